From an optimization exercise on the open Yosys and OpenROAD flow, aimed at small area; shortcuts taken in it are not production practice.
Only simulation tests tie the RTL to the original design; equivalence was not proved.
Runs are listed by start time; runs that overlapped did not see each other's results, and the first one shown may already differ from the original design.
The series may have gaps, and a smaller design here may also do less where the tests do not look.
The clock cells of run 8 come from the design's own scripts or RTL, not from TritonCTS.
No driver is modelled on the clock port, so clock power and skew are understated where the tree is cut down; a real chip needs a root buffer or a tree.
No activity file was given, so power comes from the tool's default toggle rates.

[flow/config.mk]
export PLATFORM = sky130hd
export DESIGN_NAME = stopwatch
export DESIGN_NICKNAME = stopwatch
export VERILOG_FILES = /design/flow/design.v
export SDC_FILE = /design/flow/constraint.sdc
export NUM_CORES = 4
export LEC_CHECK = 0
export CAP_MARGIN = 20
export CORE_MARGIN = 2
export CORE_UTILIZATION = 40
export SLEW_MARGIN = 20
[flow/constraint.sdc]
create_clock -name core_clock -period 10.0 [get_ports {clk}]
set_input_delay 2.0000 -clock core_clock [delete_from_list [all_inputs] [get_ports {clk}]]
set_output_delay 2.0000 -clock core_clock [all_outputs]
set_load 0.01 [all_outputs]
[flow/design.v]
`timescale 1ns / 1ps
module Debouncer(
    input button,
	 input src_clk,
	 input src_rst,
	 input src_en,
    output reg deb_sig
    );
always @ (posedge src_clk)
begin
	if (src_rst)
		deb_sig <= 1'b0;
	else if (src_en)
		deb_sig <= button;
end
endmodule
`timescale 1ns / 1ps
module initFourHz #(
    parameter HALF = 62
    )(
    input src_rst,
    input src_clk,
    output reg clk_out,
    output tick
    );
reg [$clog2(HALF+1)-1:0] fourhz;
assign tick = (fourhz == HALF) && !clk_out;
always @ (posedge src_clk)
begin
	if(src_rst)
	begin
		fourhz <= 0;
		clk_out <= 0;
	end
	else if (fourhz == HALF)
	begin
		fourhz <= 0;
		clk_out <= ~clk_out;
	end
	else
		fourhz <= fourhz + 1'b1;
end
endmodule
`timescale 1ns / 1ps
module clock_divider #(
    parameter HALF_1HZ  = 500,
    parameter HALF_2HZ  = 250,
    parameter HALF_4HZ  = 125,
    parameter HALF_50HZ = 4
    )(
    input reset,
    input src_clk,
    output reg clk_1hz,   
    output reg clk_2hz,   
    output reg clk_4hz,   
    output reg clk_50hz,  
    output tick_1hz,
    output tick_2hz,
    output tick_4hz,
    output tick_50hz
    );
reg [$clog2(HALF_1HZ+1)-1:0]  onehz;
reg [$clog2(HALF_2HZ+1)-1:0]  twohz;
reg [$clog2(HALF_4HZ+1)-1:0]  fourhz;
reg [$clog2(HALF_50HZ+1)-1:0] fiftyhz;
assign tick_1hz  = (onehz   == HALF_1HZ)  && !clk_1hz;
assign tick_2hz  = (twohz   == HALF_2HZ)  && !clk_2hz;
assign tick_4hz  = (fourhz  == HALF_4HZ)  && !clk_4hz;
assign tick_50hz = (fiftyhz == HALF_50HZ) && !clk_50hz;
always @ (posedge src_clk)
begin
	if(reset)
	begin
		onehz <= 0;
		clk_1hz <= 0;
	end
	else if (onehz == HALF_1HZ)
	begin
		onehz <= 0;
		clk_1hz <= ~clk_1hz;
	end
	else
	begin
		onehz <= onehz + 1'b1;
	end
end
always @ (posedge src_clk)
begin
	if(reset)
	begin
		twohz <= 0;
		clk_2hz <= 0;
	end
	else if (twohz == HALF_2HZ)
	begin
		twohz <= 0;
		clk_2hz <= ~clk_2hz;
	end
	else
		twohz <= twohz + 1'b1;
end
always @ (posedge src_clk)
begin
	if(reset)
	begin
		fourhz <= 0;
		clk_4hz <= 0;
	end
	else if (fourhz == HALF_4HZ)
	begin
		fourhz <= 0;
		clk_4hz <= ~clk_4hz;
	end
	else
		fourhz <= fourhz + 1'b1;
end
always @ (posedge src_clk)
begin
	if(reset)
	begin
		fiftyhz <= 0;
		clk_50hz <= 0;
	end
	else if (fiftyhz == HALF_50HZ)
	begin
		fiftyhz <= 0;
		clk_50hz <= ~clk_50hz;
	end
	else
		fiftyhz <= fiftyhz + 1'b1;
end
endmodule
`timescale 1ns / 1ps
module digitDivider(
    input src_clk,
    input src_rst,
    input [11:0] seconds,
    output reg [3:0] sec_u,
    output reg [3:0] sec_t,
    output reg [3:0] min_u,
    output reg [3:0] min_t
    );
reg [5:0] min;
reg [5:0] sec;
always @ (posedge src_clk)
begin
	if ( src_rst )
	begin
		min <= 0;
		sec <= 0;
		sec_u <= 0;
		sec_t <= 0;
		min_u <= 0;
		min_t <= 0;
	end
	else
	begin
		min <= seconds / 60;
		sec <= seconds - ((seconds / 60) * 60);
		min_u <= min % 10;
		min_t <= min / 10;
		sec_u <= sec % 10;
		sec_t <= sec / 10;
	end
end
endmodule
`timescale 1ns / 1ps
module display_digit(input [1:0] select,
    input [3:0] digit_val,
    input dp,
	 input src_clk,
	 input src_rst,
	 input src_en,
	 output reg [3:0]anode,
	 output reg [7:0]segment
    );
	always @ (posedge src_clk)
	begin
		if (src_rst)
		begin
			anode <= 4'b1111;
			segment <= 8'b11111111;
		end
		else if (src_en)
		begin
			case(select)
				0:	anode <= 4'b1110;
				1: anode <= 4'b1101;
				2: anode <= 4'b1011;
				default: anode <= 4'b0111;
			endcase
			case(digit_val)
				0:	segment <= 8'b11000000;  
				1:	segment <= 8'b11111001;
				2:	segment <= 8'b10100100;
				3:	segment <= 8'b10110000;
				4:	segment <= 8'b10011001;
				5:	segment <= 8'b10010010;
				6:	segment <= 8'b10000010;
				7:	segment <= 8'b11111000;
				8:	segment <= 8'b10000000;
				default: segment <= 8'b10011000;
			endcase
			segment[7] <= ~dp;
		end
	end
endmodule
`timescale 1ns / 1ps
module stopwatch(
	 reset,
	 btnS,
	 btnR,
	 sw,
    clk,
	 an,
	 seg,
	 Led,
	 LedA,
	 LedB
    );
input reset;
input btnS;
input btnR;
output reg [2:0] Led;
output [1:0] LedA;
output reg LedB;
input [2:0] sw;
input clk;
output reg [3:0] an;
output reg [7:0] seg;
wire init_eightHz;
wire tick_eightHz;
initFourHz #(.HALF(62)) initEightHz(.src_rst(reset), .src_clk(clk), .clk_out(init_eightHz), .tick(tick_eightHz));
wire rst_db;
Debouncer d1(.button(btnS), .src_clk(clk), .src_rst(reset), .src_en(tick_eightHz), .deb_sig(rst_db));
wire btnR_db;
Debouncer d2(.button(btnR), .src_clk(clk), .src_rst(reset), .src_en(tick_eightHz), .deb_sig(btnR_db));
wire rst;
assign rst = rst_db;
reg pauseLed;
assign LedA[1] = rst;
assign LedA[0] = pauseLed;
wire oneHz, twoHz, fourHz, fiftyHz;
wire tick_oneHz, tick_twoHz, tick_fourHz, tick_fiftyHz;
clock_divider #(.HALF_1HZ(500), .HALF_2HZ(250), .HALF_4HZ(125), .HALF_50HZ(4)) ckdv(
	.reset(reset), .src_clk(clk),
	.clk_1hz(oneHz), .clk_2hz(twoHz), .clk_4hz(fourHz), .clk_50hz(fiftyHz),
	.tick_1hz(tick_oneHz), .tick_2hz(tick_twoHz), .tick_4hz(tick_fourHz), .tick_50hz(tick_fiftyHz));
reg pause;
always @ (posedge clk)
begin
	if (reset)
	begin
		pause <= 1'b0;
		pauseLed <= 1'b0;
	end
	else if (tick_eightHz && btnR && !btnR_db)
	begin
		pause <= ~pause;
		pauseLed <= pause;
	end
end
always @ (posedge clk)
begin
	if (reset)
		Led <= 3'b000;
	else
		Led <= sw;
end
wire [3:0] s_units;
wire [3:0] s_tens;
wire [3:0] m_units;
wire [3:0] m_tens;
reg [11:0] secs;
wire clk_speed;
assign clk_speed = ((sw[0] == 1 && sw[1] == 0) ? tick_twoHz : tick_oneHz);
wire [1:0] mode;
assign mode[0] = sw[0];
assign mode[1] = sw[1];
always @ (posedge clk)
begin
	if (reset || rst)
	begin
		secs <= 0;
		LedB <= 0;
	end
	else if (clk_speed)
	begin
		if (pause == 1)
		begin
			LedB <= 1;
		end
		else if (mode == 0)
		begin
			LedB <= 0;
			if (secs == 3599)
				secs <= 0;
			else
				secs <= secs + 12'd1;
		end
		else if (mode == 1)
		begin
			LedB <= 0;
			if (sw[2] == 1)
			begin
				if (secs >= 3540)
					secs <= secs - 12'd3540;
				else
					secs <= secs + 12'd60;
			end
			else
			begin
				if (secs >= 3599)
					secs <= 0;
				else
					secs <= secs + 12'd1;
			end
		end
		else if (mode == 2)
		begin
			LedB <= 0;
			if (secs == 0)
				secs <= 3599;
			else
				secs <= secs - 12'd1;
		end
	end
end
digitDivider digDiv(.src_clk(clk), .src_rst(reset), .seconds(secs), .sec_u(s_units), .sec_t(s_tens), .min_u(m_units), .min_t(m_tens));
reg [3:0] digit_value [0:3];
always @ (posedge clk)
begin
	if(reset || rst)
	begin
		digit_value[0] <= 4'd0;
		digit_value[1] <= 4'd0;
		digit_value[2] <= 4'd0;
		digit_value[3] <= 4'd0;
	end
	else
	begin
		digit_value[0] <= s_units;
		digit_value[1] <= s_tens;
		digit_value[2] <= m_units;
		digit_value[3] <= m_tens;
	end
end
reg [1:0] digPos;
reg decp;
always @ (posedge clk)
begin
	if (reset)
	begin
		digPos <= 0;
		decp <= 0;
	end
	else if (tick_fiftyHz)
	begin
		if (digPos == 1)
		begin
			decp <= 1;
			digPos <= digPos + 2'b01;
		end
		else
		begin
			decp <= 0;
			digPos <= digPos + 2'b01;
		end
	end
end
wire [3:0]an_val;
wire [7:0]seg_val;
display_digit dispDig(.select(digPos), .digit_val(digit_value[digPos]), .dp(decp), .src_clk(clk), .src_rst(reset), .src_en(tick_fiftyHz), .anode(an_val), .segment(seg_val));
reg count_four;
always @ (posedge clk)
begin
	if (reset)
		count_four <= 0;
	else if (tick_fourHz)
		count_four <= ~count_four;
end
always @ (posedge clk)
begin
	if (reset)
	begin
		an <= 4'b1111;
		seg <= 8'b11111111;
	end
	else if (tick_fiftyHz)
	begin
		if (mode == 1)
		begin
			if (count_four == 1)
			begin
				if (sw[2] == 1)
				begin
					an[0] <= an_val[0];
					an[1] <= an_val[1];
					an[2] <= 1'b1;
					an[3] <= 1'b1;
					seg <= seg_val;
				end
				else
				begin
					an[0] <= 1'b1;
					an[1] <= 1'b1;
					an[2] <= an_val[2];
					an[3] <= an_val[3];
					seg <= seg_val;
				end
			end
			else
			begin
				an <= an_val;
				seg <= seg_val;
			end
		end
		else
		begin
			an <= an_val;
			seg <= seg_val;
		end
	end
end
endmodule
[flow/run.sh]
#!/bin/bash
# synth_recipe.tcl (not shown) runs the flow's synth.tcl, then flattens the netlist and writes it again
# the make line also repeats each setting of config.mk as NAME=value (left out here)
make -C /OpenROAD-flow-scripts/flow DESIGN_CONFIG=/design/flow/config.mk WORK_HOME=/design/flow/orfs CLKGATE_MAP_FILE= SYNTH_SCRIPT=/design/flow/synth_recipe.tcl finish
==> metrics.yaml, run 1 <==
placement:
  hpwlAfterDp_um: 10800
  gp_congestion: 0.910
  port_buffers: 24
  placed_area_mm2: 0.00755
min_path:
  min_path_type: "reg -> reg"
timing:
  tightestPinTransition_ps: 891
  hold_viol: 0
  period_share: 0.599
  rsz0062_at_grt: "false"
  tns_ps: 0
  finalMaxSlewViolations: 0
  finalSetupViolCount: 0
  slew_headroom: 0.406
  clock_skew_ps: 4.24
  max_freq_ghz: 0.167
  finalCriticalPeriod_ps: 5990
critical_path:
  critPathKind: "reg -> reg"
  r2r_setup_slack_ps: 4010
  cp-end-kind: "flop"
  path_cells: "nand3_1 -> inv_1 -> ha_1 -> nand4b_1 -> a221oi_1 -> o21ai_1 -> a211oi_2 -> xor2_1 -> a21oi_1 -> a21oi_1 -> nor4b_1 -> nand3_1 -> o32ai_2 -> nand2_1 -> ha_1 -> ha_1 -> ha_1 -> inv_1 -> ha_1 -> a21oi_1 -> xnor2_1 -> xnor2_1 -> nor2_1"
  cp_slowest_stage_delay_ps: 800
  cp-start-kind: "flop"
  cp.required_ps: 10280
  critical_path_arrival_ps: 6260
  path_max_fanout: 22
  path_common_cell: "ha_1"
  critPathSlowestCell: "dfxtp_1"
clocking:
  clkSinkCount: 126
  htreeDepth: 4
  post-cts-setup-buffers: 0
  cts_inserted_buffers: 17
  insertion_delay_ps: 410
  cts_root_buf: "clkbuf_16"
  clk_pin_slew_ps: 60
  hold_buffers: 0
  cts.path.max_buffers: 2
  cts_tree: "done"
  ctsResizeCount: 0
synth:
  syn_avg_cell_area_um2: 8.15
  synth_fa_ha_area_frac: 0.0830
  synth_cells: 884
  yosys_warnings: 8
  postSynth.asyncResetShare: 0
  synthMuxAreaShare: 0.0125
  synth_area_leaders: "dfxtp_1 35%, ha_1 7.5%, nor2_1 5.6%"
  syn_nets: 935
  synth_xor_area_frac: 0.0729
  ys_ff_latch: 126
  synthDistinctLibCells: 80
  synth_edf_count: 0
  synth-simple-area-share: 0.231
  synth_compound_area_frac: 0.198
  synth_top_family_by_area: "simple AND/OR/NAND/NOR gates"
  post-synth-top-area-fraction: 0.350
  synth-main-ff-cell: "dfxtp_1"
  yosys.area.top_type: "dfxtp_1"
  syn_area_mm2: 0.00721
  seq_area_frac_synth: 0.350
global_route:
  grt_pass1_vias: 5612
  grt_max_degree: 76
  grt_pass1_wl_um: 26800
  antenna_found_initial: 0
  track_usage: 0.167
  overflow: 0
pwr:
  ir_worst_vdd_uv: 121
  power_density_mw_per_mm2: 147
  leakage_nw: 3.20
route:
  wl_um: 15700
  wl_per_cell_um: 14.0
  drt-initial-drc-count: 451
  first_pass_iters: 5
  postRouteAntennaNets: 0
  drc: 0
  routed_via_density: 5.30
  vias: 5957
floorplan:
  num_rows: 49
  die_w_um: 138
  ios: 25
  core_mm2: 0.0178
  die_h_um: 138
  start_util: 0.404
  die-area_mm2: 0.0191
finish:
  area_growth_pct: 13.2
  final_core_util: 0.457
  drive_gt1_frac: 0.0715
  antenna_cells: 0
  fillers: 1752
  fin_nets: 934
  layout_common_cells: "126 x dfxtp_1, 108 x nor2_1, 74 x nand2_1"
  final_area_mm2: 0.00816
  final_common_cell: "dfxtp_1"
run_status:
  outcome: "no timing/DRC/antenna violations"
flow_run:
  drv_cap: 0
[cells in the mapped netlist, types with 9 or more instances]
cell type,number
a21oi_1,53
nand3_1,38
nor3_1,20
xor2_1,20
or2_2,10
o22ai_1,9
clkbuf_1,34
o21ai_0,43
ha_1,43
xnor2_1,40
and2_1,17
nand2b_1,10
a31oi_1,9
and3_1,12
inv_1,41
nor2b_1,9
dfxtp_1,126
nand2_1,74
nor2_1,108
a211oi_1,12
mux2i_1,9
nand3b_1,10
[worst max-delay path, delay by kind of cell (launching register included)]
kind	cells	cell delay [ps]
compound gates	7	1910
xor+xnor	3	450
fa+ha+maj	5	1390
buf+inv	2	160
flops	1	800
simple gates	6	1130
[worst paths after layout]
kind         cells after the start                 to       startpoint
max                             23      digDiv.sec[5]          secs[9]
min                              1  digit_value[0][2]  digDiv.sec_u[2]
max reg2reg                     23      digDiv.sec[5]          secs[9]
min reg2reg                      1  digit_value[0][2]  digDiv.sec_u[2]
[routing by layer]
layer / GRT usage / vias to the layer above / share of wire
met2: 0.267 / 112 / 0.46
met3: 0.0436 / 16 / 0.035
met4: 0.0628 / 0 / 0.016
met1: 0.218 / 2743 / 0.49
met5: 0 / - / 0
li1: - / 3086 / -
[where the power goes]
| group | total [mW] | switching, mW | internal, mW | leakage (nW) |
|---|---|---|---|---|
| clock network | 0.633 | 0.233 | 0.400 | 0.298 |
| logic | 0.0512 | 0.0308 | 0.0204 | 1.88 |
| registers | 0.518 | 0.00681 | 0.511 | 1.02 |
[through the flow]
step	cells	hold slack, ps	worst slack, ps	total power [mW]
floorplan	884	406	4430	0.564
global placement	1093	410	4070	0.580
detailed placement	1093	412	4070	0.580
CTS	1124	421	4050	1.22
global route	1124	432	3570	1.25
finish	1124	421	4010	1.20
[cell families (layout without fill, tap and decap cells)]
group,count (synthesis),in the layout
multiplexers,9,9
adder cells (fa/ha/maj),48,48
buffers and inverters,92,103
flip-flops,126,126
XOR/XNOR,60,60
AO/OA/AOI/OAI,211,211
AND/OR/NAND/NOR,338,338
[state kept, by name, indices dropped and copies added, names as in the netlist, 2 cells and up]
name,flops
digit_value,14
secs,12
ckdv.onehz,9
ckdv.twohz,8
dispDig.segment,8
seg,8
ckdv.fourhz,7
digDiv.min,6
digDiv.sec,6
initEightHz.fourhz,6
an,4
digDiv.min_u,4
digDiv.sec_u,4
dispDig.anode,4
Led,3
ckdv.fiftyhz,3
digDiv.min_t,3
digDiv.sec_t,3
digPos,2
[layout make-up]
type                       count  area (µm²)  area share
clock buffer                  19         443      0.0543
tap                          229         287      0.0351
clock inverter                12         161      0.0198
timing repair buffer          30         280      0.0344
inverter                      42         158      0.0193
sequential                   126        2520       0.309
multi-input combinational    666        4310       0.528
==> inputs of run 2 (changes only) <==
==> flow/design.v (replaced) <==
`timescale 1ns / 1ps
`timescale 1ns / 1ps
`timescale 1ns / 1ps
`timescale 1ns / 1ps
`timescale 1ns / 1ps
`timescale 1ns / 1ps
module stopwatch(
    reset,
    btnS,
    btnR,
    sw,
    clk,
    an,
    seg,
    Led,
    LedA,
    LedB
    );
input reset;
input btnS;
input btnR;
output reg [2:0] Led;
output [1:0] LedA;
output reg LedB;
input [2:0] sw;
input clk;
output [3:0] an;
output [7:0] seg;
reg [9:0] c1;    
reg [8:0] c2;    
reg [6:0] c8;    
reg       p8;    
reg [3:0] c10;   
wire tick1  = &c1;
wire tick2  = &c2;
wire tick8  = &c8;
wire tick4  = (c8 == 7'd64) & p8;   
wire tick50 = &c10;
wire ph2    = (c10 == 4'd13);       
wire ph5    = (c10 == 4'd6);        
always @(posedge clk) begin
    if (reset) begin
        c1  <= 10'd523;
        c2  <= 9'd261;
        c8  <= 7'd65;
        p8  <= 1'b0;
        c10 <= 4'd11;
    end else begin
        c1  <= tick1  ? 10'd22 : c1 + 10'd1;
        c2  <= tick2  ? 9'd10  : c2 + 9'd1;
        c8  <= tick8  ? 7'd2   : c8 + 7'd1;
        p8  <= p8 ^ tick8;
        c10 <= tick50 ? 4'd6   : c10 + 4'd1;
    end
end
reg rst_db, btnR_db, pause, pauseLed;
assign LedA = {rst_db, pauseLed};
always @(posedge clk) begin
    if (reset) begin
        rst_db   <= 1'b0;
        btnR_db  <= 1'b0;
        pause    <= 1'b0;
        pauseLed <= 1'b0;
    end else if (tick8) begin
        rst_db  <= btnS;
        btnR_db <= btnR;
        if (btnR & ~btnR_db) begin
            pause    <= ~pause;
            pauseLed <= pause;
        end
    end
end
always @(posedge clk)
    Led <= reset ? 3'b000 : sw;
reg [3:0] su, mu;
reg [2:0] st, mt;
reg [1:0] pend;    
wire mode01 = ~sw[1] & sw[0];
wire cs     = mode01 ? tick2 : tick1;
wire go     = cs & ~pause & ~(sw[1] & sw[0]);
wire [1:0] op_now = sw[1] ? 2'd3 : (mode01 & sw[2]) ? 2'd2 : 2'd1;
wire hold   = go & ph2;
wire [1:0] op = (go & ~ph2) ? op_now : ph5 ? pend : 2'd0;
wire up   = (op == 2'd1);
wire upm  = (op == 2'd2);
wire dn   = (op == 2'd3);
wire su9 = (su == 4'd9), su0 = (su == 4'd0);
wire st5 = (st == 3'd5), st0 = (st == 3'd0);
wire mu9 = (mu == 4'd9), mu0 = (mu == 4'd0);
wire mt5 = (mt == 3'd5), mt0 = (mt == 3'd0);
wire e_st = (up & su9) | (dn & su0);
wire e_mu = (up & su9 & st5) | upm | (dn & su0 & st0);
wire e_mt = e_mu & (dn ? mu0 : mu9);
always @(posedge clk) begin
    if (reset | rst_db) begin
        su <= 4'd0; st <= 3'd0; mu <= 4'd0; mt <= 3'd0;
        pend <= 2'd0;
        LedB <= 1'b0;
    end else begin
        if (up | dn) su <= dn ? (su0 ? 4'd9 : su - 4'd1) : (su9 ? 4'd0 : su + 4'd1);
        if (e_st)    st <= dn ? (st0 ? 3'd5 : st - 3'd1) : (st5 ? 3'd0 : st + 3'd1);
        if (e_mu)    mu <= dn ? (mu0 ? 4'd9 : mu - 4'd1) : (mu9 ? 4'd0 : mu + 4'd1);
        if (e_mt)    mt <= dn ? (mt0 ? 3'd5 : mt - 3'd1) : (mt5 ? 3'd0 : mt + 3'd1);
        if (hold)      pend <= op_now;
        else if (ph5)  pend <= 2'd0;
        if (cs) begin
            if (pause) LedB <= 1'b1;
            else if (~(sw[1] & sw[0])) LedB <= 1'b0;
        end
    end
end
reg [1:0] digPos;
reg       valid;
reg       count_four;
reg [3:0] stage, segd;
reg       mHi, mLo;
always @(posedge clk) begin
    if (reset) begin
        digPos     <= 2'd0;
        valid      <= 1'b0;
        count_four <= 1'b0;
    end else begin
        if (tick4) count_four <= ~count_four;
        if (tick50) begin
            digPos <= digPos + 2'd1;
            if (digPos == 2'd1) valid <= 1'b1;
        end
    end
end
reg [3:0] cur;
always @(*) begin
    case (digPos)
        2'd0: cur = su;
        2'd1: cur = {1'b0, st};
        2'd2: cur = mu;
        default: cur = {1'b0, mt};
    endcase
end
always @(posedge clk) begin
    if (tick50) begin
        stage <= rst_db ? 4'd0 : cur;
        segd  <= stage;
        mHi   <= mode01 & count_four & sw[2];
        mLo   <= mode01 & count_four & ~sw[2];
    end
end
wire [1:0] shown = digPos - 2'd2;
assign an[0] = ~valid | mLo | (shown != 2'd0);
assign an[1] = ~valid | mLo | (shown != 2'd1);
assign an[2] = ~valid | mHi | (shown != 2'd2);
assign an[3] = ~valid | mHi | (shown != 2'd3);
wire [3:0] d = segd;
wire [6:0] pat;
assign pat[0] = (~d[3] & ~d[2] & ~d[1] & d[0]) | (d[2] & ~d[1] & ~d[0]);
assign pat[1] = d[2] & (d[1] ^ d[0]);
assign pat[2] = ~d[2] & d[1] & ~d[0];
assign pat[3] = (~d[2] & ~d[1] & d[0]) | (d[2] & ~d[1] & ~d[0]) | (d[2] & d[1] & d[0]);
assign pat[4] = d[0] | (d[2] & ~d[1]);
assign pat[5] = (~d[3] & ~d[2] & d[0]) | (~d[2] & d[1]) | (d[1] & d[0]);
assign pat[6] = (~d[3] & ~d[2] & ~d[1]) | (d[2] & d[1] & d[0]);
assign seg = valid ? {digPos != 2'd0, pat} : 8'hFF;
endmodule
--- a/flow/config.mk
+++ b/flow/config.mk
@@ -5,6 +5,7 @@
 export SDC_FILE = /design/flow/constraint.sdc
 export NUM_CORES = 4
 export LEC_CHECK = 0
+export ABC_AREA = 1
 export CAP_MARGIN = 20
 export CORE_MARGIN = 2
 export CORE_UTILIZATION = 40
==> metrics.yaml, run 2 <==
critical_path:
  cp_num_buf_inv: 2
  cp-end-kind: "primary output"
  cp_slowest_stage_delay_ps: 530
  path_cells: "inv_1 -> ha_1 -> nand3_1 -> clkdlybuf4s50_1"
  critPathKind: "reg -> out"
  critical_path_arrival_ps: 1750
  cp.required_ps: 8000
  crit_family: "buffers and inverters"
  critPathSlowestCell: "clkdlybuf4s50_1"
  cp-start-kind: "flop"
  path_max_fanout: 6
timing:
  finalCriticalPeriod_ps: 3750
  slew_headroom: 0.568
  max_freq_ghz: 0.267
  worst_slack_ps: 6250
  rsz0062_at_grt: "false"
  clock_skew_ps: 14.4
  period_share: 0.375
  finalSetupViolCount: 0
  tightestPinTransition_ps: 646
  tns_ps: 0
  finalMaxSlewViolations: 0
  hold_viol: 0
global_route:
  overflow: 0
  grt_max_degree: 22
  grt_pass1_wl_um: 12400
  track_usage: 0.158
  grt_pass1_vias: 2852
  antenna_found_initial: 0
synth:
  ys_ff_latch: 69
  synth-main-ff-cell: "dfxtp_1"
  yosys_warnings: 1
  synthDistinctLibCells: 39
  ys_top_cells_by_count: "84 x nand2_1, 64 x inv_1, 59 x dfxtp_1"
  synth_area_leaders: "dfxtp_1 33%, nand2_1 8.9%, edfxtp_1 8.5%"
  postSynth.asyncResetShare: 0
  yosys.area.top_type: "dfxtp_1"
  synth_most_common_cell: "nand2_1"
  synth_cells: 472
  syn_area_mm2: 0.00355
  post-synth-top-area-fraction: 0.333
  seq_area_frac_synth: 0.418
  syn_avg_cell_area_um2: 7.51
  synth_edf_count: 10
  syn_nets: 495
min_path:
  min_path_type: "reg -> reg"
clocking:
  ctsResizeCount: 0
  cts_tree: "done"
  post-cts-setup-buffers: 0
  hold_buffers: 0
  clkSinkCount: 69
  cts_root_buf: "clkbuf_8"
  insertion_delay_ps: 340
  htreeDepth: 3
  cts.path.max_buffers: 2
  cts_inserted_buffers: 9
  clk_pin_slew_ps: 60
finish:
  final_common_cell: "nand2_1"
  largest_register: "c1"
  antenna_cells: 0
  final_area_mm2: 0.00409
  layout_common_cells: "84 x nand2_1, 64 x inv_1, 59 x dfxtp_1"
  largest_reg_flops: 10
  top_regs: "c1 x10, c2 x9, c8 x7"
  fin_nets: 522
  drive_gt1_frac: 0.0794
  area_growth_pct: 15.2
route:
  vias: 3008
  drc: 0
  wl_um: 7150
  routed_via_density: 4.92
  first_pass_iters: 4
  postRouteAntennaNets: 0
  drt-initial-drc-count: 86
  wl_per_cell_um: 11.7
flow_run:
  drv_cap: 0
floorplan:
  die-area_mm2: 0.00963
  core_mm2: 0.00868
  start_util: 0.409
  die_h_um: 98.2
  ios: 25
  num_rows: 34
  die_w_um: 98.2
placement:
  placed_area_mm2: 0.00388
  gp_congestion: 0.847
  port_buffers: 24
  hpwlAfterDp_um: 5390
  pre_cts_ws_ps: 5940
pwr:
  leakage_nw: 1.66
  ir_worst_vdd_uv: 77.8
  power_density_mw_per_mm2: 147
  power.total_mw: 0.599
run_status:
  outcome: "no timing/DRC/antenna violations"
==> run 2: changes by cell type in the layout (fill, tap and decap cells not counted), sizes merged, moves of 21 or more <==
cell | before | now
inv | 45 | 66
nand2 | 74 | 96
xnor2 | 40 | 5
ha | 43 | 16
dfxtp | 126 | 59
nor2 | 109 | 57
==> run 2: worst reg2reg max path: cells and delay by family (launching register included) <==
kind	cells	cell delay [ps]
fa+ha+maj	2	480
simple gates	15	1510
flops	1	350
buf+inv	2	210
==> run 2: final timing paths <==
check	end	slack, ps	start	cells past startpoint
worst max register to register	st[0]	7350	c2[0]	19
worst min register to register	segd[0]	430	stage[0]	0
worst min-delay path	segd[0]	430	stage[0]	0
worst max-delay path	an[2]	6250	digPos[0]	4
==> run 2: power by group <==
part | switching [mW] | internal, mW | total, mW
Combinational | 0.0340 | 0.0221 | 0.0561
Sequential | 0.0115 | 0.297 | 0.308
Clock | 0.104 | 0.130 | 0.234
==> run 2: kinds of logic after synthesis <==
| logic type | share of synthesized area |
|---|---|
| compound gates | 0.141 |
| xor+xnor | 0.0272 |
| buf+inv | 0.0843 |
| fa+ha+maj | 0.0565 |
| simple gates | 0.273 |
| flops | 0.418 |
==> run 2: layer usage <==
metal / share of wire / wire [µm] / up-vias / track usage
li1: - / - / 1604 / -
met3: 0.045 / 319 / 8 / 0.0279
met1: 0.50 / 3590 / 1331 / 0.204
met2: 0.44 / 3140 / 65 / 0.253
met5: 0 / 0 / - / 0
met4: 0.014 / 99 / 0 / 0.0801
==> run 2: stage by stage <==
| stage | util | hold WS, ps | instances |
|---|---|---|---|
| floorplan | - | 400 | 472 |
| global placement | 0.447 | 402 | 596 |
| detailed placement | 0.447 | 412 | 596 |
| CTS | 0.471 | 428 | 612 |
| global route | 0.471 | 431 | 612 |
| finish | 0.471 | 426 | 612 |
==> run 2: layout make-up <==
type                       count  area (µm²)
fill                         875        4590
multi-input combinational    328        1770
sequential                    69        1480
inverter                      67         254
timing repair buffer          24         240
clock buffer                  11         153
tap                          108         135
clock inverter                 5        57.6
==> inputs of run 3 (changes only) <==
--- a/flow/design.v
+++ b/flow/design.v
@@ -31,26 +31,26 @@
 reg [6:0] c8;    
 reg       p8;    
 reg [3:0] c10;   
-wire tick1  = &c1;
-wire tick2  = &c2;
-wire tick8  = &c8;
-wire tick4  = (c8 == 7'd64) & p8;   
-wire tick50 = &c10;
-wire ph2    = (c10 == 4'd13);       
-wire ph5    = (c10 == 4'd6);        
+wire tick1  = (c1 == 10'd989);
+wire tick2  = (c2 == 9'd264);
+wire tick8  = (c8 == 7'd63);
+wire tick4  = (c8 == 7'd7) & p8;    
+wire tick50 = (c10 == 4'd14);
+wire ph2    = (c10 == 4'd7);        
+wire ph5    = (c10 == 4'd12);       
 always @(posedge clk) begin
     if (reset) begin
-        c1  <= 10'd523;
-        c2  <= 9'd261;
-        c8  <= 7'd65;
+        c1  <= 10'd709;
+        c2  <= 9'd21;
+        c8  <= 7'd14;
         p8  <= 1'b0;
-        c10 <= 4'd11;
+        c10 <= 4'd1;
     end else begin
-        c1  <= tick1  ? 10'd22 : c1 + 10'd1;
-        c2  <= tick2  ? 9'd10  : c2 + 9'd1;
-        c8  <= tick8  ? 7'd2   : c8 + 7'd1;
+        c1  <= {c1[8:0],  c1[9] ^ c1[2] ^ tick1};
+        c2  <= {c2[7:0],  c2[8] ^ c2[3] ^ tick2};
+        c8  <= {c8[5:0],  c8[6] ^ c8[5] ^ tick8};
         p8  <= p8 ^ tick8;
-        c10 <= tick50 ? 4'd6   : c10 + 4'd1;
+        c10 <= {c10[2:0], c10[3] ^ c10[0] ^ tick50};
     end
 end
 reg rst_db, btnR_db, pause, pauseLed;
--- a/flow/config.mk
+++ b/flow/config.mk
@@ -9,4 +9,7 @@
 export CAP_MARGIN = 20
 export CORE_MARGIN = 2
 export CORE_UTILIZATION = 40
+export CTS_BUF_LIST = sky130_fd_sc_hd__clkbuf_4
+export CTS_CLUSTER_DIAMETER = 100
+export CTS_CLUSTER_SIZE = 30
 export SLEW_MARGIN = 20
==> metrics.yaml, run 3 <==
clocking:
  cts_inserted_buffers: 9
  cts.path.max_buffers: 2
  insertion_delay_ps: 420
  ctsResizeCount: 0
  cts_root_buf: "clkbuf_4"
  cts_tree: "done"
  clk_pin_slew_ps: 110
  hold_buffers: 0
  htreeDepth: 3
  post-cts-setup-buffers: 0
  clkSinkCount: 69
route:
  vias: 2980
  routed_via_density: 4.80
  wl_per_cell_um: 11.7
  drt-initial-drc-count: 136
  first_pass_iters: 4
  drc: 0
  wl_um: 7270
  postRouteAntennaNets: 0
timing:
  finalSetupViolCount: 0
  rsz0062_at_grt: "false"
  clock_skew_ps: 12.6
  slew_headroom: 0.386
  holdWs_ps: 434
  finalMaxSlewViolations: 0
  max_freq_ghz: 0.258
  tns_ps: 0
  period_share: 0.387
  hold_viol: 0
  finalCriticalPeriod_ps: 3870
  tightestPinTransition_ps: 918
critical_path:
  r2r_setup_slack_ps: 7790
  critPathKind: "reg -> out"
  critical_path_arrival_ps: 1870
  cp-end-kind: "primary output"
  cp.required_ps: 8000
  r2r_end: "mt[2]"
  rr_startpoint: "c10[3]"
  r2r_cells: 13
  path_max_fanout: 6
  cp-start-kind: "flop"
placement:
  hpwlAfterDp_um: 5430
  placed_area_mm2: 0.00374
  port_buffers: 24
  gp_congestion: 0.825
finish:
  drive_gt1_frac: 0.0872
  layout_common_cells: "113 x nand2_1, 78 x inv_1, 69 x nor2_1"
  fin_nets: 526
  area_growth_pct: 12.2
  top_regs: "c1 x10, c2 x9, c8 x7"
  fillers: 860
  largest_register: "c1"
  final_common_cell: "nand2_1"
  final_area_mm2: 0.00386
  final_core_util: 0.467
  largest_reg_flops: 10
  antenna_cells: 0
global_route:
  grt_pass1_wl_um: 12700
  overflow: 0
  grt_max_degree: 31
  antenna_found_initial: 0
  track_usage: 0.165
  grt_pass1_vias: 2798
pwr:
  power_density_mw_per_mm2: 126
  p_int_mw: 0.358
  p_sw_frac: 0.261
  leakage_nw: 1.71
  combPwrFrac: 0.060
  ir_worst_vdd_uv: 45.0
  seq_power_share: 0.607
  clkPwrFrac: 0.333
  p_sw_mw: 0.126
floorplan:
  num_rows: 33
  die-area_mm2: 0.00935
  ios: 25
  start_util: 0.416
  core_mm2: 0.00826
  die_w_um: 96.7
  die_h_um: 96.7
synth:
  ys_top_cells_by_count: "113 x nand2_1, 78 x inv_1, 69 x nor2_1"
  syn_avg_cell_area_um2: 7.07
  synth_cells: 486
  synth_most_common_cell: "nand2_1"
  postSynth.asyncResetShare: 0
  yosys_warnings: 1
  syn_area_mm2: 0.00344
  ys_ff_latch: 69
  synth_area_leaders: "dfxtp_1 34%, nand2_1 12%, edfxtp_1 8.7%"
  synth-main-ff-cell: "dfxtp_1"
  syn_nets: 501
  yosys.area.top_type: "dfxtp_1"
  seq_area_frac_synth: 0.431
  post-synth-top-area-fraction: 0.344
  synth_edf_count: 10
  synthDistinctLibCells: 33
run_status:
  outcome: "no timing/DRC/antenna violations"
min_path:
  whs_path_depth: 2
  hold-path-endpoint: "c2[7]"
  hold_path_startpoint: "c2[6]"
  min_path_type: "reg -> reg"
flow_run:
  drv_cap: 0
-- run 3: changes by cell type after synthesis, moves of 4 or more --
cell	before	now
ha_1	16	8
o21ai_0	33	18
nor2_1	54	69
or2_2	3	7
inv_1	64	78
nand2_1	84	113
a21oi_1	38	24
xor2_1	6	1
-- run 3: cell families after synthesis --
group	count (synthesis)	share of synthesized area
AOI/OAI and AO/OA	57	0.0903
and+or+nand+nor	256	0.329
adders and majority gates	8	0.0291
buffers and inverters	93	0.113
xor gates and xnor gates	3	0.00765
DFF	69	0.431
-- run 3: cell type report --
type                    count  area [µm²]  share of cell area
well taps                 105         131              0.0341
clock buffers              11        82.6              0.0214
inverters                  82         310              0.0805
multi-input cells         324        1570               0.406
flip-flops and latches     69        1480               0.384
repair buffers             25         248              0.0642
clock inverters             5        36.3             0.00941
-- run 3: per-layer routing --
layer,GRT usage,vias up,wire length [µm]
li1,-,1578,-
met1,0.230,1346,3730
met2,0.248,50,3130
met3,0.0311,6,320
met4,0.0758,0,80
met5,0,-,0
-- run 3: worst max-delay path, stage by stage (launching register included) --
cell and delay [ps]:
dfxtp_1 410, inv_1 110, ha_1 290, nand3_1 120
clkdlybuf4s50_1 530
-- run 3: metrics by stage --
| stage | total power, mW | setup slack [ps] | cells |
|---|---|---|---|
| after floorplan | 0.320 | 6650 | 486 |
| after global placement | 0.329 | 5850 | 605 |
| after detailed placement | 0.329 | 5720 | 605 |
| after CTS | 0.489 | 6120 | 621 |
| after global routing | 0.507 | 5880 | 621 |
| final | 0.484 | 6130 | 621 |
-- run 3: power groups by stage --
stage               registers [mW]  logic (mW)  clock network [mW]
floorplan                    0.299      0.0203                   0
global placement             0.300      0.0288                   0
detailed placement           0.300      0.0291                   0
CTS                          0.294      0.0292               0.166
global route                 0.295      0.0337               0.178
finish                       0.294      0.0291               0.161
-- run 3: how the worst max path moves through the flow --
stage               slack, ps      to      start
global route             5880   mt[0]      sw[1]
floorplan                6650   mt[2]      sw[1]
CTS                      6120  seg[3]    segd[1]
finish                   6130   an[2]  digPos[0]
detailed placement       5720   mt[2]      sw[1]
global placement         5850   mt[0]      sw[1]
==> inputs of run 4 (changes only) <==
==> flow/flow/run.sh (new file) <==
#!/bin/bash
# Own layout flow: the standard layout, with three changes.
#  1. Synthesis is the standard synthesis script with only the ABC
#     mapping script replaced by an area-oriented one (flow/area.abc).
#     Everything before ABC (and so every register) is unchanged.
#  2. Ports are buffered with sky130_fd_sc_hd__buf_1.
#  3. CTS uses clkbuf_4 and no dummy loads.
set -euo pipefail
HERE=$(pwd)
FL=$HERE/flow
# Same make command as standard.sh, with our synthesis script.
sed -e "s#SYNTH_SCRIPT=[^ ]*#SYNTH_SCRIPT=$FL/my_synth.tcl#" standard.sh > own_synth.sh
export MY_ABC_SCRIPT=$FL/area.abc
export MY_ABC_NOD=1
bash own_synth.sh synth > synth_own.log 2>&1
export BUFFER_PORTS_ARGS="-buffer_cell sky130_fd_sc_hd__buf_1"
export CTS_ARGS="-sink_clustering_enable -repair_clock_nets -sink_clustering_size 30 -sink_clustering_max_diameter 100 -buf_list sky130_fd_sc_hd__clkbuf_4 -dont_use_dummy_load"
bash standard.sh finish > layout.log 2>&1
==> flow/flow/area.abc (new file) <==
strash
&get -n
&deepsyn -T 20 -S 1
&put
dch
map -a
topo
==> flow/flow/my_synth.tcl (new file) <==
proc synth {args} { yosys synth -nofsm -noshare {*}$args }
proc abc {args} {
  set i [lsearch -exact $args -script]
  if {$i >= 0 && [info exists ::env(MY_ABC_SCRIPT)]} { lset args [expr {$i + 1}] $::env(MY_ABC_SCRIPT) }
  set j [lsearch -exact $args -D]
  if {$j >= 0 && [info exists ::env(MY_ABC_NOD)]} { set args [lreplace $args $j [expr {$j + 1}]] }
  yosys abc {*}$args
}
source $::env(SCRIPTS_DIR)/synth.tcl
# left out here: clear keep_hierarchy, flatten, clean up, hide names made inside functions, write 1_2_yosys.v
==> flow/standard.sh (new file) <==
#!/bin/bash
# synth_recipe.tcl (not shown) runs the flow's synth.tcl, then flattens the netlist and writes it again
# the make line also repeats each setting of config.mk as NAME=value (left out here)
make -C /OpenROAD-flow-scripts/flow DESIGN_CONFIG=/design/flow/config.mk WORK_HOME=/design/flow/orfs CLKGATE_MAP_FILE= SYNTH_SCRIPT=/design/flow/synth_recipe.tcl "${@:-finish}"
removed: flow/run.sh
==> metrics.yaml, run 4 <==
floorplan:
  die_w_um: 89.2
  core_mm2: 0.00714
  ios: 25
  num_rows: 31
  die-area_mm2: 0.00795
  die_h_um: 89.2
  start_util: 0.407
critical_path:
  r2r_end: "mu[2]"
  critPathKind: "in -> reg"
  r2r_setup_slack_ps: 6440
  cp-start-kind: "primary input"
  cp-end-kind: "flop"
  path_common_cell: "nor2_1"
  cp.required_ps: 10350
  critPathSlowestCell: "nor2_1"
  cp_num_buf_inv: 3
  r2r_cells: 19
  critical_path_arrival_ps: 5130
  path_cells: "buf_1 -> clkinv_1 -> nor2_1 -> nand2_1 -> o22ai_1 -> nand2_1 -> nor2_1 -> nor3_1 -> a22o_2 -> nor2_1 -> nand3_1 -> nor2_1 -> a31oi_1 -> nor2_1 -> clkinv_1 -> a211oi_1 -> a31oi_1 -> nor2_1 -> o21ai_0 -> a21oi_1 -> o21a_1"
  cp_slowest_stage_delay_ps: 240
  path_depth: 21
  crit_family: "simple AND/OR/NAND/NOR gates"
  path_max_fanout: 4
  rr_startpoint: "c2[5]"
synth:
  synth-main-ff-cell: "dfxtp_1"
  synth_area_leaders: "dfxtp_1 41%, edfxtp_1 10%, clkinv_1 8.2%"
  ys_top_cells_by_count: "63 x clkinv_1, 59 x dfxtp_1, 58 x nor2_1"
  syn_nets: 378
  synth_edf_count: 10
  syn_area_mm2: 0.00290
  syn_avg_cell_area_um2: 7.99
  synth_most_common_cell: "clkinv_1"
  yosys.area.top_type: "dfxtp_1"
  seq_area_frac_synth: 0.511
  yosys_warnings: 1
  post-synth-top-area-fraction: 0.407
  ys_ff_latch: 69
  synthDistinctLibCells: 28
  synth_cells: 363
  postSynth.asyncResetShare: 0
clocking:
  post-cts-setup-buffers: 0
  cts_inserted_buffers: 9
  cts_tree: "done"
  ctsResizeCount: 0
  htreeDepth: 3
  clk_pin_slew_ps: 120
  cts.path.max_buffers: 2
  clkSinkCount: 69
  cts_root_buf: "clkbuf_4"
  hold_buffers: 0
  insertion_delay_ps: 420
pwr:
  power.total_mw: 0.436
  power_density_mw_per_mm2: 137
  leakage_nw: 1.16
  ir_worst_vdd_uv: 71.4
timing:
  finalCriticalPeriod_ps: 4780
  max_freq_ghz: 0.209
  slew_headroom: 0.586
  hold_viol: 0
  rsz0062_at_grt: "false"
  clock_skew_ps: 34.7
  finalSetupViolCount: 0
  period_share: 0.478
  finalMaxSlewViolations: 0
  tightestPinTransition_ps: 618
  tns_ps: 0
  holdWs_ps: 394
global_route:
  track_usage: 0.160
  grt_pass1_vias: 2166
  antenna_found_initial: 0
  overflow: 0
  grt_pass1_wl_um: 9600
  grt_max_degree: 29
finish:
  multiInputGateArea_mm2: 0.00117
  fillers: 752
  largest_register: "c1"
  fin_nets: 413
  register_area_mm2: 0.00148
  drive_gt1_frac: 0.0480
  layout_common_cells: "63 x clkinv_1, 59 x dfxtp_1, 58 x nor2_1"
  largest_reg_flops: 10
  top_regs: "c1 x10, c2 x9, c8 x7"
  final_common_cell: "clkinv_1"
  area_growth_pct: 9.70
  antenna_cells: 0
flow_run:
  drv_cap: 0
placement:
  hpwlAfterDp_um: 4190
  gp_congestion: 0.843
  port_buffers: 24
run_status:
  outcome: "no timing/DRC/antenna violations"
min_path:
  hold_path_startpoint: "c2[0]"
  min_path_type: "reg -> reg"
  whs_path_depth: 2
  hold-path-endpoint: "c2[1]"
route:
  wl_per_cell_um: 11.4
  wl_um: 5630
  drt-initial-drc-count: 151
  routed_via_density: 4.86
  first_pass_iters: 4
  postRouteAntennaNets: 0
  vias: 2407
  drc: 0
run 4: cell types whose count changed in the layout (fill, tap and decap cells not counted), sizes merged, moves of 8 or more:
cell,before,now
nor2,74,58
buf,1,26
nand2,120,54
nor4,0,8
clkdlybuf4s50,24,0
nand3,36,11
clkinv,2,63
inv,84,0
run 4: worst max path at each step:
| stage | slack [ps] | from | to |
|---|---|---|---|
| after floorplan | 5470 | sw[0] | mu[2] |
| after global placement | 5060 | sw[0] | mu[2] |
| after detailed placement | 4810 | sw[0] | mu[2] |
| after CTS | 5240 | sw[0] | mu[2] |
| after global routing | 4630 | sw[0] | mu[2] |
| final | 5220 | sw[0] | mu[2] |
run 4: layer usage:
layer  wire length, µm  GRT usage
met1              2760      0.202
met2              2510      0.252
met3               237     0.0517
met4               114     0.0692
met5                 0          0
run 4: cell type report:
class | count | area share
clock buffers | 9 | 0.0212
inverters | 63 | 0.0743
multi-input cells | 229 | 0.367
flip-flops and latches | 69 | 0.465
well taps | 99 | 0.0389
repair buffers | 26 | 0.0330
run 4: where the power goes:
part	internal, mW	leakage (nW)	total [mW]	switching [mW]
Sequential	0.288	0.577	0.293	0.00417
Clock	0.0418	0.0414	0.124	0.0822
Combinational	0.00608	0.544	0.0194	0.0133
Total	0.336	1.16	0.436	0.0997
run 4: worst reg2reg max path: cells and delay by family (launching register included):
kind | cells | cell delay, ps
and+or+nand+nor | 10 | 1810
buffers and inverters | 1 | 140
DFF | 1 | 320
AOI/OAI and AO/OA | 8 | 1250
run 4: stage by stage:
stage,std cells,area [µm²],utilization,setup WS [ps]
finish,495,3180,0.446,5220
global route,495,3180,0.446,4630
CTS,495,3180,0.446,5240
detailed placement,486,3120,0.437,4810
global placement,486,3120,0.437,5060
floorplan,363,2900,-,5470
run 4: logic make-up after synthesis:
logic type	after synthesis	share of synthesized area
fa+ha+maj	8	0.0345
xor+xnor	1	0.00302
compound gates	72	0.149
simple gates	148	0.216
buf+inv	65	0.0867
flops	69	0.511
==> inputs of run 5 (changes only) <==
--- a/flow/design.v
+++ b/flow/design.v
@@ -26,31 +26,35 @@
 input clk;
 output [3:0] an;
 output [7:0] seg;
-reg [9:0] c1;    
-reg [8:0] c2;    
-reg [6:0] c8;    
-reg       p8;    
-reg [3:0] c10;   
-wire tick1  = (c1 == 10'd989);
+reg [1:0] m4;
+reg [5:0] m63;
+reg [8:0] m501;
+reg [8:0] c2;
+reg [2:0] m5;
+wire even   = ~m4[0];
+wire s62    = (m63 == 6'd32);
+wire j501   = (m501 == 9'd289);
 wire tick2  = (c2 == 9'd264);
-wire tick8  = (c8 == 7'd63);
-wire tick4  = (c8 == 7'd7) & p8;    
-wire tick50 = (c10 == 4'd14);
-wire ph2    = (c10 == 4'd7);        
-wire ph5    = (c10 == 4'd12);       
+wire j5     = (m5 == 3'd6);
+wire tick1  = even & j501;
+wire tick8  = even & s62;
+wire tick4  = (m4 == 2'd1) & s62;
+wire tick50 = even & j5;
+wire ph2    = even & (m5 == 3'd3);      
+wire ph5    = m4[0] & (m5 == 3'd4);     
 always @(posedge clk) begin
     if (reset) begin
-        c1  <= 10'd709;
-        c2  <= 9'd21;
-        c8  <= 7'd14;
-        p8  <= 1'b0;
-        c10 <= 4'd1;
+        m4   <= 2'd0;
+        m63  <= 6'd1;
+        m501 <= 9'd66;
+        c2   <= 9'd21;
+        m5   <= 3'd4;
     end else begin
-        c1  <= {c1[8:0],  c1[9] ^ c1[2] ^ tick1};
-        c2  <= {c2[7:0],  c2[8] ^ c2[3] ^ tick2};
-        c8  <= {c8[5:0],  c8[6] ^ c8[5] ^ tick8};
-        p8  <= p8 ^ tick8;
-        c10 <= {c10[2:0], c10[3] ^ c10[0] ^ tick50};
+        m4   <= m4 + 2'd1;
+        m63  <= {m63[4:0],  m63[5] ^ m63[4]};
+        m501 <= {m501[7:0], m501[8] ^ m501[3] ^ j501};
+        c2   <= {c2[7:0],   c2[8] ^ c2[3] ^ tick2};
+        m5   <= {m5[1:0],   m5[2] ^ m5[0] ^ j5};
     end
 end
 reg rst_db, btnR_db, pause, pauseLed;
--- a/flow/flow/run.sh
+++ b/flow/flow/run.sh
@@ -14,5 +14,5 @@
 export MY_ABC_NOD=1
 bash own_synth.sh synth > synth_own.log 2>&1
 export BUFFER_PORTS_ARGS="-buffer_cell sky130_fd_sc_hd__buf_1"
-export CTS_ARGS="-sink_clustering_enable -repair_clock_nets -sink_clustering_size 30 -sink_clustering_max_diameter 100 -buf_list sky130_fd_sc_hd__clkbuf_4 -dont_use_dummy_load"
+export CTS_ARGS="-sink_clustering_enable -sink_clustering_size 24 -sink_clustering_max_diameter 300 -buf_list sky130_fd_sc_hd__clkbuf_4 -dont_use_dummy_load"
 bash standard.sh finish > layout.log 2>&1
==> flow/flow/area.abc (replaced) <==
strash
&get -n
&deepsyn -T 20 -S 1
&put
dch -f
amap
topo
==> metrics.yaml, run 5 <==
run_status:
  outcome: "no timing/DRC/antenna violations"
clocking:
  cts_root_buf: "clkbuf_4"
  clkSinkCount: 67
  clk_pin_slew_ps: 80
  cts.path.max_buffers: 2
  cts_inserted_buffers: 9
  ctsResizeCount: 0
  insertion_delay_ps: 400
  htreeDepth: 3
  hold_buffers: 0
  cts_tree: "done"
  post-cts-setup-buffers: 0
synth:
  yosys.area.top_type: "dfxtp_1"
  seq_area_frac_synth: 0.519
  yosys_warnings: 1
  ys_top_cells_by_count: "60 x nor2_1, 57 x dfxtp_1, 50 x clkinv_1"
  synth-main-ff-cell: "dfxtp_1"
  postSynth.asyncResetShare: 0
  synth_edf_count: 10
  syn_avg_cell_area_um2: 8.68
  synthDistinctLibCells: 35
  synth_area_leaders: "dfxtp_1 41%, edfxtp_1 11%, nor2_1 8.1%"
  synth_most_common_cell: "nor2_1"
  ys_ff_latch: 67
  post-synth-top-area-fraction: 0.411
  syn_nets: 337
  syn_area_mm2: 0.00278
  synth_cells: 320
finish:
  fillers: 695
  layout_common_cells: "60 x nor2_1, 57 x dfxtp_1, 50 x clkinv_1"
  top_regs: "c2 x9, m501 x9, m63 x6"
  fin_cells: 432
  antenna_cells: 0
  final_core_util: 0.448
  area_growth_pct: 9.01
  final_common_cell: "nor2_1"
  drive_gt1_frac: 0.0284
  fin_nets: 371
timing:
  tns_ps: 0
  finalCriticalPeriod_ps: 6180
  period_share: 0.618
  rsz0062_at_grt: "false"
  max_freq_ghz: 0.162
  finalSetupViolCount: 0
  finalMaxSlewViolations: 0
  tightestPinTransition_ps: 1040
  slew_headroom: 0.301
  hold_viol: 0
  clock_skew_ps: 48.7
placement:
  gp_congestion: 0.848
  dp.cells: 423
  port_buffers: 24
  hpwlAfterDp_um: 3830
route:
  drc: 0
  drt-initial-drc-count: 139
  wl_per_cell_um: 11.9
  vias: 2217
  wl_um: 5140
  first_pass_iters: 4
  routed_via_density: 5.13
  postRouteAntennaNets: 0
flow_run:
  drv_cap: 0
pwr:
  leakage_nw: 1.05
  ir_worst_vdd_uv: 95.3
  power_density_mw_per_mm2: 147
global_route:
  grt_max_degree: 41
  grt_pass1_vias: 2046
  grt_pass1_wl_um: 9060
  overflow: 0
  track_usage: 0.155
  antenna_found_initial: 0
critical_path:
  cp-end-kind: "flop"
  cp.required_ps: 10240
  r2r_setup_slack_ps: 4880
  critical_path_arrival_ps: 6410
  path_max_fanout: 5
  critPathKind: "in -> reg"
  cp-start-kind: "primary input"
floorplan:
  die_w_um: 87.3
  die-area_mm2: 0.00762
  ios: 25
  die_h_um: 87.3
  num_rows: 30
  core_mm2: 0.00676
  start_util: 0.411
min_path:
  min_path_type: "reg -> reg"
[run 5: final cells by class]
class | count | area (µm²) | area share
Multi-Input combinational cell | 201 | 1130 | 0.374
Inverter | 50 | 188 | 0.0620
Timing Repair Buffer | 25 | 97.6 | 0.0322
Tap cell | 80 | 100 | 0.0331
Clock buffer | 9 | 67.6 | 0.0223
Sequential cell | 67 | 1440 | 0.476
[run 5: final timing paths]
path                              start       to  cells after the start
worst max register to register    c2[3]    mt[1]                     27
worst min register to register  m501[7]  m501[8]                      2
worst min-delay path            m501[7]  m501[8]                      2
worst max-delay path              sw[1]    mt[1]                     26
[run 5: stage by stage]
step	total power [mW]	setup slack, ps	area (µm²)	hold WS (ps)
global route	0.474	3180	3030	418
floorplan	0.318	4360	2780	400
global placement	0.330	3720	2960	402
finish	0.446	3820	3030	407
CTS	0.454	3930	3030	413
detailed placement	0.331	3550	2960	409
[run 5: power by group]
part           total [mW]  internal [mW]  switching [mW]  leakage, nW
logic              0.0348         0.0119          0.0229        0.446
clock network       0.122         0.0418          0.0805       0.0414
registers           0.289          0.283         0.00611        0.559
total               0.446          0.337           0.110         1.05
[run 5: worst max-delay path, stage by stage]
cell and delay [ps]:
buf_1 130, clkinv_1 100, and3_1 160, o21ai_0 200, or2_0 210, nand2_1 90
o22ai_1 240, nor2b_1 360, clkinv_1 170, nor2_1 180, o21ai_0 130, nor2_1 150
o221ai_1 190, clkinv_1 130, o21ai_0 180, nor2_1 130, a21oi_1 90, nor3_1 400
clkinv_1 200, o22ai_1 180, nand3_1 140, clkinv_1 90, o21ai_0 150, a21oi_1 210
o21a_1 140, nor3_1 40
[run 5: kinds of logic after synthesis]
group                    Yosys count  synth area share
flip-flops                        67             0.519
buffers and inverters             52            0.0730
adder cells (fa/ha/maj)           10            0.0451
AND/OR/NAND/NOR                  130             0.210
AO/OA/AOI/OAI                     61             0.153
[run 5: per-layer routing]
metal | global-route usage | part of all wire | up-vias
li1 | - | - | 1167
met1 | 0.196 | 0.48 | 997
met2 | 0.240 | 0.44 | 42
met3 | 0.0351 | 0.045 | 11
met4 | 0.0937 | 0.026 | 0
met5 | 0 | 0 | -
==> inputs of run 6 (changes only) <==
--- a/flow/flow/run.sh
+++ b/flow/flow/run.sh
@@ -14,5 +14,5 @@
 export MY_ABC_NOD=1
 bash own_synth.sh synth > synth_own.log 2>&1
 export BUFFER_PORTS_ARGS="-buffer_cell sky130_fd_sc_hd__buf_1"
-export CTS_ARGS="-sink_clustering_enable -sink_clustering_size 24 -sink_clustering_max_diameter 300 -buf_list sky130_fd_sc_hd__clkbuf_4 -dont_use_dummy_load"
+export CTS_ARGS="-sink_clustering_enable -sink_clustering_size 35 -sink_clustering_max_diameter 300 -buf_list sky130_fd_sc_hd__clkbuf_8 -dont_use_dummy_load"
 bash standard.sh finish > layout.log 2>&1
==> metrics.yaml, run 6 <==
route:
  drc: 0
  wl_per_cell_um: 11.9
  postRouteAntennaNets: 0
  drt-initial-drc-count: 146
  routed_via_density: 5.13
  first_pass_iters: 4
  vias: 2215
  wl_um: 5140
critical_path:
  path_max_fanout: 5
  crit_family: "simple AND/OR/NAND/NOR gates"
  cp-end-kind: "flop"
  r2r_cells: 27
  r2r_setup_slack_ps: 4880
  cp_slowest_stage_delay_ps: 400
  cp-start-kind: "primary input"
  r2r_end: "mt[1]"
  critPathKind: "in -> reg"
  rr_startpoint: "c2[3]"
  cp_num_buf_inv: 6
  critical_path_arrival_ps: 6430
  path_common_cell: "clkinv_1"
  critPathSlowestCell: "nor3_1"
  cp.required_ps: 10180
pwr:
  power_density_mw_per_mm2: 158
  p_int_mw: 0.375
  combPwrFrac: 0.072
  p_sw_frac: 0.232
  ir_worst_vdd_uv: 103
  clkPwrFrac: 0.336
  p_sw_mw: 0.113
  leakage_nw: 1.07
  seq_power_share: 0.593
global_route:
  antenna_found_initial: 0
  grtUsageMet2: 0.240
  track_usage: 0.154
  grt_pass1_vias: 2038
  overflow: 0
  met3_usage: 0.0351
  use_met1: 0.196
  gr-max-usage-layer: "met2"
  grt_max_degree: 41
  grt_pass1_wl_um: 9030
min_path:
  whs_path_depth: 2
  hold-path-endpoint: "m501[8]"
  min_path_type: "reg -> reg"
  hold_path_startpoint: "m501[7]"
synth:
  ys_top_cells_by_count: "60 x nor2_1, 57 x dfxtp_1, 50 x clkinv_1"
  post-synth-top-area-fraction: 0.411
  synth_area_leaders: "dfxtp_1 41%, edfxtp_1 11%, nor2_1 8.1%"
  synth-main-ff-cell: "dfxtp_1"
  postSynth.asyncResetShare: 0
  yosys.area.top_type: "dfxtp_1"
  synth_edf_count: 10
  ys_ff_latch: 67
  syn_area_mm2: 0.00278
  synthDistinctLibCells: 35
  syn_nets: 337
  syn_avg_cell_area_um2: 8.68
  synth_cells: 320
  seq_area_frac_synth: 0.519
  yosys_warnings: 1
  synth_most_common_cell: "nor2_1"
placement:
  hpwlAfterDp_um: 3830
  placed_area_mm2: 0.00296
  port_buffers: 24
  gp_congestion: 0.848
timing:
  finalSetupViolCount: 0
  tns_ps: 0
  period_share: 0.624
  finalMaxSlewViolations: 0
  tightestPinTransition_ps: 1040
  finalCriticalPeriod_ps: 6240
  slew_headroom: 0.305
  hold_viol: 0
  rsz0062_at_grt: "false"
  clock_skew_ps: 31.1
  max_freq_ghz: 0.160
floorplan:
  core_mm2: 0.00676
  die_h_um: 87.3
  num_rows: 30
  start_util: 0.411
  die_w_um: 87.3
  die-area_mm2: 0.00762
  ios: 25
clocking:
  cts_tree: "done"
  clk_pin_slew_ps: 50
  hold_buffers: 0
  cts.path.max_buffers: 2
  cts_root_buf: "clkbuf_8"
  ctsResizeCount: 0
  htreeDepth: 3
  post-cts-setup-buffers: 0
  clkSinkCount: 67
  cts_inserted_buffers: 9
  insertion_delay_ps: 340
finish:
  area_growth_pct: 11.0
  antenna_cells: 0
  final_common_cell: "nor2_1"
  top_regs: "c2 x9, m501 x9, m63 x6"
  final_area_mm2: 0.00308
  fin_nets: 371
  layout_common_cells: "60 x nor2_1, 57 x dfxtp_1, 50 x clkinv_1"
  fillers: 692
  drive_gt1_frac: 0.0284
flow_run:
  drv_cap: 0
run_status:
  outcome: "no timing/DRC/antenna violations"
-- run 6: cell counts after synthesis --
No cell type changed its count.
-- run 6: layout make-up --
type	count	area, µm²	share of cell area
Sequential cell	67	1440	0.468
Inverter	50	188	0.0609
Tap cell	80	100	0.0325
Multi-Input combinational cell	201	1130	0.367
Clock buffer	9	124	0.0402
Timing Repair Buffer	25	97.6	0.0317
-- run 6: power by group through the flow --
| stage | clock, mW | sequential [mW] | combinational [mW] |
|---|---|---|---|
| finish | 0.164 | 0.290 | 0.0350 |
| global route | 0.185 | 0.291 | 0.0407 |
| CTS | 0.171 | 0.290 | 0.0357 |
| detailed placement | 0 | 0.296 | 0.0356 |
| global placement | 0 | 0.295 | 0.0342 |
| floorplan | 0 | 0.294 | 0.0238 |
-- run 6: worst max path at each step --
stage,start,to,cells past startpoint
floorplan,sw[1],mt[1],25
global placement,sw[1],mt[1],26
finish,sw[1],mt[1],26
global route,sw[1],mt[1],26
detailed placement,sw[1],mt[1],26
CTS,sw[1],mt[1],26
-- run 6: tightest hold or removal path: stages, from the launching register on --
cell      delay [ps]
dfxtp_1          300
clkinv_1          50
nor2_1            40
-- run 6: logic make-up (layout without fill, tap and decap cells) --
family	count (synthesis)	in the layout	synth area share
and+or+nand+nor	130	130	0.210
DFF	67	67	0.519
buffers and inverters	52	84	0.0730
adders and majority gates	10	10	0.0451
AOI/OAI and AO/OA	61	61	0.153
-- run 6: per-layer routing --
layer | wire [µm] | vias to the layer above
met5 | 0 | -
met4 | 129 | 0
met3 | 238 | 11
met1 | 2450 | 996
met2 | 2320 | 45
li1 | - | 1163
-- run 6: stage by stage --
step                hold WS, ps  total power, mW   util  setup slack [ps]  std cells
global route                423            0.517  0.456              3110        432
finish                      409            0.489  0.456              3760        432
global placement            402            0.330  0.438              3720        423
floorplan                   400            0.318      -              4360        320
detailed placement          409            0.331  0.438              3550        423
CTS                         413            0.496  0.456              3860        432
==> inputs of run 7 (changes only) <==
--- a/flow/design.v
+++ b/flow/design.v
@@ -117,7 +117,7 @@
 reg       valid;
 reg       count_four;
 reg [3:0] stage, segd;
-reg       mHi, mLo;
+reg       blank;    
 always @(posedge clk) begin
     if (reset) begin
         digPos     <= 2'd0;
@@ -144,15 +144,14 @@
     if (tick50) begin
         stage <= rst_db ? 4'd0 : cur;
         segd  <= stage;
-        mHi   <= mode01 & count_four & sw[2];
-        mLo   <= mode01 & count_four & ~sw[2];
+        blank <= mode01 & count_four & (sw[2] == (digPos[1] ^ ~digPos[0]));
     end
 end
 wire [1:0] shown = digPos - 2'd2;
-assign an[0] = ~valid | mLo | (shown != 2'd0);
-assign an[1] = ~valid | mLo | (shown != 2'd1);
-assign an[2] = ~valid | mHi | (shown != 2'd2);
-assign an[3] = ~valid | mHi | (shown != 2'd3);
+assign an[0] = ~valid | blank | (shown != 2'd0);
+assign an[1] = ~valid | blank | (shown != 2'd1);
+assign an[2] = ~valid | blank | (shown != 2'd2);
+assign an[3] = ~valid | blank | (shown != 2'd3);
 wire [3:0] d = segd;
 wire [6:0] pat;
 assign pat[0] = (~d[3] & ~d[2] & ~d[1] & d[0]) | (d[2] & ~d[1] & ~d[0]);
==> flow/flow/run.sh (replaced) <==
#!/bin/bash
# Own layout flow: the standard layout, with three changes.
#  1. Synthesis is the standard synthesis script with the ABC
#     mapping script replaced by an area-oriented one (flow/area.abc).
#     Yosys's own gate-level adder lowering is used instead of ORFS's
#     half/full-adder cell mapping, so ABC sees all combinational logic.
#     Everything else (and so every register) is unchanged.
#  2. Ports are buffered with sky130_fd_sc_hd__buf_1.
#  3. CTS uses clkbuf_4 and no dummy loads.
set -euo pipefail
HERE=$(pwd)
FL=$HERE/flow
# Same make command as standard.sh, with our synthesis script.
sed -e "s#SYNTH_SCRIPT=[^ ]*#SYNTH_SCRIPT=$FL/my_synth.tcl#" standard.sh > own_synth.sh
export MY_ABC_SCRIPT=$FL/area.abc
export MY_ABC_NOD=1
export MY_NO_ADDER=1
bash own_synth.sh synth > synth_own.log 2>&1
export BUFFER_PORTS_ARGS="-buffer_cell sky130_fd_sc_hd__buf_1"
export CTS_ARGS="-sink_clustering_enable -repair_clock_nets -sink_clustering_size 30 -sink_clustering_max_diameter 100 -buf_list sky130_fd_sc_hd__clkbuf_4 -dont_use_dummy_load"
bash standard.sh finish > layout.log 2>&1
--- a/flow/flow/my_synth.tcl
+++ b/flow/flow/my_synth.tcl
@@ -6,5 +6,6 @@
   if {$j >= 0 && [info exists ::env(MY_ABC_NOD)]} { set args [lreplace $args $j [expr {$j + 1}]] }
   yosys abc {*}$args
 }
+if {[info exists ::env(MY_NO_ADDER)]} { unset -nocomplain ::env(ADDER_MAP_FILE) }
 source $::env(SCRIPTS_DIR)/synth.tcl
 # left out here: clear keep_hierarchy, flatten, clean up, hide names made inside functions, write 1_2_yosys.v
--- a/flow/config.mk
+++ b/flow/config.mk
@@ -8,7 +8,7 @@
 export ABC_AREA = 1
 export CAP_MARGIN = 20
 export CORE_MARGIN = 2
-export CORE_UTILIZATION = 40
+export CORE_UTILIZATION = 60
 export CTS_BUF_LIST = sky130_fd_sc_hd__clkbuf_4
 export CTS_CLUSTER_DIAMETER = 100
 export CTS_CLUSTER_SIZE = 30
==> metrics.yaml, run 7 <==
floorplan:
  ios: 25
  die-area_mm2: 0.00493
  start_util: 0.613
  die_w_um: 70.2
  core_mm2: 0.00429
  die_h_um: 70.2
  num_rows: 24
critical_path:
  cp.required_ps: 10290
  path_max_fanout: 4
  r2r_cells: 26
  r2r_setup_slack_ps: 4930
  critical_path_arrival_ps: 6370
  critPathKind: "in -> reg"
  cp-end-kind: "flop"
  r2r_end: "mt[2]"
  critical_path.startpoint: "sw[1]"
  cp-start-kind: "primary input"
  rr_startpoint: "c2[1]"
finish:
  drive_gt1_frac: 0.0349
  fillers: 385
  antenna_cells: 0
  layout_common_cells: "63 x nor2_1, 57 x dfxtp_1, 49 x clkinv_1"
  top_regs: "c2 x9, m501 x9, m63 x6"
  fin_nets: 353
  final_common_cell: "nor2_1"
  final_area_mm2: 0.00286
  area_growth_pct: 8.70
  final_core_util: 0.666
  fin_cells: 396
global_route:
  gr-max-usage-layer: "met1"
  grt_pass1_vias: 1915
  antenna_found_initial: 0
  grt_pass1_wl_um: 8290
  use_met1: 0.302
  grtUsageMet2: 0.299
  grt_max_degree: 39
  overflow: 0
  met3_usage: 0.0678
  track_usage: 0.214
timing:
  finalMaxSlewViolations: 0
  worst_slack_ps: 3920
  finalSetupViolCount: 0
  finalCriticalPeriod_ps: 6080
  max_freq_ghz: 0.165
  clock_skew_ps: 31.1
  slew_headroom: 0.502
  period_share: 0.608
  holdWs_ps: 422
  rsz0062_at_grt: "false"
  tightestPinTransition_ps: 728
  tns_ps: 0
  hold_viol: 0
synth:
  seq_area_frac_synth: 0.536
  synth_edf_count: 9
  yosys.area.top_type: "dfxtp_1"
  syn_avg_cell_area_um2: 8.46
  synthDistinctLibCells: 34
  ys_top_cells_by_count: "63 x nor2_1, 57 x dfxtp_1, 49 x clkinv_1"
  syn_nets: 318
  yosys_warnings: 1
  synth_cells: 311
  synth_most_common_cell: "nor2_1"
  postSynth.asyncResetShare: 0
  synth-main-ff-cell: "dfxtp_1"
  ys_ff_latch: 66
  synth_area_leaders: "dfxtp_1 43%, edfxtp_1 10%, nor2_1 9.0%"
  syn_area_mm2: 0.00263
  post-synth-top-area-fraction: 0.433
min_path:
  min_path_type: "reg -> reg"
  hold_path_startpoint: "m501[7]"
  whs_path_depth: 2
  hold-path-endpoint: "m501[8]"
clocking:
  cts_root_buf: "clkbuf_4"
  htreeDepth: 3
  insertion_delay_ps: 400
  cts.path.max_buffers: 2
  hold_buffers: 0
  clkSinkCount: 66
  clk_pin_slew_ps: 100
  ctsResizeCount: 0
  post-cts-setup-buffers: 0
  cts_tree: "done"
  cts_inserted_buffers: 9
placement:
  gp_congestion: 0.877
  placed_area_mm2: 0.00279
  pre_cts_ws_ps: 3670
  dp.cells: 387
  port_buffers: 24
  hpwlAfterDp_um: 3480
route:
  vias: 2127
  wl_per_cell_um: 11.9
  first_pass_iters: 4
  drt-initial-drc-count: 145
  wl_um: 4710
  postRouteAntennaNets: 0
  drc: 0
  routed_via_density: 5.37
pwr:
  power_density_mw_per_mm2: 146
  leakage_nw: 0.977
  ir_worst_vdd_uv: 111
  power.total_mw: 0.417
flow_run:
  drv_cap: 0
run_status:
  outcome: "no timing/DRC/antenna violations"
-- run 7: cell types whose count changed in the layout (fill, tap and decap cells not counted), moves of 4 or more --
cell      change
ha_1         -10
clkbuf_4      +9
clkbuf_8      -9
nor3_1        -7
o22ai_1       -6
a211oi_1      +5
a21oi_1       +4
-- run 7: final cells by class --
| cell class | count | area, µm² | area share |
|---|---|---|---|
| inverters | 49 | 184 | 0.0643 |
| well taps | 52 | 65.1 | 0.0227 |
| multi-input cells | 194 | 1030 | 0.359 |
| flip-flops and latches | 66 | 1410 | 0.493 |
| clock buffers | 9 | 67.6 | 0.0236 |
| repair buffers | 26 | 105 | 0.0367 |
-- run 7: worst max-delay path by stage --
stage	endpoint	cells past startpoint
6_report	mt[2]	27
3_3_place_gp	mt[2]	27
3_5_place_dp	mt[2]	27
5_1_grt	mu[3]	28
2_1_floorplan	mt[2]	27
4_1_cts	mt[2]	27
-- run 7: critical path, cell delays in order --
cell and delay, ps:
buf_1 150, nor2_1 100, and2_0 160, o21ai_0 270, nand2b_1 200, nand3_1 120
o22ai_1 270, clkinv_1 150, nor2_1 170, clkinv_1 110, nor2_1 190, nor2_1 70
a211oi_1 390, o221ai_1 240, clkinv_1 90, nand2_1 100, nor2_1 90, o21ai_0 100
nor2_1 200, a21oi_1 80, nor2_1 170, nand2_1 120, nor3_1 230, o221ai_1 210
clkinv_1 90, o21ai_0 100, o31ai_1 200
-- run 7: power by group --
group	leakage, nW	total, mW	internal (mW)	switching, mW
clock network	0.0414	0.118	0.0418	0.0763
registers	0.550	0.280	0.276	0.00444
logic	0.386	0.0187	0.00654	0.0122
-- run 7: metal layers --
layer,vias to the layer above,share of wire
met5,-,0
met4,0,0.021
met3,11,0.061
met2,50,0.40
met1,936,0.52
li1,1130,-
-- run 7: logic make-up (layout without fill, tap and decap cells) --
group,count (synthesis),in the layout,share of synthesized area
AOI/OAI and AO/OA,65,65,0.169
DFF,66,66,0.536
buffers and inverters,51,84,0.0756
and+or+nand+nor,129,129,0.219
==> inputs of run 8 (changes only) <==
--- a/flow/flow/run.sh
+++ b/flow/flow/run.sh
@@ -18,4 +18,7 @@
 bash own_synth.sh synth > synth_own.log 2>&1
 export BUFFER_PORTS_ARGS="-buffer_cell sky130_fd_sc_hd__buf_1"
 export CTS_ARGS="-sink_clustering_enable -repair_clock_nets -sink_clustering_size 30 -sink_clustering_max_diameter 100 -buf_list sky130_fd_sc_hd__clkbuf_4 -dont_use_dummy_load"
+export POST_CTS_TCL=$FL/quad_clk.tcl
+export QCLK_ROOT_CELL=none
+export QCLK_LEAF_CELL=sky130_fd_sc_hd__clkbuf_8
 bash standard.sh finish > layout.log 2>&1
==> flow/flow/quad_clk.tcl (new file) <==
# POST_CTS hook: replace the clock tree that CTS built by a two-level tree:
# one root buffer (QCLK_ROOT_CELL, or none: then the clock port itself) driving one leaf buffer
# (QCLK_LEAF_CELL) per quadrant of the register placement; each leaf drives
# the register clock pins of its quadrant. All registers get the same
# structure (port -> root -> leaf -> register).
set block [ord::get_db_block]
set db [ord::get_db]
set lmaster [$db findMaster $::env(QCLK_LEAF_CELL)]
set port_net [$block findNet clk]
set sinks {}
set bufs {}
foreach inst [$block getInsts] {
  set m [[$inst getMaster] getName]
  if {[string match "*__df*" $m] || [string match "*__edf*" $m]} {
    lappend sinks [$inst findITerm CLK]
  }
  if {[string match "clkbuf_*" [$inst getName]] || [string match "clkload*" [$inst getName]]} {
    lappend bufs $inst
  }
}
puts "quad_clk: [llength $sinks] sinks, removing [llength $bufs] tree cells"
set nets {}
foreach b $bufs {
  foreach it [$b getITerms] {
    set n [$it getNet]
    if {$n != "NULL" && [$n getName] != "clk"} { lappend nets $n }
    $it disconnect
  }
  odb::dbInst_destroy $b
}
foreach n [lsort -unique $nets] { catch { odb::dbNet_destroy $n } }
# sink coordinates and medians
set xs {}; set ys {}
foreach it $sinks {
  set bb [[$it getInst] getBBox]
  set x [expr {([$bb xMin] + [$bb xMax]) / 2}]
  set y [expr {([$bb yMin] + [$bb yMax]) / 2}]
  lappend pts [list $it $x $y]
  lappend xs $x; lappend ys $y
}
set xs [lsort -integer $xs]; set ys [lsort -integer $ys]
set mx [lindex $xs [expr {[llength $xs] / 2}]]
set my [lindex $ys [expr {[llength $ys] / 2}]]
if {$::env(QCLK_ROOT_CELL) eq "none"} {
  set root ""
  set rnet $port_net
} else {
  set root [odb::dbInst_create $block [$db findMaster $::env(QCLK_ROOT_CELL)] clkbuf_root]
  set rnet [odb::dbNet_create $block clknet_root]
  $rnet setSigType CLOCK
  [$root findITerm A] connect $port_net
  [$root findITerm X] connect $rnet
}
for {set q 0} {$q < 4} {incr q} { set grp($q) {} }
foreach p $pts {
  lassign $p it x y
  set q [expr {($x >= $mx ? 1 : 0) + ($y >= $my ? 2 : 0)}]
  lappend grp($q) $p
}
set tx 0; set ty 0; set nl 0
for {set q 0} {$q < 4} {incr q} {
  if {[llength $grp($q)] == 0} continue
  set leaf [odb::dbInst_create $block $lmaster clkbuf_leaf_$q]
  set lnet [odb::dbNet_create $block clknet_leaf_$q]
  $lnet setSigType CLOCK
  [$leaf findITerm A] connect $rnet
  [$leaf findITerm X] connect $lnet
  set sx 0; set sy 0
  foreach p $grp($q) {
    lassign $p it x y
    $it disconnect
    $it connect $lnet
    incr sx $x; incr sy $y
  }
  set n [llength $grp($q)]
  set lx [expr {$sx / $n}]; set ly [expr {$sy / $n}]
  $leaf setLocation $lx $ly
  $leaf setPlacementStatus PLACED
  puts "quad_clk: leaf $q drives $n registers"
  incr tx $lx; incr ty $ly; incr nl
}
if {$root ne ""} {
  $root setLocation [expr {$tx / $nl}] [expr {$ty / $nl}]
  $root setPlacementStatus PLACED
}
detailed_placement
check_placement -verbose
estimate_parasitics -placement
report_clock_skew
==> metrics.yaml, run 8 <==
run_status:
  outcome: "no timing/DRC/antenna violations"
timing:
  tns_ps: 0
  hold_viol: 0
  rsz0062_at_grt: "false"
  max_freq_ghz: 0.158
  finalSetupViolCount: 0
  clock_skew_ps: 14.2
  worst_slack_ps: 3690
  finalMaxSlewViolations: 0
  finalCriticalPeriod_ps: 6310
  period_share: 0.631
  slew_headroom: 0.509
  tightestPinTransition_ps: 718
floorplan:
  die_w_um: 70.2
  start_util: 0.613
  die_h_um: 70.2
  num_rows: 24
  ios: 25
  die-area_mm2: 0.00493
  core_mm2: 0.00429
critical_path:
  cp_num_buf_inv: 5
  critPathSlowestCell: "a211oi_1"
  cp.required_ps: 10060
  rr_startpoint: "c2[1]"
  critical_path.startpoint: "sw[1]"
  critPathKind: "in -> reg"
  cp_slowest_stage_delay_ps: 390
  cp-start-kind: "primary input"
  crit_family: "simple AND/OR/NAND/NOR gates"
  cp-end-kind: "flop"
  path_common_cell: "nor2_1"
  path_max_fanout: 4
  critical_path_arrival_ps: 6370
pwr:
  ir_worst_vdd_uv: 114
  leakage_nw: 0.964
  power_density_mw_per_mm2: 139
global_route:
  grt_pass1_vias: 1873
  overflow: 0
  grt_pass1_wl_um: 8130
  antenna_found_initial: 0
  track_usage: 0.206
  grt_max_degree: 39
route:
  routed_via_density: 5.35
  wl_um: 4620
  vias: 2093
  wl_per_cell_um: 11.8
  first_pass_iters: 4
  drt-initial-drc-count: 110
  drc: 0
  postRouteAntennaNets: 0
synth:
  synth_edf_count: 9
  synth_cells: 311
  yosys_warnings: 1
  syn_nets: 318
  ys_ff_latch: 66
  ys_top_cells_by_count: "63 x nor2_1, 57 x dfxtp_1, 49 x clkinv_1"
  synth_area_leaders: "dfxtp_1 43%, edfxtp_1 10%, nor2_1 9.0%"
  synth_most_common_cell: "nor2_1"
  postSynth.asyncResetShare: 0
  syn_area_mm2: 0.00263
  synthDistinctLibCells: 34
  syn_avg_cell_area_um2: 8.46
  seq_area_frac_synth: 0.536
  synth-main-ff-cell: "dfxtp_1"
  yosys.area.top_type: "dfxtp_1"
  post-synth-top-area-fraction: 0.433
finish:
  drive_gt1_frac: 0.0206
  top_regs: "c2 x9, m501 x9, m63 x6"
  fin_nets: 348
  antenna_cells: 0
  final_common_cell: "nor2_1"
  layout_common_cells: "63 x nor2_1, 57 x dfxtp_1, 49 x clkinv_1"
  area_growth_pct: 8.22
min_path:
  hold_path_startpoint: "c2[7]"
  min_path_type: "reg -> reg"
clocking:
  clk_pin_slew_ps: 90
  insertion_delay_ps: 160
  clkSinkCount: 66
placement:
  hpwlAfterDp_um: 3480
  pre_cts_ws_ps: 3670
  port_buffers: 24
  gp_congestion: 0.877
flow_run:
  drv_cap: 0
run 8: cell counts after synthesis:
Identical to the previous run, type by type.
run 8: path summary, 6_finish.rpt:
path                               to  cells after the start  slack, ps
worst min-delay path            c2[8]                      2        420
worst min register to register  c2[8]                      2        420
worst max-delay path            mt[2]                     27       3690
worst max register to register  mt[2]                     26       4970
run 8: tightest hold or removal path, cell delays in order, from the launching register on:
cell and delay, ps:
dfxtp_1 310, clkinv_1 50, nor2_1 30
run 8: where the power goes:
group	total (mW)	internal, mW	leakage (nW)	switching (mW)
combinational	0.0187	0.00654	0.386	0.0121
sequential	0.280	0.276	0.550	0.00440
clock	0.0973	0.0370	0.0288	0.0603
total	0.396	0.319	0.964	0.0768
run 8: area by class of cell:
cell class / count / area (µm²)
inverter: 49 / 184
tap: 52 / 65.1
fill: 384 / 1450
multi-input combinational: 194 / 1030
buffer: 4 / 55.1
timing repair buffer: 26 / 105
sequential: 66 / 1410
run 8: kinds of logic after synthesis:
logic type	count (synthesis)	share of synthesized area
flops	66	0.536
buf+inv	51	0.0756
simple gates	129	0.219
compound gates	65	0.169
run 8: per-stage QoR:
| stage | power (mW) | area, µm² | instances | hold WS [ps] | util |
|---|---|---|---|---|---|
| floorplan | 0.297 | 2630 | 311 | 400 | - |
| global placement | 0.305 | 2790 | 387 | 402 | 0.651 |
| detailed placement | 0.305 | 2790 | 387 | 405 | 0.651 |
| global route | 0.412 | 2850 | 391 | 433 | 0.663 |
| finish | 0.396 | 2850 | 391 | 422 | 0.663 |
run 8: routing by layer:
layer,part of all wire,up-vias,track usage
met1,0.51,921,0.297
met2,0.42,51,0.303
met3,0.054,7,0.0548
met4,0.018,0,0.0620
li1,-,1114,-
met5,0,-,0
==> inputs of run 9 (changes only) <==
==> flow/flow/run.sh (replaced) <==
#!/bin/bash
# Own layout flow: the standard layout, with these changes.
#  1. Synthesis is the standard synthesis script (flow/my_synth.tcl is
#     synth_recipe.tcl plus two overrides) with the ABC mapping script
#     replaced by an area-oriented one, and Yosys's own gate-level adder
#     lowering used instead of ORFS's half/full-adder cell mapping, so ABC sees
#     all combinational logic. Everything before ABC (so every register) is
#     unchanged. ABC's deepsyn is randomised: synthesis runs with four seeds
#     in parallel and the netlist with the smallest area is laid out.
#  2. Ports are buffered with sky130_fd_sc_hd__buf_1.
#  3. CTS settings in CTS_ARGS below.
set -euo pipefail
HERE=$(pwd)
FL=$HERE/flow
sed -e "s#SYNTH_SCRIPT=[^ ]*#SYNTH_SCRIPT=$FL/my_synth.tcl#" standard.sh > own_synth.sh
export MY_ABC_NOD=1
export MY_NO_ADDER=1
for k in 1 2 3 4; do
  sed -e "s#WORK_HOME=[^ ]*#WORK_HOME=$HERE/orfs_s$k#" own_synth.sh > own_synth_$k.sh
  sed -e "s#&deepsyn .*#\&deepsyn -T 30 -S $k#" $FL/area.abc > area_$k.abc
  MY_ABC_SCRIPT=$HERE/area_$k.abc bash own_synth_$k.sh synth > synth_s$k.log 2>&1 &
done
wait
best=""; besta=""
for k in 1 2 3 4; do
  f=orfs_s$k/reports/$FLOW_PLATFORM/stopwatch/base/synth_stat.txt
  [[ -f $f ]] || continue
  a=$(grep "Chip area for module" $f | awk '{print $NF}')
  echo "seed $k area $a" >> synth_choice.log
  if [[ -z $best ]] || awk "BEGIN{exit !($a < $besta)}"; then best=$k; besta=$a; fi
done
echo "chosen seed $best area $besta" >> synth_choice.log
mv orfs_s$best orfs
for k in 1 2 3 4; do rm -rf orfs_s$k; done
export BUFFER_PORTS_ARGS="-buffer_cell sky130_fd_sc_hd__buf_1"
export CTS_ARGS="-sink_clustering_enable -repair_clock_nets -sink_clustering_size 30 -sink_clustering_max_diameter 100 -buf_list sky130_fd_sc_hd__clkbuf_4 -dont_use_dummy_load"
bash standard.sh finish > layout.log 2>&1
removed: flow/flow/quad_clk.tcl
==> metrics.yaml, run 9 <==
pwr:
  p_int_mw: 0.324
  power_density_mw_per_mm2: 147
  seq_power_share: 0.668
  leakage_nw: 1.01
  combPwrFrac: 0.045
  p_sw_mw: 0.0948
  clkPwrFrac: 0.287
  p_sw_frac: 0.226
  ir_worst_vdd_uv: 117
global_route:
  antenna_found_initial: 0
  track_usage: 0.215
  grt_max_degree: 41
  grt_pass1_vias: 1877
  grt_pass1_wl_um: 8190
  overflow: 0
clocking:
  clkSinkCount: 66
  clk_pin_slew_ps: 110
  htreeDepth: 3
  hold_buffers: 0
  cts_inserted_buffers: 9
  ctsResizeCount: 0
  cts_root_buf: "clkbuf_4"
  cts_tree: "done"
  cts.path.max_buffers: 2
  insertion_delay_ps: 420
  post-cts-setup-buffers: 0
critical_path:
  r2r_setup_slack_ps: 5260
  r2r_end: "mt[2]"
  cp-end-kind: "flop"
  r2r_cells: 23
  critical_path_arrival_ps: 5710
  path_max_fanout: 4
  critPathKind: "in -> reg"
  cp-start-kind: "primary input"
  rr_startpoint: "c2[1]"
  cp.required_ps: 10320
synth:
  synth_cells: 311
  syn_avg_cell_area_um2: 8.45
  synth_edf_count: 9
  synthDistinctLibCells: 32
  syn_area_mm2: 0.00263
  synth_area_leaders: "dfxtp_1 43%, edfxtp_1 10%, nor2_1 9.6%"
  synth-main-ff-cell: "dfxtp_1"
  synth_most_common_cell: "nor2_1"
  post-synth-top-area-fraction: 0.434
  yosys.area.top_type: "dfxtp_1"
  ys_ff_latch: 66
  yosys_warnings: 1
  seq_area_frac_synth: 0.537
  ys_top_cells_by_count: "67 x nor2_1, 57 x dfxtp_1, 44 x clkinv_1"
  syn_nets: 318
  postSynth.asyncResetShare: 0
route:
  vias: 2131
  postRouteAntennaNets: 0
  drc: 0
  wl_per_cell_um: 12.3
  first_pass_iters: 4
  drt-initial-drc-count: 102
  wl_um: 4880
  routed_via_density: 5.38
timing:
  finalMaxSlewViolations: 0
  finalCriticalPeriod_ps: 5390
  tightestPinTransition_ps: 526
  clock_skew_ps: 29.7
  finalSetupViolCount: 0
  max_freq_ghz: 0.186
  hold_viol: 0
  slew_headroom: 0.640
  tns_ps: 0
  period_share: 0.539
  rsz0062_at_grt: "false"
run_status:
  outcome: "no timing/DRC/antenna violations"
finish:
  final_core_util: 0.664
  fillers: 375
  layout_common_cells: "67 x nor2_1, 57 x dfxtp_1, 44 x clkinv_1"
  final_common_cell: "nor2_1"
  area_growth_pct: 8.48
  top_regs: "c2 x9, m501 x9, m63 x6"
  fin_nets: 353
  antenna_cells: 0
  drive_gt1_frac: 0.0320
floorplan:
  die-area_mm2: 0.00492
  start_util: 0.612
  die_h_um: 70.2
  die_w_um: 70.2
  core_mm2: 0.00429
  num_rows: 24
  ios: 25
min_path:
  whs_path_depth: 2
  min_path_type: "reg -> reg"
  hold_path_startpoint: "m501[6]"
  hold-path-endpoint: "m501[7]"
placement:
  hpwlAfterDp_um: 3610
  port_buffers: 24
  gp_congestion: 0.863
flow_run:
  drv_cap: 0
-- run 9: cell count changes after synthesis, sizes merged, moves of 2 or more --
cell | previous run | this run
a211oi | 8 | 3
clkinv | 49 | 44
nor2 | 63 | 67
a2111oi | 2 | 5
and3 | 0 | 3
o22a | 3 | 0
or3 | 5 | 8
a221oi | 3 | 5
a311oi | 2 | 0
nor3 | 5 | 7
o211a | 2 | 0
o21ai | 14 | 12
-- run 9: per-layer routing --
layer	track usage	wire length [µm]	vias up
met3	0.0476	193	12
li1	-	-	1133
met1	0.271	2350	945
met5	0	0	-
met4	0.115	122	0
met2	0.345	2210	41
-- run 9: final cells by class --
cell class                 instances  area, µm²  share of cell area
sequential                        66       1410               0.495
clock buffer                       9       67.6              0.0237
timing repair buffer              26        105              0.0369
inverter                          44        165              0.0579
multi-input combinational        199       1040               0.363
tap                               52       65.1              0.0228
-- run 9: metrics by stage --
stage / cells / total power, mW / cell area (µm²) / hold WS (ps) / worst slack, ps
CTS: 396 / 0.422 / 2850 / 406 / 4640
floorplan: 311 / 0.297 / 2630 / 400 / 4940
global route: 396 / 0.433 / 2850 / 425 / 4020
finish: 396 / 0.419 / 2850 / 409 / 4610
global placement: 387 / 0.305 / 2780 / 402 / 4440
detailed placement: 387 / 0.305 / 2780 / 405 / 4230
-- run 9: power groups by stage --
stage | Combinational [mW] | Clock (mW) | Sequential (mW)
floorplan | 0.0115 | 0 | 0.286
global placement | 0.0187 | 0 | 0.286
detailed placement | 0.0190 | 0 | 0.286
CTS | 0.0190 | 0.122 | 0.280
global route | 0.0215 | 0.130 | 0.281
finish | 0.0187 | 0.120 | 0.280
-- run 9: worst max-delay path by stage --
stage	from	to	cells past startpoint
finish	sw[1]	mt[2]	24
global route	sw[1]	mt[2]	24
CTS	sw[1]	mt[2]	24
detailed placement	sw[1]	mt[2]	25
global placement	sw[1]	mt[2]	25
floorplan	sw[1]	mt[2]	24
-- run 9: kinds of logic (layout without fill, tap and decap cells) --
group / Yosys count / count (layout) / synth area share
DFF: 66 / 66 / 0.537
buffers and inverters: 46 / 79 / 0.0686
and+or+nand+nor: 138 / 138 / 0.237
AOI/OAI and AO/OA: 61 / 61 / 0.158
-- run 9: critical path, stage by stage --
cell	delay, ps
buf_1	130
clkinv_1	110
and3_1	170
o21ai_0	240
nor2_1	120
nand2_1	90
o21ai_0	130
nor2_1	180
clkinv_1	130
nor2_1	160
nand3_1	110
nor2_1	170
nand3_1	140
o21ai_0	320
a21oi_1	140
nor2_1	140
nand2_1	80
nand2_1	80
clkinv_1	80
nor4_1	310
o221ai_1	240
clkinv_1	110
o21ai_0	120
o31ai_1	210

-- re-timing with driven ports --
In the flow no input, the clock included, has a driving cell. The finished layouts below were timed again as built, in two steps.
Step 1 assumes that a clkbuf_16 drives the clock port and a buf_2 every other input.
Step 2, shift: input delay + t, output delay - t, t = (earliest + latest rising clock arrival at the registers) / 2. This alone moves slack from input paths to output paths.
Slacks: ideal / step 1 / step 2; pairs: ideal / step 1.
run	t (ns)	setup slack, ns	hold WS [ns]	worst setup path at the end
run 1	0.455	4.013 / 4.013 / 4.013	0.421 / 0.421 / 0.421	register to register
run 2	0.360	6.252 / 6.222 / 5.935	0.426 / 0.426 / 0.426	input to register
run 3	0.445	6.130 / 6.101 / 5.706	0.434 / 0.434 / 0.434	input to register
run 4	0.429	5.219 / 5.225 / 4.795	0.394 / 0.394 / 0.394	input to register
run 5	0.407	3.825 / 3.831 / 3.423	0.407 / 0.407 / 0.407	input to register
run 6	0.350	3.755 / 3.764 / 3.414	0.409 / 0.409 / 0.409	input to register
run 7	0.412	3.922 / 3.923 / 3.510	0.422 / 0.422 / 0.422	input to register
run 8	0.206	3.688 / 3.721 / 3.515	0.422 / 0.422 / 0.422	input to register
run 9	0.427	4.613 / 4.616 / 4.189	0.409 / 0.409 / 0.409	input to register
After both steps every run listed still meets setup and hold.
